This is an optimization exercise on Yosys and OpenROAD, whose aim is a short achievable clock period and few clock cycles, not a production implementation. Only simulation tests tie the RTL to the original design; equivalence was not proved. Runs are listed by start time; runs that overlapped did not see each other's results, and the first one shown may already differ from the original design. Some runs may be left out. An edit can pass the tests and still lose a function that they never use. Power and IR drop assume default switching activity.

<file path="config.mk">
export PLATFORM = sky130hd
export DESIGN_NAME = PCPU
export DESIGN_NICKNAME = PCPU
export VERILOG_FILES = /design/flow/design.v
export SDC_FILE = /design/flow/constraint.sdc
export NUM_CORES = 4
export LEC_CHECK = 0
export CAP_MARGIN = 20
export CORE_MARGIN = 2
export CORE_UTILIZATION = 30
export PLACE_DENSITY = 0.5
export SLEW_MARGIN = 20
</file>
<file path="constraint.sdc">
create_clock -name core_clock -period 8.0 [get_ports {clk}]
set_input_delay 1.6000 -clock core_clock [delete_from_list [all_inputs] [get_ports {clk}]]
set_output_delay 1.6000 -clock core_clock [all_outputs]
set_load 0.01 [all_outputs]
</file>
<file path="design.v">
`timescale 1ns / 1ps
module   MUX4T1_32(input [1:0]s,
						 input [31:0]I0,
						 input [31:0]I1,
						 input [31:0]I2,
						 input [31:0]I3,						
						 output reg[31:0]o
						 );
		always@*				 
			case(s)
			2'b00: o <= I0;
			2'b01: o <= I1;
			2'b10: o <= I2;
			2'b11: o <= I3;
			endcase
endmodule
`timescale 1ns / 1ps
module ALU(
	input [31:0] A,
	input [31:0] B,
	input [3:0] ALU_operation,
	output reg [31:0] res,
	output zero
);
	localparam ALUC_AND = 4'h0;
	localparam ALUC_OR = 4'h1;
	localparam ALUC_ADD = 4'h2;
	localparam ALUC_XOR = 4'h3;
	localparam ALUC_NOR = 4'h4;
	localparam ALUC_SUB = 4'h5;
	localparam ALUC_SLT = 4'h6;
	localparam ALUC_SLTU = 4'h7;
	localparam ALUC_LUI = 4'h8;
	localparam ALUC_SRL = 4'h9;
	localparam ALUC_SLL = 4'hA;
	localparam ALUC_SRA = 4'hB;
	localparam ALUC_SRLV = 4'hC;
	localparam ALUC_SLLV = 4'hD;
	localparam ALUC_SRAV = 4'hE;
	wire signed [31:0] A_signed = A;
	wire signed [31:0] B_signed = B;
	always @*
		case (ALU_operation)
			ALUC_AND: res = A & B;
			ALUC_OR: res = A | B;
			ALUC_ADD: res = A + B;
			ALUC_XOR: res = A ^ B;
			ALUC_NOR: res = ~(A | B);
			ALUC_SUB: res = A - B;
			ALUC_SLT: res = A_signed < B_signed;
			ALUC_SLTU: res = A < B;
			ALUC_SRL: res = B >> A[4:0];
			ALUC_SLL: res = B << A[4:0];
			ALUC_SRA: res = B >>> A[4:0];
			ALUC_SRLV: res = B >> A;
			ALUC_SLLV: res = B << A;
			ALUC_SRAV: res = B >>> A;
			ALUC_LUI: res = { B[15:0], 16'h0 };
			default: res = 32'h0;
		endcase
	assign zero = res == 0;
endmodule
`timescale 1ns / 1ps
module RegFile(
	input clk, rst, we,
	input [4:0] a, b, w, 
	input [31:0] w_data,
	output [31:0] a_data, b_data
);
	reg [31:0] regs [1:31];  
	assign a_data = a != 0 ? ((a == w && we) ? w_data : regs[a]) : 0;
	assign b_data = b != 0 ? ((b == w && we) ? w_data : regs[b]) : 0;
	integer i;
	always @(posedge clk or posedge rst) begin
		if (rst) for (i = 1; i < 32; i = i + 1) regs[i] <= 0; 
		else if (w != 0 && we) regs[w] <= w_data;
	end
endmodule
module Control(
	input wire [5:0] op,
	input wire [4:0] rs,
	input wire [4:0] rt,
	input wire [5:0] func,
	input wire rsrtequ,
	input wire [4:0] exe_regw_addr,
	input wire [4:0] mem_regw_addr,
	input wire exe_wreg,
	input wire exe_mem2reg,
	input wire mem_wreg,
	input wire mem_mem2reg,
	output reg jal,
	output reg wreg,
	output reg branch,
	output reg mem2reg,
	output reg wmem,
	output reg [3:0] aluc,
	output reg aluimm,
	output reg shift,
	output reg sext,
	output reg jr, 
	output reg regrt,
	output reg [1:0] fwdb,
	output reg [1:0] fwda,
	output reg stall,
	output reg jump,
	output reg cancel_next
);
	reg rs_used, rt_used;
    reg branch_t, wreg_t, wmem_t;
	parameter INS_R = 6'b000000, RFUNC_SLL = 6'b000000, RFUNC_SRL = 6'b000010, RFUNC_JR = 6'b001000, RFUNC_ADD = 6'b100000, RFUNC_SUB = 6'b100010, RFUNC_AND = 6'b100100,
			RFUNC_OR = 6'b100101, RFUNC_XOR = 6'b100110, RFUNC_NOR = 6'b100111, RFUNC_SLT = 6'b101010;
	parameter  INS_J = 6'b000010, INS_JAL = 6'b000011, INS_BEQ = 6'b000100, INS_BNE = 6'b000101, INS_LUI = 6'b001111;
	parameter INS_ADDI = 6'b001000, INS_ANDI = 6'b001100, INS_ORI = 6'b001101, INS_XORI = 6'b001110, INS_LW = 6'b100011, INS_SW = 6'b101011;
    parameter RFUNC_ADDU = 6'b100001, RFUNC_SUBU = 6'b100011, RFUNC_SLTU = 6'b101011, RFUNC_SRA = 6'b000011, RFUNC_SLLV = 6'b000100, RFUNC_SRLV = 6'b000110,RFUNC_SRAV = 6'b000111;
    parameter INS_ADDIU = 6'b001001, INS_SLTI = 6'b001011, INS_SLTIU = 6'b001011;
	localparam ALUC_AND = 4'h0;
	localparam ALUC_OR = 4'h1;
	localparam ALUC_ADD = 4'h2;
	localparam ALUC_XOR = 4'h3;
	localparam ALUC_NOR = 4'h4;
	localparam ALUC_SUB = 4'h5;
	localparam ALUC_SLT = 4'h6;
	localparam ALUC_SLTU = 4'h7;
	localparam ALUC_LUI = 4'h8;
	localparam ALUC_SRL = 4'h9;
	localparam ALUC_SLL = 4'hA;
	localparam ALUC_SRA = 4'hB;
	localparam ALUC_SRLV = 4'hC;
	localparam ALUC_SLLV = 4'hD;
	localparam ALUC_SRAV = 4'hE;
	always @(*) begin
		rs_used = 0;
		rt_used = 0;
		branch_t = 0;
		jr = 0;
		jump = 0;
		jal = 0;
		wreg_t = 0;
		mem2reg = 0;
		wmem_t = 0;
		aluc = 0;
		aluimm = 0;
		shift = 0;
		sext = 0;
		regrt = 0;
		case(op)
			INS_R: begin
				case(func)
					RFUNC_SRL: begin
						aluc = ALUC_SRL;
						shift = 1'b1;
						regrt = 1'b1;
						wreg_t = 1'b1;
						rt_used = 1;
					end
					RFUNC_JR: begin
						rs_used = 1'b1;
						branch_t = 1'b1;
						jr = 1;
					end					
                    RFUNC_ADD: begin
						aluc = ALUC_ADD;
						regrt = 1'b1;
						wreg_t = 1'b1;
						rs_used = 1;
						rt_used = 1;
					end
					RFUNC_SUB,RFUNC_SUBU: begin
						regrt = 1'b1;
						wreg_t = 1'b1;
						aluc = ALUC_SUB;	
						rs_used = 1'b1;
						rt_used = 1'b1;					
					end
					RFUNC_AND,RFUNC_ADDU: begin
						aluc = ALUC_AND;
						wreg_t = 1'b1;
						regrt = 1'b1;
						rs_used = 1'b1;
						rt_used = 1'b1;
					end
                    RFUNC_NOR: begin
						aluc = ALUC_NOR;
						wreg_t = 1'b1;
						regrt = 1'b1;
						rs_used = 1'b1;
						rt_used = 1'b1;
					end
					RFUNC_OR: begin
						aluc = ALUC_OR;
						wreg_t = 1'b1;
						regrt = 1'b1;
						rs_used = 1'b1;
						rt_used = 1'b1;
					end
					RFUNC_XOR: begin
						aluc = ALUC_XOR;
						wreg_t = 1'b1;
						regrt = 1'b1;
						rs_used = 1'b1;
						rt_used = 1'b1;
					end
					RFUNC_SLT: begin
						aluc = ALUC_SLT;
						wreg_t = 1;
						regrt = 1'b1;
						rs_used = 1'b1;
						rt_used = 1'b1;
					end
					RFUNC_SLTU: begin
						aluc = ALUC_SLTU;
						wreg_t = 1;
						regrt = 1'b1;
						rs_used = 1'b1;
						rt_used = 1'b1;
					end
                    RFUNC_SLL: begin
                        aluc = ALUC_SLL;
                        wreg_t = 1;
                        regrt = 1;
                        rt_used = 1;
                        shift = 1;
                    end
                    RFUNC_SRL: begin
                        aluc = ALUC_SRL;
                        wreg_t = 1;
                        regrt = 1;
                        rt_used = 1;
                        shift = 1;
                    end
                    RFUNC_SRA: begin
                        aluc = ALUC_SRA;
                        wreg_t = 1;
                        regrt = 1;
                        rt_used = 1;
                        shift = 1;
                    end
                    RFUNC_SLLV: begin
                        aluc = ALUC_SLLV;
                        wreg_t = 1;
                        regrt = 1;
                        rs_used = 1;
                        rt_used = 1;
                    end
                    RFUNC_SRLV: begin
                        aluc = ALUC_SRLV;
                        wreg_t = 1;
                        regrt = 1;
                        rt_used = 1;
                        rs_used = 1;                   
                    end
                    RFUNC_SRAV: begin
                        aluc = ALUC_SRAV;
                        wreg_t = 1;
                        regrt = 1;
                        rt_used = 1;
                        rs_used = 1;
                    end                   
				endcase	
			end
			INS_J: begin
				jump = 1'b1;
				branch_t = 1'b1;
			end
			INS_JAL: begin
				jal = 1'b1;
				jump = 1;
				wreg_t = 1'b1;
				aluc = ALUC_ADD;
				branch_t = 1'b1;
			end
			INS_BEQ: begin
				aluc = ALUC_ADD;
				aluimm = 1'b1;
				if (rsrtequ == 1'b1) branch_t = 1'b1;
				sext = 1'b1;
				rs_used = 1'b1;
				rt_used = 1'b1;
			end
			INS_BNE: begin
				aluc = ALUC_ADD;
				aluimm = 1'b1;
				if (rsrtequ == 1'b0) branch_t = 1'b1;
				sext = 1'b1;
				rs_used = 1'b1;
				rt_used = 1'b1;
			end
			INS_ADDI,INS_ADDIU: begin
				aluc = ALUC_ADD;
				aluimm = 1'b1;
				sext = 1'b1;
				wreg_t = 1'b1;
				rs_used = 1'b1;				
			end
			INS_ANDI: begin
				aluc = ALUC_AND;
				aluimm = 1'b1;
				wreg_t = 1'b1;
				rs_used = 1'b1;			
			end
			INS_ORI: begin
				aluc = ALUC_OR;
				aluimm = 1'b1;
				wreg_t = 1'b1;	
				rs_used = 1'b1;			
			end
			INS_XORI: begin
				aluc = ALUC_XOR;
				aluimm = 1'b1;
				wreg_t = 1'b1;	
				rs_used = 1'b1;			
			end
			INS_LUI: begin
				aluc = ALUC_LUI;			
				aluimm = 1;	
				wreg_t = 1'b1;
			end
			INS_LW: begin
				aluc = ALUC_ADD;
				aluimm = 1'b1;
				sext = 1'b1;
				mem2reg = 1'b1;
				rs_used = 1'b1;
				wreg_t = 1'b1;
			end
			INS_SW: begin
				aluc = ALUC_ADD;
				aluimm = 1'b1;
				sext = 1'b1;
				wmem_t = 1'b1;
				rs_used = 1'b1;
				rt_used = 1'b1;
			end
            INS_SLTI,INS_SLTIU: begin
                aluc = ALUC_SLT;
				wreg_t = 1;
				rs_used = 1'b1;
                sext = 1;
                aluimm = 1;
            end
		endcase	      
	end
	always @(*) begin
		stall = 0;
		branch = 0;
		wreg = 0;
		wmem = 0;
		cancel_next = 0;
		if (rs_used && rs != 0) begin
			if (exe_regw_addr == rs && exe_mem2reg) begin
				stall = 1'b1;
			end
		end
		if (rt_used && rt != 0) begin
			if (exe_regw_addr == rt && exe_mem2reg) begin
				stall = 1'b1;
			end
		end
		branch = stall ? 0 : branch_t;
       		wreg = stall ? 0 : wreg_t;
       		wmem = stall ? 0 : wmem_t;
		if (branch) begin
			cancel_next = 1;
		end
	end
	always @(*) begin
		fwda = 2'b00;
		fwdb = 2'b00;
		if (rs_used && rs != 0) begin
			if (exe_regw_addr == rs && exe_wreg)
				fwda = 2'b01;
			else if (mem_regw_addr == rs && mem_wreg && !mem_mem2reg)
				fwda = 2'b10;
			else if (mem_regw_addr == rs && mem_wreg && mem_mem2reg)
				fwda = 2'b11;
		end
		if (rt_used && rt != 0) begin
			if (exe_regw_addr == rt && exe_wreg)
				fwdb = 2'b01;
			else if (mem_regw_addr == rt && mem_wreg && !mem_mem2reg)
				fwdb = 2'b10;
			else if (mem_regw_addr == rt && mem_wreg && mem_mem2reg)
				fwdb = 2'b11;
		end
	end
endmodule
`timescale 1ns / 1ps
module PCPU(
    input wire clk,
    input wire rst,
    output wire [31:0] inst_addr,
    input wire [31:0] inst_mem,
    output wire [31:0] data_addr,
    input wire [31:0] data_mem,
    output wire data_we,
    output wire [31:0] data_write
);
    wire stall, cancel_next;  
    wire [31:0] pc_new;  
    reg [31:0] pc;
    assign inst_addr = pc;
    always @(posedge clk or posedge rst) begin
        if (rst) pc <= 0;
        else pc <= stall ? pc : pc_new;
    end
    wire branch;
    wire [31:0] branch_target;
    assign pc_new = branch ? branch_target : pc + 4'h4;
    reg [31:0] ifid_ir, ifid_pc;
    always @(posedge clk or posedge rst) begin
        if (rst) begin
            ifid_pc <= 0;
            ifid_ir <= 0;
        end
        else begin
            if (stall) begin
                ifid_ir <= ifid_ir;
            end
            else if (cancel_next) begin
                ifid_pc <= pc + 4'h4;
                ifid_ir <= 0;
            end
            else begin
                ifid_pc <= pc + 4'h4;
                ifid_ir <= inst_mem;
            end
        end
    end
    wire [5:0] op = ifid_ir[31:26];
    wire [4:0] rs = ifid_ir[25:21];
    wire [4:0] rt = ifid_ir[20:16];
    wire [4:0] rd = ifid_ir[15:11];
    wire [5:0] func = ifid_ir[5:0];
    wire [15:0] imm = ifid_ir[15:0];
    wire [31:0] imm_ext = { {16{sext ? imm[15] : 1'h0}}, imm };
    wire rsrtequ;  
    wire jal, wreg, m2reg, wmem, aluimm, shift, sext, jr, reg_wb_rd, jump;
    wire [3:0] aluc;
    wire [1:0] fwda, fwdb;
    wire [4:0] exe_regw_addr, mem_regw_addr;
    wire exe_wreg, exe_mem2reg, mem_wreg, mem_mem2reg;
    Control cu(
        .op(op), .rs(rs), .rt(rt), .func(func), .rsrtequ(rsrtequ),
        .exe_regw_addr(exe_regw_addr),
        .mem_regw_addr(mem_regw_addr),
        .exe_wreg(exe_wreg),
        .exe_mem2reg(exe_mem2reg),
        .mem_wreg(mem_wreg),
        .mem_mem2reg(mem_mem2reg),
        .jal(jal),
        .wreg(wreg),
        .branch(branch),
        .mem2reg(m2reg),
        .wmem(wmem),
        .aluc(aluc),
        .aluimm(aluimm),
        .shift(shift),
        .sext(sext),
        .jr(jr), 
        .regrt(reg_wb_rd),
        .fwdb(fwdb),
        .fwda(fwda),
        .stall(stall),
        .jump(jump),
        .cancel_next(cancel_next)
    );
    wire reg_we;
	 wire [4:0] reg_w;  
    wire [31:0] reg_w_data;  
    wire [31:0] reg_a_data, reg_b_data;
    RegFile regs(
        .clk(clk), .rst(rst),
        .we(reg_we), .w(reg_w), .w_data(reg_w_data), 
        .a(rs), .b(rt), .a_data(reg_a_data), .b_data(reg_b_data)
    );
    wire [31:0] fwd_ex_alu_res, fwd_mem_alu_res, fwd_mem_data;  
    wire [31:0] a_fwd_data, b_fwd_data;
    MUX4T1_32 a_fwd_mux(.s(fwda), .I0(reg_a_data), .I1(fwd_ex_alu_res), .I2(fwd_mem_alu_res), .I3(fwd_mem_data), .o(a_fwd_data));
    MUX4T1_32 b_fwd_mux(.s(fwdb), .I0(reg_b_data), .I1(fwd_ex_alu_res), .I2(fwd_mem_alu_res), .I3(fwd_mem_data), .o(b_fwd_data));
    assign rsrtequ = a_fwd_data == b_fwd_data;
    wire [31:0] j_addr = { ifid_pc[31:28], ifid_ir[25:0], 2'h0 };
    wire [31:0] br_addr = ifid_pc + {imm, 2'h0};
    wire [31:0] jr_addr = a_fwd_data;
    assign branch_target = jr ? jr_addr : (jump ? j_addr : br_addr);
    wire [31:0] a_final = jal ? ifid_pc : a_fwd_data;
    wire [31:0] b_final = jal ? 0 : b_fwd_data;
    wire [4:0] wreg_dst_final = jal ? 5'h1F : (reg_wb_rd ? rd : rt);
    reg [31:0] idex_ir;
    reg [3:0] idex_aluc;
    reg idex_wreg, idex_m2reg, idex_wmem, idex_aluimm, idex_shift;
    reg [31:0] idex_a_data, idex_b_data;
    reg [31:0] idex_imm_ext;
    reg [4:0] idex_wreg_dst;
    always @(posedge clk or posedge rst) begin
        if (rst) begin
            idex_ir <= 0;
            idex_aluc <= 0;
            idex_wreg <= 0;
            idex_m2reg <= 0;
            idex_wmem <= 0;
            idex_aluimm <= 0;
            idex_shift <= 0;
            idex_a_data <= 0;
            idex_b_data <= 0;
            idex_imm_ext <= 0;
            idex_wreg_dst <= 0;
        end
        else begin
            idex_ir <= ifid_ir;
            idex_aluc <= aluc;
            idex_wreg <= wreg;
            idex_m2reg <= (m2reg && !stall);
            idex_wmem <= wmem;
            idex_aluimm <= aluimm;
            idex_shift <= shift;
            idex_a_data <= a_final;
            idex_b_data <= b_final;
            idex_imm_ext <= imm_ext;
            idex_wreg_dst <= wreg_dst_final;
        end
    end
    wire [4:0] shamt = idex_imm_ext[10:6];
    wire [31:0] alu_a = idex_shift ? shamt : idex_a_data;
    wire [31:0] alu_b = idex_aluimm ? idex_imm_ext : idex_b_data;
    wire [31:0] ex_alu_result;
    ALU alu(
        .A(alu_a),
        .B(alu_b),
        .ALU_operation(idex_aluc),
        .res(ex_alu_result)
    );
    assign fwd_ex_alu_res = ex_alu_result;
    assign exe_mem2reg = idex_m2reg;
    assign exe_wreg = idex_wreg;
    assign exe_regw_addr = idex_wreg_dst;
    reg [31:0] exmem_ir;
    reg exmem_wreg, exmem_m2reg, exmem_wmem;
    reg [31:0] exmem_alu_result, exmem_b_data;
    reg [4:0] exmem_wreg_dst;
    always @(posedge clk or posedge rst) begin
        if (rst) begin
            exmem_ir <= 0;
            exmem_wreg <= 0;
            exmem_m2reg <= 0;
            exmem_wmem <= 0;
            exmem_alu_result <= 0;
            exmem_b_data <= 0;
            exmem_wreg_dst <= 0;
        end
        else begin
            exmem_ir <= idex_ir;
            exmem_wreg <= idex_wreg;
            exmem_m2reg <= idex_m2reg;
            exmem_wmem <= idex_wmem;
            exmem_alu_result <= ex_alu_result;
            exmem_b_data <= idex_b_data;
            exmem_wreg_dst <= idex_wreg_dst;
        end
    end
    assign data_we = exmem_wmem;
    assign data_addr = exmem_alu_result;
    assign data_write = exmem_b_data;
    assign fwd_mem_alu_res = exmem_alu_result;
    assign fwd_mem_data = data_mem;
    assign mem_wreg = exmem_wreg;
    assign mem_mem2reg = exmem_m2reg;
    assign mem_regw_addr = exmem_wreg_dst;
    reg [31:0] memwb_ir;
    reg memwb_wreg, memwb_m2reg;
    reg [31:0] memwb_data, memwb_alu_result;
    reg [4:0] memwb_wreg_dst;
    always @(posedge clk or posedge rst) begin
        if (rst) begin
            memwb_ir <= 0;
            memwb_wreg <= 0;
            memwb_m2reg <= 0;
            memwb_data <= 0;
            memwb_alu_result <= 0;
            memwb_wreg_dst <= 0;
        end
        else begin
            memwb_ir <= exmem_ir;
            memwb_wreg <= exmem_wreg;
            memwb_m2reg <= exmem_m2reg;
            memwb_data <= data_mem;
            memwb_alu_result <= exmem_alu_result;
            memwb_wreg_dst <= exmem_wreg_dst;
        end
    end
    assign reg_we = memwb_wreg;
    assign reg_w = memwb_wreg_dst;
    assign reg_w_data = memwb_m2reg ? memwb_data : memwb_alu_result;
endmodule
</file>
<file path="run.sh">
#!/bin/bash
# synth_recipe.tcl (not shown) runs the flow's synth.tcl, then flattens the netlist and writes it again
# the make line also repeats each setting of config.mk as NAME=value (left out here)
make -C /OpenROAD-flow-scripts/flow DESIGN_CONFIG=/design/flow/config.mk WORK_HOME=/design/flow/orfs CLKGATE_MAP_FILE= SYNTH_SCRIPT=/design/flow/synth_recipe.tcl finish
</file>
==> impl_results.md, run 1 <==
- Slew of the pin with the lowest slew margin: between 1 and 1.5 ns
- Switch share: a little over two fifths
- Outcome: finished clean
- Final Non-Filler Cells: 12300
- Number of H-tree levels: 4
- Hold buffers post-CTS: 0
- Placer Congestion: ~1.1
- Most area-hungry cell type in the Yosys netlist: dfrtp_1
- RSZ-0062 raised after global routing: no
- CTS clk-pin slew, worst paths: around 0.06 ns
- Setup_tns: 0 ns
- Final Max Slew Viols: 0
- Via count: roughly 80000
- Sequential power share: between 30% and 40%
- Crit. End Element: register
- Share of the synthesized area in the top cell type: 44.0%
- Worst EP required: roughly 8.7 ns
- Chip width: 505 um
- Initial Util: a little under a third
- Worst-case clock buffer depth: 3
- Relative slew slack: a little over a tenth
- Area Overhead vs Synth: 18.3%
- Mapped Nets: about 8900
- Crit path max fanout: 14
- Synth area leaders: dfrtp_1 44%, a22oi_1 6.5%, a21oi_1 5.0%
- Port buffer count: between 150 and 200
- Netlist Area Pre-Place: between 70000 and 80000 sq um
- Grt ovf: 0
- CTS sink cnt: 1326
- Dpl cells: approximately 12000
- Synth Warn #: 6
- Layout cells sized above 1: around an eighth
- CTS buffer count: around 160
- Core Rows: 184
- Final hold violations: 0
- Top FF cell, synth: dfrtp_1
- Clock latency on the worst-skew pair: approximately 0.9 ns
- Max-cap violations: 0
- Most frequent cells in the layout: 1319 x dfrtp_1, 995 x nand2_1, 853 x nor2_1, 758 x a21oi_1, 675 x o21ai_0
- Sequential fraction of the synthesis area: between 40 and 50%
- Buf/Inv on CP: 3
- CP cell instances: buf_4 > mux2i_1 > ha_1 > nor4_1 > nand2_1 > nor4_2 > nor4b_1 > buf_4 > o41a_1 > or3_1 > a32oi_1 > a21o_1 > xor2_1 > o2111a_1 > and3_1 > a31oi_2 > o21a_2 > nor2_1 > buf_12 > o211ai_1
- Clock share of power: approximately 29%
- Asr flop ratio synth: 100%
- Final period utilization: 95.9%
- Finished Core Util: between 30% and 40%
- Total wire length: approximately 500000 um
- Initial drt markers: 13800
- Avg Cell Area, Syn: between 8 and 9 sq um
- Via/cell ratio: 6.61
- CP startpoint kind: register
- Cell-internal power: 0.0156 W
- WL/cell: roughly 40 um
- Combinational share of power: roughly a third
- Post-route minimum period: about 7.7 ns
- Number of global-route vias before repair: 75500
- Crit path DAT: 8.39 ns
- CTS tree: yes
- Largest net degree at the start of global routing: 160
- Root buf cell: clkbuf_16
- Post-synth cell types: approximately 110
- Post-synth EDFFs: 0
- Crit path largest cell delay: 0.67 ns
- Syn Inst Count: 8745
- Yosys reg bits: between 1000 and 1500
- P_sw: approximately 0.011 W
- Min Hold Slack: around 0.37 ns
- Type of the worst setup path: register to register
- HPWL after DPL: around 340000 um
- Crit-path leading delay family: simple AND/OR/NAND/NOR gates
- Worst path slowest cell: mux2i_1
- Antenna Nets Post-Route: 0
- Core area: 251000 sq um
- Total GRT Usage: 36.8%
- P_leak: 38.4 nW
- VDD IR max: approximately 0.28 mV
- Final nets: around 9000
- First-pass GRT wire length: between 600000 and 700000 um
- Clock skew: between 0.06 and 0.07 ns
- Fmax: roughly 130 MHz
- Initial antenna violation count: 44
- Most common cell after layout, fill and taps aside: dfrtp_1
- Die Area: around 260000 sq um
- Hold Crit Class: register to register
- Power density over the cells: around 300 nW/um^2
- Number of setup violations in the final report: 0
- Die Ht: roughly 510 um
- I/O Pins: between 150 and 200
- DRT Pass-1 Iters: 6
- DRC violations left: 0
- Most used cell, CP: buf_4
power groups by stage:
stage | registers, W | logic (W) | clock network, W
after global placement | 0.00991 | 0.00887 | 0
after floorplan | 0.00918 | 0.00490 | 0
after global routing | 0.0100 | 0.00969 | 0.00810
after CTS | 0.00982 | 0.00891 | 0.00785
final | 0.00993 | 0.00930 | 0.00780
after detailed placement | 0.00992 | 0.00887 | 0
Yosys cell counts (all sizes together) (70+ instances only):
library cell     n
o211ai          70
inv            155
dfrtp         1326
o22ai           73
buf            116
nand4          153
nand2         1005
nor2           937
nor4            71
a21oi          758
and3           230
a221oi          86
a22oi          650
nor3           100
o21ai          686
nand3          256
mux2i          178
ha             117
clkbuf         642
through the flow:
| stage | area, sq um | total power [W] | setup WS, ns |
|---|---|---|---|
| 2_1_floorplan | 75400 | 0.0141 | -11.94 |
| 3_3_place_gp | 83100 | 0.0188 | 0.0542 |
| 3_5_place_dp | 83300 | 0.0188 | 0.248 |
| 4_1_cts | 88800 | 0.0266 | 0.266 |
| 5_1_grt | 89100 | 0.0278 | 0.209 |
| 6_report | 89200 | 0.0270 | 0.329 |
registers in the layout, indices dropped and copies added, names as in the netlist, 17 cells and up:
name and cells:
idex_b_data 32, idex_imm_ext 17, regs.regs 992, ifid_ir 32, memwb_data 32, idex_a_data 32, pc 32, ifid_pc 32
exmem_b_data 32, memwb_alu_result 32, exmem_alu_result 32
path summary, 6_finish.rpt:
| path | slack (ns) | startpoint | to | depth (start not counted) |
|---|---|---|---|---|
| worst max register to register | 0.33 | idex_aluimm | pc[8] | 20 |
| max in group asynchronous | 4.85 | rst | regs.regs[6][11] | 4 |
| min in group asynchronous | 1.13 | rst | regs.regs[10][31] | 2 |
| worst min register to register | 0.37 | idex_wmem | exmem_wmem | 0 |
| worst max-delay path | 0.33 | idex_aluimm | pc[8] | 20 |
| worst min-delay path | 0.37 | idex_wmem | exmem_wmem | 0 |
layer usage:
metal / track usage, % / part of all wire [%]
met3: 12.7 / 12
met1: 45.1 / 37
met4: 26.7 / 9.2
met2: 53.6 / 42
met5: 0 / 0.052
layout make-up:
cell class	count	area (sq um)
Antenna cell	31	77.6
Multi-Input combinational cell	6505	39900
Tap cell	3348	4190
Clock inverter	60	963
Timing Repair Buffer	633	5710
Sequential cell	1326	33200
Inverter	156	592
Fill cell	25600	162000
Clock buffer	225	4540
cell families (layout without fill, tap and decap cells):
logic type                 count (synthesis)  count (layout)  synth area share [%]
AOI/OAI and AO/OA                       2973            2973                  25.8
xor gates and xnor gates                 102             102                  1.19
adders and majority gates                120             120                  2.02
buffers and inverters                    914            1074                  4.77
DFF                                     1326            1326                  44.0
muxes                                    213             213                  3.11
other                                      0              31                     0
and+or+nand+nor                         3097            3097                  19.1
repair_timing:
item | 4_1_cts | 5_1_grt
setup endpoints to repair | 0 | 10
setup buffers | 0 | 0
gates resized for setup | 0 | 2
Testbench counts, summed over its fixed seeds: cycles 59,544.
==> inputs of run 2 (changes only) <==
==> design.v (replaced) <==
`timescale 1ns / 1ps
module   MUX4T1_32(input [1:0]s,
						 input [31:0]I0,
						 input [31:0]I1,
						 input [31:0]I2,
						 input [31:0]I3,						
						 output reg[31:0]o
						 );
		always@*				 
			case(s)
			2'b00: o <= I0;
			2'b01: o <= I1;
			2'b10: o <= I2;
			2'b11: o <= I3;
			endcase
endmodule
module ALU(
	input  wire [31:0] A,
	input  wire [31:0] B,
	input  wire [10:0] sel,
	output wire [31:0] sum,
	output wire [31:0] diff,
	output wire        slt,
	output wire        sltu,
	output wire [31:0] misc
);
	assign sum  = A + B;
	assign diff = A - B;
	wire signed [31:0] A_signed = A;
	wire signed [31:0] B_signed = B;
	assign slt  = A_signed < B_signed;
	assign sltu = A < B;
	wire big = |A[31:5];
	wire [31:0] shl = big ? 32'h0 : (B << A[4:0]);
	wire [31:0] shr = big ? 32'h0 : (B >> A[4:0]);
	assign misc = ({32{sel[2]}} & (A & B)) |
	              ({32{sel[3]}} & (A | B)) |
	              ({32{sel[4]}} & (A ^ B)) |
	              ({32{sel[5]}} & ~(A | B)) |
	              ({32{sel[8]}} & shl) |
	              ({32{sel[9]}} & shr);
endmodule
module RegFile(
	input  wire        clk, rst, we,
	input  wire [31:0] a_oh, b_oh,
	input  wire [4:0]  w,
	input  wire [31:0] w_data,
	output reg  [31:0] a_data, b_data
);
	reg [31:0] regs [1:31];
	reg [31:1] valid;
	integer i;
	always @(*) begin
		a_data = 32'h0;
		b_data = 32'h0;
		for (i = 1; i < 32; i = i + 1) begin
			a_data = a_data | ({32{a_oh[i] & valid[i]}} & regs[i]);
			b_data = b_data | ({32{b_oh[i] & valid[i]}} & regs[i]);
		end
	end
	always @(posedge clk or posedge rst) begin
		if (rst) valid <= 31'h0;
		else if (we && w != 5'd0) valid[w] <= 1'b1;
	end
	always @(posedge clk) begin
		for (i = 1; i < 32; i = i + 1)
			if (we && w == i) regs[i] <= w_data;
	end
endmodule
module Control(
	input  wire [31:0] ir,
	output wire        uses_rs,     
	output wire        uses_rt,     
	output wire        is_sw,       
	output wire        wreg,        
	output wire [4:0]  dst,
	output wire        is_lw,
	output wire        is_beq,
	output wire        is_bne,
	output wire        is_jr,
	output wire        is_j,        
	output wire        is_jal,
	output wire        shamt_op,    
	output wire        imm_op,      
	output wire [1:0]  imm_kind,    
	output wire [10:0] alu_sel      
);
	wire [5:0] op = ir[31:26];
	wire [5:0] fn = ir[5:0];
	wire r = op == 6'h00;
	wire f_sll  = r & fn == 6'h00;
	wire f_srl  = r & (fn == 6'h02 | fn == 6'h03);
	wire f_sllv = r & fn == 6'h04;
	wire f_srlv = r & (fn == 6'h06 | fn == 6'h07);
	wire f_jr   = r & fn == 6'h08;
	wire f_add  = r & fn == 6'h20;
	wire f_and  = r & (fn == 6'h21 | fn == 6'h24);
	wire f_sub  = r & (fn == 6'h22 | fn == 6'h23);
	wire f_or   = r & fn == 6'h25;
	wire f_xor  = r & fn == 6'h26;
	wire f_nor  = r & fn == 6'h27;
	wire f_slt  = r & fn == 6'h2A;
	wire f_sltu = r & fn == 6'h2B;
	wire r_alu  = f_sll | f_srl | f_sllv | f_srlv | f_add | f_and | f_sub | f_or | f_xor | f_nor | f_slt | f_sltu;
	wire o_j    = op == 6'h02;
	wire o_jal  = op == 6'h03;
	wire o_beq  = op == 6'h04;
	wire o_bne  = op == 6'h05;
	wire o_addi = op == 6'h08 | op == 6'h09;
	wire o_slti = op == 6'h0B;
	wire o_andi = op == 6'h0C;
	wire o_ori  = op == 6'h0D;
	wire o_xori = op == 6'h0E;
	wire o_lui  = op == 6'h0F;
	wire o_lw   = op == 6'h23;
	wire o_sw   = op == 6'h2B;
	wire i_alu  = o_addi | o_slti | o_andi | o_ori | o_xori | o_lui | o_lw;
	wire [4:0] d = o_jal ? 5'd31 : (r ? ir[15:11] : ir[20:16]);
	assign dst = d;
	assign wreg = (r_alu | i_alu | o_jal) & (d != 5'd0);
	assign uses_rs = (r_alu & ~f_sll & ~f_srl) | f_jr | o_beq | o_bne | o_addi | o_slti |
	                 o_andi | o_ori | o_xori | o_lw | o_sw;
	assign uses_rt = r_alu | o_beq | o_bne;
	assign is_sw = o_sw;
	assign is_lw = o_lw;
	assign is_beq = o_beq;
	assign is_bne = o_bne;
	assign is_jr = f_jr;
	assign is_j = o_j | o_jal;
	assign is_jal = o_jal;
	assign shamt_op = f_sll | f_srl;
	assign imm_op = i_alu | o_sw | o_jal;
	assign imm_kind = o_jal ? 2'd3 : o_lui ? 2'd2 : (o_andi | o_ori | o_xori) ? 2'd1 : 2'd0;
	assign alu_sel[0]  = f_add | o_addi | o_lw | o_sw;
	assign alu_sel[1]  = f_sub;
	assign alu_sel[2]  = f_and | o_andi;
	assign alu_sel[3]  = f_or | o_ori | o_lui | o_jal;
	assign alu_sel[4]  = f_xor | o_xori;
	assign alu_sel[5]  = f_nor;
	assign alu_sel[6]  = f_slt | o_slti;
	assign alu_sel[7]  = f_sltu;
	assign alu_sel[8]  = f_sll | f_sllv;
	assign alu_sel[9]  = f_srl | f_srlv;
	assign alu_sel[10] = 1'b0;
endmodule
`timescale 1ns / 1ps
module PCPU(
    input wire clk,
    input wire rst,
    output wire [31:0] inst_addr,
    input wire [31:0] inst_mem,
    output wire [31:0] data_addr,
    input wire [31:0] data_mem,
    output wire data_we,
    output wire [31:0] data_write
);
    localparam IB = 5;               
    localparam NB = 1 << IB;
    localparam TW = 10 - IB;         
    localparam K_REL = 2'd0, K_ABS = 2'd1, K_RET = 2'd2;
    reg [11:0] f_lo;
    reg [19:0] f_hb, f_ha;
    wire [19:0] f_hi = f_hb + f_ha;
    wire [31:0] f_pc = {f_hi, f_lo};
    assign inst_addr = {f_hb, f_lo};
    reg [NB-1:0] b_v;
    reg [TW-1:0] b_tag [0:NB-1];
    reg [9:0]    b_lo  [0:NB-1];
    reg [7:0]    b_hi  [0:NB-1];
    reg [1:0]    b_kind[0:NB-1];
    reg [1:0]    b_ctr [0:NB-1];
    reg [NB-1:0] b_pt;               
    reg [31:0]   ras;
    reg  [NB-1:0] f_oh;
    wire [TW-1:0] f_tag = f_lo[11:IB+2];
    reg          s_v;
    reg [TW-1:0] s_tag;
    reg [9:0]    s_lo;
    reg [7:0]    s_hi;
    reg [1:0]    s_kind, s_ctr;
    integer k;
    always @(*) begin
        s_v = 1'b0; s_tag = 0; s_lo = 10'h0; s_hi = 8'h0; s_kind = 2'd0; s_ctr = 2'd0;
        for (k = 0; k < NB; k = k + 1) begin
            s_v    = s_v    | (f_oh[k] & b_v[k]);
            s_tag  = s_tag  | ({TW{f_oh[k]}} & b_tag[k]);
            s_lo   = s_lo   | ({10{f_oh[k]}} & b_lo[k]);
            s_hi   = s_hi   | ({8{f_oh[k]}} & b_hi[k]);
            s_kind = s_kind | ({2{f_oh[k]}} & b_kind[k]);
            s_ctr  = s_ctr  | ({2{f_oh[k]}} & b_ctr[k]);
        end
    end
    reg [NB-1:0] f_mt;
    always @(*) for (k = 0; k < NB; k = k + 1) f_mt[k] = b_tag[k] == f_tag;
    wire f_hit = |(f_oh & f_mt & b_v);
    wire [1:0] f_ctr = s_ctr;
    wire f_pt = |(f_oh & f_mt & b_pt);
    wire [1:0] f_kind = s_kind;
    function [NB-1:0] onehot(input [11:0] a);
        onehot = {{(NB-1){1'b0}}, 1'b1} << a[IB+1:2];
    endfunction
    wire [12:0] f_lo4 = {1'b0, f_lo} + 13'd4;
    wire [19:0] f_hi4 = f_hb + f_ha + {19'd0, f_lo4[12]};
    reg [11:0] p_lo;
    reg [19:0] p_hb, p_ha;
    always @(*) begin
        if (f_pt && f_kind == K_RET) begin
            p_lo = ras[11:0]; p_hb = ras[31:12]; p_ha = 20'd0;
        end else if (f_pt && f_kind == K_ABS) begin
            p_lo = {s_lo, 2'b00}; p_hb = {f_hi[19:16], 8'h00, s_hi}; p_ha = 20'd0;
        end else if (f_pt) begin
            p_lo = {s_lo, f_lo[1:0]}; p_hb = f_hi; p_ha = {12'h0, s_hi};
        end else begin
            p_lo = f_lo4[11:0]; p_hb = f_hi; p_ha = {19'd0, f_lo4[12]};
        end
    end
    wire [NB-1:0] p_oh = !f_pt ? {f_oh[NB-2:0], f_oh[NB-1]} :
                         (f_kind == K_RET) ? onehot(ras[11:0]) : onehot({s_lo, 2'b00});
    reg        d_v, d_pt, d_hit;
    reg [1:0]  d_ctr;
    reg [31:0] d_ir, d_pc, d_pc4;
    wire [4:0] rs = d_ir[25:21];
    wire [4:0] rt = d_ir[20:16];
    wire [15:0] imm = d_ir[15:0];
    wire c_uses_rs, c_uses_rt, c_sw, c_wreg, c_lw, c_beq, c_bne, c_jr, c_j, c_jal, c_shamt, c_immop;
    wire [4:0] c_dst;
    wire [1:0] c_immk;
    wire [10:0] c_sel;
    Control cu(
        .ir(d_ir), .uses_rs(c_uses_rs), .uses_rt(c_uses_rt), .is_sw(c_sw), .wreg(c_wreg),
        .dst(c_dst), .is_lw(c_lw), .is_beq(c_beq), .is_bne(c_bne), .is_jr(c_jr), .is_j(c_j),
        .is_jal(c_jal), .shamt_op(c_shamt), .imm_op(c_immop), .imm_kind(c_immk), .alu_sel(c_sel)
    );
    reg        e_v, e_wreg, e_lw, e_sw, e_beq, e_bne, e_jr, e_j, e_jal;
    reg        e_hit, e_ret;
    reg [4:0]  e_dst, e_rt;
    reg [1:0]  e_ctr;
    reg [10:0] e_sel;
    reg [31:0] e_a, e_b, e_sd, e_pc, e_pc4, e_tgtt, e_tgtn, e_pn;
    reg        e_okt, e_okn;
    reg        m_wreg, m_lw, m_sw;
    reg [4:0]  m_dst;
    reg [31:0] m_sd;
    reg [31:0] r_add, r_sub, r_misc;
    reg        r_slt, r_sltu;
    reg [3:0]  r_t;                  
    wire [31:0] m_res = r_t[0] ? r_sub : r_t[1] ? {31'h0, r_slt} :
                        r_t[2] ? {31'h0, r_sltu} : r_t[3] ? r_misc : r_add;
    reg [5:0]  e_fa, e_fb, e_fsd;    
    reg [4:0]  e_ty;                 
    reg        w_wreg;
    reg [4:0]  w_dst;
    reg [31:0] w_val;
    wire ex_mp;
    wire [31:0] ex_tgt;
    reg mp_r;
    reg [31:0] tgt_r;
    wire [31:0] rf_a, rf_b;
    reg [31:0] q_rs_oh, q_rt_oh;
    reg q_fe_rs, q_fe_rt, q_fm_rs, q_fm_rt, q_fw_rs, q_fw_rt;
    RegFile regs(
        .clk(clk), .rst(rst), .we(w_wreg), .w(w_dst), .w_data(w_val),
        .a_oh(q_rs_oh), .b_oh(q_rt_oh), .a_data(rf_a), .b_data(rf_b)
    );
    wire [31:0] m_val = m_lw ? data_mem : m_res;
    wire fe_rs = e_wreg && q_fe_rs;
    wire fe_rt = e_wreg && q_fe_rt;
    wire fm_rs = m_wreg && q_fm_rs;
    wire fm_rt = m_wreg && q_fm_rt;
    wire fw_rs = w_wreg && q_fw_rs;
    wire fw_rt = w_wreg && q_fw_rt;
    wire [31:0] rs_early = fm_rs ? m_val : (fw_rs ? w_val : rf_a);
    wire [31:0] rt_early = fm_rt ? m_val : (fw_rt ? w_val : rf_b);
    wire stall = d_v && e_lw && ((c_uses_rs && q_fe_rs) || (c_uses_rt && q_fe_rt));
    reg [31:0] immv;
    always @(*) begin
        case (c_immk)
            2'd0: immv = {{16{imm[15]}}, imm};
            2'd1: immv = {16'h0, imm};
            2'd2: immv = {imm, 16'h0};
            default: immv = 32'h0;
        endcase
    end
    wire a_is_rs = !c_shamt && !c_jal && c_immk != 2'd2;
    wire [31:0] opa_early = c_shamt ? {27'h0, d_ir[10:6]} :
                            c_jal ? d_pc4 :
                            (c_immk == 2'd2 && c_immop) ? 32'h0 : rs_early;
    wire [31:0] opb_early = c_immop ? immv : rt_early;
    wire pa = fe_rs && a_is_rs;
    wire pb = fe_rt && !c_immop;
    wire psd = fe_rt;
    wire [5:0] e_src = {e_lw, e_ty & {5{!e_lw}}};
    wire [31:0] opa = pa ? 32'h0 : opa_early;
    wire [31:0] opb = pb ? 32'h0 : opb_early;
    wire [31:0] sdv = psd ? 32'h0 : rt_early;
    wire [31:0] id_jtgt = {d_pc4[31:28], d_ir[25:0], 2'b00};
    wire [31:0] id_btgt = d_pc4 + {14'h0, imm, 2'b00};
    wire id_rd = d_v && c_j && !d_pt;
    wire [31:0] id_pn = id_rd ? id_jtgt : f_pc;
    wire [31:0] id_tgtt = c_j ? id_jtgt : id_btgt;
    wire [31:0] id_tgtn = c_j ? id_jtgt : d_pc4;
    wire id_okj = id_rd || f_pc == id_jtgt;
    wire id_okt = c_j ? id_okj : f_pc == id_btgt;
    wire id_okn = c_j ? id_okj : f_pc == d_pc4;
    function [31:0] fwd(input [31:0] early, input [5:0] f);
        fwd = early | ({32{f[0]}} & r_add) | ({32{f[1]}} & r_sub) |
              {31'h0, f[2] & r_slt} | {31'h0, f[3] & r_sltu} | ({32{f[4]}} & r_misc);
    endfunction
    wire [31:0] xb_a  = fwd(e_a, e_fa);
    wire [31:0] xb_sd = fwd(e_sd, e_fsd);
    wire [31:0] x_a   = xb_a;
    wire [31:0] x_b   = fwd(e_b, e_fb);
    wire [31:0] x_sd  = xb_sd | ({32{e_fsd[5]}} & data_mem);
    wire [31:0] ex_sum, ex_diff, ex_misc;
    wire ex_slt, ex_sltu;
    ALU alu(.A(x_a), .B(x_b), .sel(e_sel), .sum(ex_sum), .diff(ex_diff), .slt(ex_slt),
            .sltu(ex_sltu), .misc(ex_misc));
    wire eq = xb_a == xb_sd;
    wire taken = (e_beq && eq) || (e_bne && !eq);
    wire m_a   = e_pn == xb_a;
    wire mp_eq = e_beq ? !e_okt : !e_okn;
    wire mp_ne = e_bne ? !e_okt : !e_okn;
    assign ex_mp = e_v && !mp_r && (e_jr ? !m_a : (eq ? mp_eq : mp_ne));
    assign ex_tgt = e_jr ? xb_a : taken ? e_tgtt : e_tgtn;
    reg          u_full, u_cnt;
    reg [IB-1:0] u_idx;
    reg [TW-1:0] u_tag;
    reg [31:0]   u_tgt;
    reg [19:0]   u_pchi;
    reg [1:0]    u_kind, u_ctr;
    wire [19:0]  u_dhi = u_tgt[31:12] - u_pchi;
    wire [7:0]   u_hi = (u_kind == K_REL) ? u_dhi[7:0] : u_tgt[19:12];
    integer i;
    always @(posedge clk or posedge rst) begin
        if (rst) begin
            f_lo <= 12'h0; f_hb <= 20'h0; f_ha <= 20'h0; f_oh <= {{(NB-1){1'b0}}, 1'b1};
            d_v <= 1'b0; d_pt <= 1'b0; d_hit <= 1'b0; d_ctr <= 2'd0;
            e_v <= 1'b0; e_wreg <= 1'b0; e_lw <= 1'b0; e_sw <= 1'b0; e_beq <= 1'b0; e_bne <= 1'b0;
            e_jr <= 1'b0; e_j <= 1'b0; e_jal <= 1'b0;
            m_wreg <= 1'b0; m_lw <= 1'b0; m_sw <= 1'b0; m_dst <= 5'd0;
            w_wreg <= 1'b0; w_dst <= 5'd0;
            u_full <= 1'b0; u_cnt <= 1'b0; mp_r <= 1'b0;
            ras <= 32'h0;
            for (i = 0; i < NB; i = i + 1) b_v[i] <= 1'b0;
            b_pt <= {NB{1'b0}};
        end else begin
            if (mp_r) begin
                f_lo <= tgt_r[11:0]; f_hb <= tgt_r[31:12]; f_ha <= 20'h0; f_oh <= onehot(tgt_r[11:0]);
            end else if (id_rd) begin
                f_lo <= id_jtgt[11:0]; f_hb <= id_jtgt[31:12]; f_ha <= 20'h0; f_oh <= onehot(id_jtgt[11:0]);
            end else if (!stall) begin
                f_lo <= p_lo; f_hb <= p_hb; f_ha <= p_ha; f_oh <= p_oh;
            end
            if (mp_r || id_rd) begin
                d_v <= 1'b0; d_pt <= 1'b0; d_hit <= 1'b0;
            end else if (!stall) begin
                d_v <= 1'b1; d_pt <= f_pt; d_hit <= f_hit; d_ctr <= f_ctr;
            end
            if (mp_r || stall || !d_v) begin
                e_v <= 1'b0; e_wreg <= 1'b0; e_lw <= 1'b0; e_sw <= 1'b0; e_beq <= 1'b0; e_bne <= 1'b0;
                e_jr <= 1'b0; e_j <= 1'b0; e_jal <= 1'b0;
            end else begin
                e_v <= 1'b1; e_wreg <= c_wreg; e_lw <= c_lw && c_wreg; e_sw <= c_sw;
                e_beq <= c_beq; e_bne <= c_bne; e_jr <= c_jr; e_j <= c_j; e_jal <= c_jal;
            end
            m_wreg <= e_wreg && !mp_r; m_lw <= e_lw && !mp_r; m_sw <= e_sw && !mp_r; m_dst <= e_dst;
            mp_r <= ex_mp;
            w_wreg <= m_wreg; w_dst <= m_dst;
            u_full <= e_v && !mp_r && (taken || e_jr || e_j);
            u_cnt <= e_v && !mp_r && (e_beq || e_bne) && !taken && e_hit;
            if (u_full || u_cnt) begin
                b_v[u_idx] <= 1'b1;
                b_ctr[u_idx] <= u_ctr;
                b_pt[u_idx] <= u_ctr[1];
            end
            if (e_v && e_jal && !mp_r) ras <= e_pc4;
        end
    end
    always @(posedge clk) begin
        if (stall) begin
            q_fe_rs <= 1'b0; q_fe_rt <= 1'b0;
            q_fm_rs <= q_fe_rs; q_fm_rt <= q_fe_rt;
            q_fw_rs <= q_fm_rs; q_fw_rt <= q_fm_rt;
        end else begin
            q_rs_oh <= 32'h1 << inst_mem[25:21];
            q_rt_oh <= 32'h1 << inst_mem[20:16];
            q_fe_rs <= inst_mem[25:21] == c_dst;
            q_fe_rt <= inst_mem[20:16] == c_dst;
            q_fm_rs <= inst_mem[25:21] == e_dst;
            q_fm_rt <= inst_mem[20:16] == e_dst;
            q_fw_rs <= inst_mem[25:21] == m_dst;
            q_fw_rt <= inst_mem[20:16] == m_dst;
            d_ir <= inst_mem; d_pc <= f_pc; d_pc4 <= {f_hi4, f_lo4[11:0]};
        end
        begin
            e_a <= opa; e_b <= opb; e_sd <= sdv; e_sel <= c_sel; e_rt <= rt;
            e_pc <= d_pc; e_pc4 <= d_pc4; e_tgtt <= id_tgtt; e_tgtn <= id_tgtn;
            e_okt <= id_okt; e_okn <= id_okn;
            e_pn <= id_pn; e_hit <= d_hit; e_ctr <= d_ctr; e_dst <= c_dst; e_ret <= rs == 5'd31; 
            e_fa <= e_src & {6{pa}}; e_fb <= e_src & {6{pb}}; e_fsd <= e_src & {6{psd}};
            e_ty <= {c_sel[2] | c_sel[3] | c_sel[4] | c_sel[5] | c_sel[8] | c_sel[9], c_sel[7], c_sel[6], c_sel[1], c_sel[0]};
        end
        r_add <= ex_sum; r_sub <= ex_diff; r_slt <= ex_slt; r_sltu <= ex_sltu; r_misc <= ex_misc;
        r_t <= e_ty[4:1];
        m_sd <= x_sd;
        w_val <= m_val;
        u_idx <= e_pc[IB+1:2];
        u_tag <= e_pc[11:IB+2];
        u_tgt <= ex_tgt;
        tgt_r <= ex_tgt;
        u_pchi <= e_pc[31:12];
        u_kind <= e_jr ? (e_ret ? K_RET : K_ABS) : e_j ? K_ABS : K_REL;
        u_ctr <= (e_beq || e_bne) ? (taken ? (e_hit ? (e_ctr == 2'd3 ? 2'd3 : e_ctr + 2'd1) : 2'd3)
                                           : (e_ctr == 2'd0 ? 2'd0 : e_ctr - 2'd1))
                                  : 2'd3;
        if (u_full) begin
            b_tag[u_idx] <= u_tag; b_lo[u_idx] <= u_tgt[11:2]; b_hi[u_idx] <= u_hi; b_kind[u_idx] <= u_kind;
        end
    end
    assign data_we = m_sw;
    assign data_addr = r_add;
    assign data_write = m_sd;
endmodule
--- a/config.mk
+++ b/config.mk
@@ -7,6 +7,8 @@
 export LEC_CHECK = 0
+export ABC_CLOCK_PERIOD_IN_PS = 2500
 export CAP_MARGIN = 20
 export CORE_MARGIN = 2
-export CORE_UTILIZATION = 30
-export PLACE_DENSITY = 0.5
+export CORE_UTILIZATION = 35
+export PLACE_DENSITY = 0.55
+export SETUP_SLACK_MARGIN = 5
 export SLEW_MARGIN = 20
==> impl_results.md, run 2 <==
- Outcome: finished clean
- Initial antenna violation count: 40
- Final nets: a little over 10000
- DRT Pass-1 Iters: 8
- Placer Congestion: about 1
- Most frequent cells in the layout: 2000 x edfxtp_1, 573 x buf_4, 549 x a22o_1, 528 x nand2_1, 515 x a221oi_1
- Area Overhead vs Synth: 27.7%
- CTS sink cnt: between 2000 and 3000
- Final Max Slew Viols: 0
- Number of global-route vias before repair: between 90000 and 100k
- Worst EP required: between 8 and 9 ns
- CP startpoint kind: register
- P_leak: between 50 and 60 nW
- RSZ-0062 raised after global routing: yes
- Core area: around 340000 sq um
- Largest regs: regs.regs x992, b_lo x320, b_hi x256
- CTS tree: yes
- Total wire length: about 600000 um
- Initial drt markers: about 18000
- Sequential fraction of the synthesis area: 63.8%
- Most area-hungry cell type in the Yosys netlist: edfxtp_1
- Via/cell ratio: 6.69
- Number of H-tree levels: 5
- Synth area leaders: edfxtp_1 51%, dfxtp_1 8.4%, dfrtp_1 4.8%
- Crit. End Element: register
- Netlist Area Pre-Place: ~120000 sq um
- Avg Cell Area, Syn: roughly 13 sq um
- CTS buffer count: between 300 and 400
- WL/cell: ~40 um
- Post-synth cell types: 98
- Crit path max fanout: 8
- Clock latency on the worst-skew pair: 0.98 ns
- Slew of the pin with the lowest slew margin: between 1 and 1.5 ns
- Via count: 99300
- Syn Inst Count: 9309
- Count leader, synth: edfxtp_1
- Initial Util: about a third
- Share of the synthesized area in the top cell type: between 50% and 60%
- Die Ht: approximately 590 um
- Core Rows: between 200 and 250
- Post-route minimum period: 3.85 ns
- HPWL after DPL: between 300000 and 400000 um
- Hold path depth: 0
- Layout cells sized above 1: a little over a quarter
- Antenna Nets Post-Route: 0
- Most common cell after layout, fill and taps aside: edfxtp_1
- Mapped Nets: 9528
- Die Area: 344000 sq um
- Power density over the cells: roughly 320 nW/um^2
- Post-synth EDFFs: 2000
- Total GRT Usage: between 30% and 40%
- Hold Crit Class: register to register
- Top post-synthesis cells by count: 2000 x edfxtp_1, 607 x nor2_1, 604 x clkbuf_1
- Top FF cell, synth: edfxtp_1
- Synth Warn #: 4
- I/O Pins: approximately 160
- VDD IR max: approximately 0.38 mV
- DRC violations left: 0
- Max reg flops: 992
- Root buf cell: clkbuf_16
- Type of the worst setup path: register to register
- Worst-case clock buffer depth: 4
- Crit path DAT: ~4.6 ns
- Grt ovf: 0
- Finished Core Util: about 45%
- Max-cap violations: 0
- CTS clk-pin slew, worst paths: about 0.06 ns
- Final period utilization: between 40 and 50%
- Asr flop ratio synth: under 10%
- First-pass GRT wire length: just under 800000 um
- Reg with most FFs: regs.regs
- Largest net degree at the start of global routing: about 130
- Port buffer count: approximately 160
- Yosys reg bits: 2729
- Number of setup violations in the final report: 0
- Final hold violations: 0
- R2R depth: 9
- Clock skew: about 0.11 ns
- Chip width: approximately 600 um
- Setup_tns: 0 ns
- Min Hold Slack: 0.323 ns
- Fmax: ~260 MHz
- Relative slew slack: between 15 and 20%
==> run 2: worst max-delay path, stage by stage, from the launching register on <==
cell and delay, ns:
dfxtp_4 0.39, bufbuf_16 0.29, buf_4 0.16, a211oi_4 0.64, inv_1 0.35, ha_1 0.68, inv_1 0.21, a21oi_2 0.35
o21bai_1 0.19, o31ai_4 0.42
==> run 2: through the flow <==
stage | area (sq um) | power [W] | instances | setup WS, ns
after detailed placement | 127000 | 0.0298 | 13500 | 3.03
final | 152000 | 0.0486 | 14800 | 4.15
after global placement | 127000 | 0.0297 | 13500 | 3.02
after floorplan | 120000 | 0.0244 | 9309 | 3.39
after global routing | 152000 | 0.0495 | 14800 | 4.10
after CTS | 147000 | 0.0467 | 14600 | 4.22
==> run 2: path summary, 6_finish.rpt <==
kind	startpoint	to	slack [ns]
max in group asynchronous	rst	regs.valid[18]	5.04
min	e_pc[13]	u_pchi[1]	0.32
max reg2reg	e_fb[1]	r_slt	4.15
min in group asynchronous	rst	f_oh[26]	1.42
min reg2reg	e_pc[13]	u_pchi[1]	0.32
max	e_fb[1]	r_slt	4.15
==> run 2: final cells by class <==
cell class | count | area, sq um
diodes | 37 | 92.6
clock buffers | 425 | 8490
clock inverters | 127 | 1330
fillers | 29700 | 185000
inverters | 180 | 758
multi-input cells | 5698 | 46500
flip-flops and latches | 2729 | 76100
well taps | 4515 | 5650
repair buffers | 1117 | 12500
repair inverters | 16 | 302
==> run 2: metal layers <==
metal,global-route usage [%],part of all wire (%)
met5,0.364,0.097
met4,20.2,8.1
met3,11.7,15
met2,48.3,42
met1,40.7,35
==> run 2: report_power, final <==
part           internal [W]  total, W  switching [W]
Clock               0.00810    0.0141        0.00603
Sequential           0.0175    0.0191        0.00160
Combinational       0.00570    0.0153        0.00960
==> run 2: logic make-up after synthesis <==
kind of cell / after synthesis / share of synthesized area, %
xor+xnor: 477 / 3.54
compound gates: 2621 / 16.8
simple gates: 2126 / 8.57
mux: 306 / 2.66
buf+inv: 897 / 2.91
fa+ha+maj: 153 / 1.64
flops: 2729 / 63.8
==> run 2: timing repair <==
item                                     CTS  global route
hold buffers                               0             0
pin swaps                                303           322
endpoints found under the setup margin   716           613
resized for setup                       1758           610
setup buffers                            427           200
gates cloned                              70            18
Testbench counts for the RTL of run 2, summed over its fixed seeds: cycles 56,428.
==> inputs of run 3 (changes only) <==
--- a/design.v
+++ b/design.v
@@ -156,3 +156,3 @@
 );
-    localparam IB = 5;               
+    localparam IB = 4;               
     localparam NB = 1 << IB;
@@ -202,3 +202,11 @@
     wire [12:0] f_lo4 = {1'b0, f_lo} + 13'd4;
-    wire [19:0] f_hi4 = f_hb + f_ha + {19'd0, f_lo4[12]};
+    wire [20:0] f_hi1 = {f_hb, 1'b1} + {f_ha, 1'b1};    
+    wire [19:0] f_hi4 = f_lo4[12] ? f_hi1[20:1] : f_hi;
+    wire [5:0]  i_op = inst_mem[31:26];
+    wire        i_j  = i_op == 6'h02 || i_op == 6'h03;
+    wire        i_jr = i_op == 6'h00 && inst_mem[5:0] == 6'h08;
+    wire        i_bb = (i_op == 6'h04 || i_op == 6'h05) && inst_mem[15] && !f_hit;
+    wire [12:0] i_blo = f_lo4 + {1'b0, inst_mem[9:0], 2'b00};
+    wire [6:0]  i_bha = {1'b0, inst_mem[15:10]} + {6'h0, i_blo[12]};
+    wire        i_pt = i_j || i_jr || i_bb;
     reg [11:0] p_lo;
@@ -212,2 +220,8 @@
             p_lo = {s_lo, f_lo[1:0]}; p_hb = f_hi; p_ha = {12'h0, s_hi};
+        end else if (i_j) begin
+            p_lo = {inst_mem[9:0], 2'b00}; p_hb = {f_hi4[19:16], inst_mem[25:10]}; p_ha = 20'd0;
+        end else if (i_jr) begin
+            p_lo = ras[11:0]; p_hb = ras[31:12]; p_ha = 20'd0;
+        end else if (i_bb) begin
+            p_lo = i_blo[11:0]; p_hb = f_hi; p_ha = {13'h0, i_bha};
         end else begin
@@ -216,4 +230,6 @@
     end
-    wire [NB-1:0] p_oh = !f_pt ? {f_oh[NB-2:0], f_oh[NB-1]} :
-                         (f_kind == K_RET) ? onehot(ras[11:0]) : onehot({s_lo, 2'b00});
+    wire [NB-1:0] p_oh = f_pt ? ((f_kind == K_RET) ? onehot(ras[11:0]) : onehot({s_lo, 2'b00})) :
+                         i_j ? onehot({inst_mem[9:0], 2'b00}) :
+                         i_jr ? onehot(ras[11:0]) :
+                         i_bb ? onehot(i_blo[11:0]) : {f_oh[NB-2:0], f_oh[NB-1]};
     reg        d_v, d_pt, d_hit;
@@ -240,2 +256,5 @@
     reg        e_okt, e_okn;
+    reg        e_elw;
+    reg [31:0] e_addr;               
+    reg [31:0] m_addr;               
     reg        m_wreg, m_lw, m_sw;
@@ -245,5 +264,6 @@
     reg        r_slt, r_sltu;
-    reg [3:0]  r_t;                  
-    wire [31:0] m_res = r_t[0] ? r_sub : r_t[1] ? {31'h0, r_slt} :
-                        r_t[2] ? {31'h0, r_sltu} : r_t[3] ? r_misc : r_add;
+    reg [4:0]  r_t;                  
+    wire [31:0] m_res = ({32{r_t[0]}} & r_add) | ({32{r_t[1]}} & r_sub) |
+                        {31'h0, r_t[2] & r_slt} | {31'h0, r_t[3] & r_sltu} |
+                        ({32{r_t[4]}} & r_misc);
     reg [5:0]  e_fa, e_fb, e_fsd;    
@@ -254,7 +274,4 @@
     wire ex_mp;
-    wire [31:0] ex_tgt;
     reg mp_r;
-    reg [31:0] tgt_r;
     wire [31:0] rf_a, rf_b;
-    reg [31:0] q_rs_oh, q_rt_oh;
     reg q_fe_rs, q_fe_rt, q_fm_rs, q_fm_rt, q_fw_rs, q_fw_rt;
@@ -262,4 +279,7 @@
         .clk(clk), .rst(rst), .we(w_wreg), .w(w_dst), .w_data(w_val),
-        .a_oh(q_rs_oh), .b_oh(q_rt_oh), .a_data(rf_a), .b_data(rf_b)
+        .a_oh(32'h1 << inst_mem[25:21]), .b_oh(32'h1 << inst_mem[20:16]), .a_data(rf_a), .b_data(rf_b)
     );
+    wire [31:0] i_ra = (w_wreg && w_dst == inst_mem[25:21]) ? w_val : rf_a;
+    wire [31:0] i_rb = (w_wreg && w_dst == inst_mem[20:16]) ? w_val : rf_b;
+    reg  [31:0] d_ra, d_rb;
     wire [31:0] m_val = m_lw ? data_mem : m_res;
@@ -271,4 +291,4 @@
     wire fw_rt = w_wreg && q_fw_rt;
-    wire [31:0] rs_early = fm_rs ? m_val : (fw_rs ? w_val : rf_a);
-    wire [31:0] rt_early = fm_rt ? m_val : (fw_rt ? w_val : rf_b);
+    wire [31:0] rs_early = fm_rs ? m_val : (fw_rs ? w_val : d_ra);
+    wire [31:0] rt_early = fm_rt ? m_val : (fw_rt ? w_val : d_rb);
     wire stall = d_v && e_lw && ((c_uses_rs && q_fe_rs) || (c_uses_rt && q_fe_rt));
@@ -291,3 +311,6 @@
     wire psd = fe_rt;
-    wire [5:0] e_src = {e_lw, e_ty & {5{!e_lw}}};
+    wire [5:0] e_src = {e_lw, e_ty};
+    wire id_elw = c_lw && c_wreg && !fe_rs && !e_lw && !e_sw && !(fm_rs && m_lw);
+    wire [31:0] id_base = fm_rs ? m_res : (fw_rs ? w_val : d_ra);
+    wire [31:0] id_addr = id_base + {{16{imm[15]}}, imm};
     wire [31:0] opa = pa ? 32'h0 : opa_early;
@@ -297,7 +320,6 @@
     wire [31:0] id_btgt = d_pc4 + {14'h0, imm, 2'b00};
-    wire id_rd = d_v && c_j && !d_pt;
-    wire [31:0] id_pn = id_rd ? id_jtgt : f_pc;
+    wire [31:0] id_pn = f_pc;
     wire [31:0] id_tgtt = c_j ? id_jtgt : id_btgt;
     wire [31:0] id_tgtn = c_j ? id_jtgt : d_pc4;
-    wire id_okj = id_rd || f_pc == id_jtgt;
+    wire id_okj = f_pc == id_jtgt;
     wire id_okt = c_j ? id_okj : f_pc == id_btgt;
@@ -323,9 +345,15 @@
     assign ex_mp = e_v && !mp_r && (e_jr ? !m_a : (eq ? mp_eq : mp_ne));
-    assign ex_tgt = e_jr ? xb_a : taken ? e_tgtt : e_tgtn;
-    reg          u_full, u_cnt;
     reg [IB-1:0] u_idx;
     reg [TW-1:0] u_tag;
-    reg [31:0]   u_tgt;
+    reg          g_v, g_taken, g_jr, g_j, g_br, g_hit;
+    reg [1:0]    g_ctr;
+    reg [31:0]   g_a, g_tt, g_tn;
+    wire [31:0]  u_tgt = g_jr ? g_a : g_taken ? g_tt : g_tn;
+    wire         u_full = g_v && (g_taken || g_jr || g_j);
+    wire         u_cnt = g_v && g_br && !g_taken && g_hit;
+    wire [1:0]   u_ctr = g_br ? (g_taken ? (g_hit ? (g_ctr == 2'd3 ? 2'd3 : g_ctr + 2'd1) : 2'd3)
+                                         : (g_ctr == 2'd0 ? 2'd0 : g_ctr - 2'd1))
+                              : 2'd3;
     reg [19:0]   u_pchi;
-    reg [1:0]    u_kind, u_ctr;
+    reg [1:0]    u_kind;
     wire [19:0]  u_dhi = u_tgt[31:12] - u_pchi;
@@ -337,3 +365,3 @@
             d_v <= 1'b0; d_pt <= 1'b0; d_hit <= 1'b0; d_ctr <= 2'd0;
-            e_v <= 1'b0; e_wreg <= 1'b0; e_lw <= 1'b0; e_sw <= 1'b0; e_beq <= 1'b0; e_bne <= 1'b0;
+            e_v <= 1'b0; e_wreg <= 1'b0; e_lw <= 1'b0; e_elw <= 1'b0; e_sw <= 1'b0; e_beq <= 1'b0; e_bne <= 1'b0;
             e_jr <= 1'b0; e_j <= 1'b0; e_jal <= 1'b0;
@@ -341,3 +369,3 @@
             w_wreg <= 1'b0; w_dst <= 5'd0;
-            u_full <= 1'b0; u_cnt <= 1'b0; mp_r <= 1'b0;
+            g_v <= 1'b0; mp_r <= 1'b0;
             ras <= 32'h0;
@@ -347,5 +375,3 @@
             if (mp_r) begin
-                f_lo <= tgt_r[11:0]; f_hb <= tgt_r[31:12]; f_ha <= 20'h0; f_oh <= onehot(tgt_r[11:0]);
-            end else if (id_rd) begin
-                f_lo <= id_jtgt[11:0]; f_hb <= id_jtgt[31:12]; f_ha <= 20'h0; f_oh <= onehot(id_jtgt[11:0]);
+                f_lo <= u_tgt[11:0]; f_hb <= u_tgt[31:12]; f_ha <= 20'h0; f_oh <= onehot(u_tgt[11:0]);
             end else if (!stall) begin
@@ -353,12 +379,12 @@
             end
-            if (mp_r || id_rd) begin
+            if (mp_r) begin
                 d_v <= 1'b0; d_pt <= 1'b0; d_hit <= 1'b0;
             end else if (!stall) begin
-                d_v <= 1'b1; d_pt <= f_pt; d_hit <= f_hit; d_ctr <= f_ctr;
+                d_v <= 1'b1; d_pt <= f_pt || i_pt; d_hit <= f_hit; d_ctr <= f_ctr;
             end
             if (mp_r || stall || !d_v) begin
-                e_v <= 1'b0; e_wreg <= 1'b0; e_lw <= 1'b0; e_sw <= 1'b0; e_beq <= 1'b0; e_bne <= 1'b0;
+                e_v <= 1'b0; e_wreg <= 1'b0; e_lw <= 1'b0; e_elw <= 1'b0; e_sw <= 1'b0; e_beq <= 1'b0; e_bne <= 1'b0;
                 e_jr <= 1'b0; e_j <= 1'b0; e_jal <= 1'b0;
             end else begin
-                e_v <= 1'b1; e_wreg <= c_wreg; e_lw <= c_lw && c_wreg; e_sw <= c_sw;
+                e_v <= 1'b1; e_wreg <= c_wreg; e_lw <= c_lw && c_wreg && !id_elw; e_elw <= id_elw; e_sw <= c_sw;
                 e_beq <= c_beq; e_bne <= c_bne; e_jr <= c_jr; e_j <= c_j; e_jal <= c_jal;
@@ -368,4 +394,3 @@
             w_wreg <= m_wreg; w_dst <= m_dst;
-            u_full <= e_v && !mp_r && (taken || e_jr || e_j);
-            u_cnt <= e_v && !mp_r && (e_beq || e_bne) && !taken && e_hit;
+            g_v <= e_v && !mp_r;
             if (u_full || u_cnt) begin
@@ -383,5 +408,7 @@
             q_fw_rs <= q_fm_rs; q_fw_rt <= q_fm_rt;
+            if (fw_rs) d_ra <= w_val;
+            if (fw_rt) d_rb <= w_val;
         end else begin
-            q_rs_oh <= 32'h1 << inst_mem[25:21];
-            q_rt_oh <= 32'h1 << inst_mem[20:16];
+            d_ra <= i_ra;
+            d_rb <= i_rb;
             q_fe_rs <= inst_mem[25:21] == c_dst;
@@ -400,6 +427,10 @@
             e_fa <= e_src & {6{pa}}; e_fb <= e_src & {6{pb}}; e_fsd <= e_src & {6{psd}};
-            e_ty <= {c_sel[2] | c_sel[3] | c_sel[4] | c_sel[5] | c_sel[8] | c_sel[9], c_sel[7], c_sel[6], c_sel[1], c_sel[0]};
+            e_ty <= {id_elw | c_sel[2] | c_sel[3] | c_sel[4] | c_sel[5] | c_sel[8] | c_sel[9], c_sel[7], c_sel[6], c_sel[1],
+                     c_sel[0] && !c_lw};
+            e_addr <= id_addr & {32{id_elw && d_v && !stall && !mp_r}};
         end
-        r_add <= ex_sum; r_sub <= ex_diff; r_slt <= ex_slt; r_sltu <= ex_sltu; r_misc <= ex_misc;
-        r_t <= e_ty[4:1];
+        r_add <= ex_sum; r_sub <= ex_diff; r_slt <= ex_slt; r_sltu <= ex_sltu;
+        r_misc <= e_elw ? data_mem : ex_misc;
+        r_t <= e_ty;
+        m_addr <= (x_a + e_b) & {32{e_lw || e_sw}};
         m_sd <= x_sd;
@@ -408,9 +439,6 @@
         u_tag <= e_pc[11:IB+2];
-        u_tgt <= ex_tgt;
-        tgt_r <= ex_tgt;
+        g_taken <= taken; g_jr <= e_jr; g_j <= e_j; g_br <= e_beq || e_bne; g_hit <= e_hit; g_ctr <= e_ctr;
+        g_a <= xb_a; g_tt <= e_tgtt; g_tn <= e_tgtn;
         u_pchi <= e_pc[31:12];
         u_kind <= e_jr ? (e_ret ? K_RET : K_ABS) : e_j ? K_ABS : K_REL;
-        u_ctr <= (e_beq || e_bne) ? (taken ? (e_hit ? (e_ctr == 2'd3 ? 2'd3 : e_ctr + 2'd1) : 2'd3)
-                                           : (e_ctr == 2'd0 ? 2'd0 : e_ctr - 2'd1))
-                                  : 2'd3;
         if (u_full) begin
@@ -420,3 +448,3 @@
     assign data_we = m_sw;
-    assign data_addr = r_add;
+    assign data_addr = e_addr | m_addr;
     assign data_write = m_sd;
--- a/config.mk
+++ b/config.mk
@@ -14 +14,2 @@
 export SLEW_MARGIN = 20
+export SYNTH_HIERARCHICAL = 1
==> impl_results.md, run 3 <==
- Outcome: finished clean
- CTS clk-pin slew, worst paths: around 0.060 ns
- Post-route minimum period: around 3.8 ns
- Initial antenna violation count: 37
- Hold path depth: 0
- Clock skew: a little over 0.09 ns
- Max reg flops: around 1000
- Port buffer count: around 160
- Crit path max fanout: 18
- Final period utilization: 47.5%
- Initial drt markers: 17300
- Hold path endpoint: u_tag[1]
- VDD IR max: about 0.35 mV
- Combinational share of power: between 20% and 30%
- Avg Cell Area, Syn: around 12 sq um
- Setup_tns: 0 ns
- Number of setup violations in the final report: 0
- Relative slew slack: a little under a fifth
- CTS sink cnt: between 2000 and 2500
- Most common cell after layout, fill and taps aside: edfxtp_1
- Most frequent cells in the layout: 1522 x edfxtp_1, 658 x a22oi_1, 643 x dfxtp_1, 588 x buf_4, 498 x nor2_1
- Syn Inst Count: 9420
- HP Start: e_pc[7]
- Chip width: 567 um
- CTS tree: yes
- Slew of the pin with the lowest slew margin: 1.23 ns
- I/O Pins: 163
- Cell-internal power: ~0.027 W
- Sequential power share: around 40%
- Initial Util: between 30% and 40%
- Largest net degree at the start of global routing: between 80 and 90
- Die Area: between 300000 and 400000 sq um
- First-pass GRT wire length: 728000 um
- CP startpoint kind: input port
- Total wire length: roughly 540000 um
- Type of the worst setup path: input port to register
- R2r setup slk: 4.21 ns
- Worst EP required: approximately 9 ns
- RR Endpoint: e_addr[30]
- Via count: about 96000
- R2R depth: 13
- Placer Congestion: 0.970
- Final hold violations: 0
- Core Rows: roughly 210
- RSZ-0062 raised after global routing: yes
- P_leak: ~52 nW
- Netlist Area Pre-Place: around 110000 sq um
- HPWL after DPL: 314000 um
- Clock latency on the worst-skew pair: 0.94 ns
- Power density over the cells: between 200 and 300 nW/um^2
- Worst-case clock buffer depth: 4
- P_sw: 0.0137 W
- Core area: between 300000 and 400000 sq um
- Root buf cell: clkbuf_16
- Antenna Nets Post-Route: 0
- Crit path DAT: ~4.6 ns
- Reg with most FFs: regs.regs
- Finished Core Util: roughly 44%
- Crit. End Element: register
- Layout cells sized above 1: around 28%
- Final Max Slew Viols: 0
- Number of global-route vias before repair: ~90000
- Worst R2R Start: r_t[0]
- Min Hold Slack: between 0.3 and 0.4 ns
- Area Overhead vs Synth: 25.9%
- Largest regs: regs.regs x992, b_lo x160, b_hi x128
- Hold Crit Class: register to register
- Via/cell ratio: between 6 and 7
- Total GRT Usage: between 30% and 40%
- DRT Pass-1 Iters: 13
- Post-Place Setup Slack: ~2.6 ns
- Switch share: roughly a third
- DRC violations left: 0
- Grt ovf: 0
- Max-cap violations: 0
- Clock share of power: between 30% and 40%
- Fmax: between 200 and 300 MHz
- Synth Warn #: 10
- Setup ws final: about 4.2 ns
- CTS buffer count: 267
- Dpl cells: 13300
- Final Non-Filler Cells: 14400
- Number of H-tree levels: 5
- Final nets: between 10000 and 15000
- WL/cell: around 38 um
- Mapped Nets: between 9000 and 10000
- Die Ht: 567 um
-- run 3: critical path, stage by stage --
cell and delay (ns):
clkdlybuf4s15_2 0.38, nand3b_1 0.32, nor2_1 0.14, and2_4 0.60
buf_4 0.59, a22oi_1 0.17, nand4_1 0.16, or4_1 0.36
o22ai_2 0.14, nor2_2 0.12
-- run 3: stage by stage --
step | area (sq um) | power, W
floorplan | 114000 | 0.0214
global placement | 119000 | 0.0250
detailed placement | 119000 | 0.0251
CTS | 135000 | 0.0391
global route | 140000 | 0.0413
finish | 140000 | 0.0403
-- run 3: what timing repair did --
action                     in CTS  in global routing
cloned                         37                  4
setup endpoints to repair     815                584
resized for setup            1469                602
hold buffers                    0                  0
pin swaps                     336                363
buffers inserted              405                178
-- run 3: final cells by class --
class	count	area [sq um]
diodes	14	35.0
clock buffers	366	7400
clock inverters	115	1300
fillers	28500	176000
inverters	254	1030
multi-input cells	6082	49800
flip-flops and latches	2399	64300
well taps	4160	5200
repair buffers	1015	10500
repair inverters	4	63.8
-- run 3: worst max path at each step --
| stage | end | from | slack, ns | cells past startpoint |
|---|---|---|---|---|
| 2_1_floorplan | f_ha[4] | inst_mem[0] | 3.98 | 18 |
| 3_3_place_gp | f_ha[4] | inst_mem[0] | 2.63 | 19 |
| 3_5_place_dp | d_rb[13] | inst_mem[19] | 2.63 | 11 |
| 4_1_cts | f_hb[9] | d_ir[29] | 4.28 | 12 |
| 5_1_grt | f_oh[5] | d_ir[28] | 4.13 | 15 |
| 6_report | d_ra[26] | inst_mem[24] | 4.20 | 10 |
-- run 3: per-layer routing --
metal	track usage [%]	part of all wire, %
met1	41.1	37
met2	47.0	42
met3	10.8	14
met4	17.2	7.2
met5	0.283	0.054
-- run 3: power groups by stage --
| stage | clock (W) | sequential (W) | combinational (W) |
|---|---|---|---|
| floorplan | 0 | 0.0156 | 0.00574 |
| CTS | 0.0126 | 0.0160 | 0.0106 |
| global placement | 0 | 0.0163 | 0.00873 |
| global route | 0.0131 | 0.0161 | 0.0122 |
| detailed placement | 0 | 0.0163 | 0.00880 |
| finish | 0.0126 | 0.0160 | 0.0117 |
Testbench counts for the RTL of run 3, summed over its fixed seeds: cycles 53,102.

==> afterwards: timing with drivers on the ports <==
The flow's constraints put no driver on any port. The routed layouts listed below were extracted and timed again, unchanged, in two steps.
Step 1 sets driving cells, clkbuf_16 on the clock port and buf_2 on the other inputs (assumed; they add their load-dependent delay and slew).
Step 2 moves the port delays by t, midway between the first and last clock arrival at a register: inputs arrive t later, outputs are due t later. That takes back most of the time a late clock gives input paths.
Three values: ideal, step 1, step 2; two values: the first two.
| run | t (ns) | setup WS [ns] | worst register clock-pin slew, ns | worst data-port slew with drivers (ns) | pins driven straight from the clock port |
|---|---|---|---|---|---|
| run 1 | 0.964 | 0.329 / 0.329 / 0.329 | 0.07 / 0.07 | 0.10 | 1 |
| run 2 | 1.047 | 4.152 / 4.152 / 4.080 | 0.07 / 0.07 | 0.13 | 1 |
| run 3 | 1.001 | 4.198 / 4.162 / 3.161 | 0.07 / 0.07 | 0.20 | 1 |
After both steps setup and hold are still met in every run listed. For run 3, which loses most, drivers alone change the setup slack by -0.036 ns; drivers and shift together by -1.037 ns. Setup slack includes reset recovery checks.
